From an optimization exercise on the open Yosys and OpenROAD flow, aimed at small area; shortcuts taken in it are not production practice.
RTL that was checked went through simulation tests only; none was proved equivalent to the original.
Order is by start time. A run may have started before the one above it ended, and the first run may already hold edits.
The series may have gaps, and a smaller design here may also do less where the tests do not look.
For run 6, only the layout was checked, not whether the RTL still works.
Power is estimated from default activity; no workload was simulated.

File: flow/config.mk
export PLATFORM = sky130hd
export DESIGN_NAME = Scheduler
export DESIGN_NICKNAME = Scheduler
export VERILOG_FILES = /design/flow/design.v
export SDC_FILE = /design/flow/constraint.sdc
export NUM_CORES = 4
export LEC_CHECK = 0
export CAP_MARGIN = 20
export CORE_MARGIN = 2
export CORE_UTILIZATION = 40
export PLACE_DENSITY = 0.6
export SLEW_MARGIN = 20
File: flow/constraint.sdc
create_clock -name core_clock -period 12.0 [get_ports {clock}]
set_input_delay 2.4000 -clock core_clock [delete_from_list [all_inputs] [get_ports {clock}]]
set_output_delay 2.4000 -clock core_clock [all_outputs]
set_load 0.01 [all_outputs]
File: flow/design.v
module Compare #(parameter CW = 16) (Count1, Count2, Index1, Index2, Max);
input [CW-1:0]Count1, Count2;
input [2:0]Index1,Index2;
output logic [2:0] Max;
always_comb begin
	if(Count2>Count1)
		Max = Index2;
	else 
		Max = Index1;
end
endmodule
module CalcMax#(parameter BuffLength = 8, parameter CW = 16)(Counters, MaxValue);
input [BuffLength - 1:0][CW-1:0] Counters;
output logic [2:0]MaxValue;
wire [5:0][2:0]max;
Compare #(.CW(CW)) c0(Counters[0],Counters[1],3'd0,3'd1,max[0]);
Compare #(.CW(CW)) c1(Counters[2],Counters[3],3'd2,3'd3,max[1]);
Compare #(.CW(CW)) c2(Counters[4],Counters[5],3'd4,3'd5,max[2]);
Compare #(.CW(CW)) c3(Counters[6],Counters[7],3'd6,3'd7,max[3]);
Compare #(.CW(CW)) c4(Counters[max[0]],Counters[max[1]],max[0],max[1],max[4]);
Compare #(.CW(CW)) c5(Counters[max[2]],Counters[max[3]],max[2],max[3],max[5]);
Compare #(.CW(CW)) c6(Counters[max[4]],Counters[max[5]],max[4],max[5],MaxValue);
endmodule
module Scheduler
#(
	parameter TRP = 16,
	parameter TRCD = 16,
	parameter TCL = 16,
	parameter TCCD_L = 6,
	parameter TCCD_S = 4,
	parameter CWIDTH = 10,
	parameter RWIDTH = 15,
	parameter BWIDTH = 2,
	parameter BGWIDTH = 2,
	parameter TWIDTH = 3,
	parameter DATAWIDTH = 64,
	parameter ADDRESSWIDTH = 32,
	parameter AWIDTH = 18,
	parameter DWIDTH = 64,
	parameter BANKGROUP = 4,
	parameter BANKS = 4,
	parameter B_BITS = $clog2(BANKS),	
	parameter BG_BITS = $clog2(BANKGROUP),	
	parameter SHIFTBITS = $clog2(TCL),
	parameter BuffLength = 8,
	parameter BuffBits = $clog2(BuffLength),
	parameter Threshold = 16'h1000
)
(
	input logic [DATAWIDTH-1:0] DataIn,
	input logic [ADDRESSWIDTH-1:0] AddrIn,
	input logic rw_in,reset,clock,
	input logic done,valid,buff,
	input logic [BuffBits-1:0] tagfsm,
	output logic [DATAWIDTH-1:0] DataOut,
	output logic [ADDRESSWIDTH-1:0] AddrOut,
	output logic rw_out, full,refresh,ap,
	output logic start,
	output logic [BuffBits -1:0]tagread, tag,
	output logic PageMiss, PageEmpty,
	output logic [1:0] PageHit
);
logic [BuffLength-1:0]                 Queue_rw;
logic [BuffLength-1:0][DATAWIDTH-1:0]  Queue_data;
logic [BuffLength-1:0][RWIDTH-1:0]     Queue_row;
logic [BuffLength-1:0][CWIDTH-1:0]     Queue_column;
logic [BuffLength-1:0][BWIDTH-1:0]     Queue_bank;
logic [BuffLength-1:0][BGWIDTH-1:0]    Queue_bankgrp;
logic [BuffLength-1:0]                 Queue_rstcount;
logic [RWIDTH-1:0]  CurrentTx_row;
logic [BWIDTH-1:0]  CurrentTx_bank;
logic [BGWIDTH-1:0] CurrentTx_bankgrp;
assign refresh = 1'b0;
assign ap = 1'b0;
wire checkthresh;
wire empty;
wire issue;
logic NextPageHitL, NextPageHitS;
logic [BuffBits-1:0] PageHitIndL,PageHitIndS;
logic [BuffLength-1:0][15:0] Counters;
logic [BuffLength-1:0][16:0] EligibleCount;
logic [BuffBits-1:0] Readptr,Writeptr;
logic [BuffBits-1:0] NextTr;
logic [BuffLength-1:0] Freelist;
logic [BuffLength-1:0] ThresholdCrossed;
logic [BuffLength-1:0] ScheduledList;
logic [BuffLength-1:0] Eligible;
logic [BuffBits-1:0] MaxValue;
logic [1:0] PageHitT;
logic PageMissT;
logic PageEmptyT;
logic [BuffLength-1:0] OpenPageShort, OpenPageLong;
logic [BANKGROUP*BANKS-1:0]             OpenRowValid;
logic [BANKGROUP*BANKS-1:0][RWIDTH-1:0] OpenRowAddress;
assign full = &Freelist;  
assign empty = ~(|Eligible);
assign tag = valid ? Writeptr : '0;
always_comb begin
	Writeptr = '0;
	for (int i = BuffLength-1; i >= 0; i--)
		if (!Freelist[i])
			Writeptr = i[BuffBits-1:0];
end
always_ff@(posedge clock) begin
	if(valid) begin
		Queue_rw[Writeptr] <= rw_in;
		Queue_row[Writeptr] <= AddrIn[31:17];
		Queue_column[Writeptr] <= {AddrIn[14:8],AddrIn[5:3]};
		Queue_bank[Writeptr] <= AddrIn[16:15];
		Queue_bankgrp[Writeptr] <= AddrIn[7:6];
		Queue_data[Writeptr] <= DataIn;
		Queue_rstcount[Writeptr] <= 1'b1;
	end
	else begin
		Queue_rstcount <= '0;
	end
end
always_ff@(posedge clock) begin
	for (int i = 0; i < BuffLength; i++) begin
		if(Queue_rstcount[i] || ~Freelist[i] || ScheduledList[i])
			Counters[i] <= '0;
		else	 
			Counters[i] <= Counters[i] + 1'b1;
	end
end
always_ff@(posedge clock) begin
	if(reset)
		Freelist <= '0;
	else begin
	if(valid)
		Freelist[Writeptr] <= 1'b1;
	if(start && !rw_out)
		Freelist[tagread] <= 1'b0;
	if(buff)
		Freelist[tagfsm] <= 1'b0;
	end
end
always_ff@(posedge clock) begin
	if(reset)
		ScheduledList <= '0;
	else begin
		if(start && rw_out)
			ScheduledList[tagread] <= 1'b1;
		if(buff)
			ScheduledList[tagfsm] <= 1'b0;
	end
end
assign Eligible = Freelist & ~ScheduledList;
always_comb begin
	for (int i = 0; i < BuffLength; i++)
		EligibleCount[i] = Eligible[i] ? {1'b1, Counters[i]} : 17'd0;
end
CalcMax #(.BuffLength(BuffLength), .CW(17)) CM (EligibleCount, MaxValue);
always_comb begin
	for (int i = 0; i<BuffLength; i++) begin
		if(Eligible[i] && Counters[i] > Threshold)
			ThresholdCrossed[i] = 1'b1;
		else
			ThresholdCrossed[i] = 1'b0;
	end
end
assign checkthresh = |ThresholdCrossed;
always_comb begin
	for (int i = 0; i < BuffLength; i++) begin
		OpenPageLong[i] = Queue_row[i] == OpenRowAddress[{Queue_bankgrp[i], Queue_bank[i]}]
				&& OpenRowValid[{Queue_bankgrp[i], Queue_bank[i]}] && Eligible[i];
		OpenPageShort[i] = OpenPageLong[i] && CurrentTx_bankgrp != Queue_bankgrp[i];
	end
end
always_comb begin
	NextPageHitS = 1'b0;
	PageHitIndS = '0;
	for (int i = BuffLength-1; i >= 0; i--)
		if (OpenPageShort[i]) begin
			NextPageHitS = 1'b1;
			PageHitIndS = i[BuffBits-1:0];
		end
end
always_comb begin
	NextPageHitL = 1'b0;
	PageHitIndL = '0;
	for (int i = BuffLength-1; i >= 0; i--)
		if (OpenPageLong[i]) begin
			NextPageHitL = 1'b1;
			PageHitIndL = i[BuffBits-1:0];
		end
end
always_comb begin
	if(checkthresh) begin
		NextTr = MaxValue;
		if(OpenPageShort[MaxValue])
			{PageHitT,PageMissT,PageEmptyT} = 4'b1000;
		else if(OpenPageLong[MaxValue])
			{PageHitT,PageMissT,PageEmptyT} = 4'b1100;
		else if(OpenRowValid[{Queue_bankgrp[MaxValue],Queue_bank[MaxValue]}])
			{PageHitT,PageMissT,PageEmptyT} = 4'b0010;
		else
			{PageHitT,PageMissT,PageEmptyT} = 4'b0001;
	end
	else if(NextPageHitS) begin
		NextTr = PageHitIndS;
		{PageHitT,PageMissT,PageEmptyT} = 4'b1000;
	end
	else if(NextPageHitL) begin
		NextTr = PageHitIndL;
		{PageHitT,PageMissT,PageEmptyT} = 4'b1100;
	end
	else begin
		NextTr = MaxValue;
		if(OpenRowValid[{Queue_bankgrp[MaxValue],Queue_bank[MaxValue]}])
			{PageHitT,PageMissT,PageEmptyT} = 4'b0010;
		else
			{PageHitT,PageMissT,PageEmptyT} = 4'b0001;
	end
end
assign issue = done && !start && !empty;
always_ff@(posedge clock) begin
	if(reset)
		start <= 1'b0;
	else
		start <= issue;
end
always_ff@(posedge clock) begin
	if(issue) begin
		CurrentTx_row <= Queue_row[NextTr];
		CurrentTx_bank <= Queue_bank[NextTr];
		CurrentTx_bankgrp <= Queue_bankgrp[NextTr];
		{PageHit,PageMiss,PageEmpty} <= {PageHitT,PageMissT,PageEmptyT};
		Readptr <= NextTr;
		tagread <= NextTr;
	end
end
always_ff@(posedge clock) begin
	if(issue) begin
		rw_out <= Queue_rw[NextTr];
	 	AddrOut[31:17] <= Queue_row[NextTr];
		AddrOut[14:8] <= Queue_column[NextTr][CWIDTH-1:3];
		AddrOut[16:15] <= Queue_bank[NextTr];
		AddrOut[7:6] <= Queue_bankgrp[NextTr];
		AddrOut[5:0] <= 6'b0;
		DataOut <= Queue_data[NextTr];
	end
end
always_ff@(posedge clock) begin
	if(reset)
		OpenRowValid <= '0;
	else if(start)
		OpenRowValid[{CurrentTx_bankgrp,CurrentTx_bank}] <= 1'b1;
end
always_ff@(posedge clock) begin
	OpenRowAddress[{CurrentTx_bankgrp,CurrentTx_bank}] <= CurrentTx_row;
end
endmodule
File: flow/run.sh
#!/bin/bash
# synth_recipe.tcl (not shown) runs the flow's synth.tcl, then flattens the netlist and writes it again
# the make line also repeats each setting of config.mk as NAME=value (left out here)
make -C /OpenROAD-flow-scripts/flow DESIGN_CONFIG=/design/flow/config.mk WORK_HOME=/design/flow/orfs CLKGATE_MAP_FILE= SYNTH_SCRIPT=/design/flow/synth_recipe.tcl finish
==> impl.org, run 1 <==
** Finish
- Number of nets at the end of the flow :: around 7,100
- Final design instance area without fill :: 0.0896 mm^2
- Once layout is complete, the cells apart from fillers number between 9,000 and 10,000.
- From synthesis to final layout, the design area changed by 12.0%.
- Ratio of cells with drive above 1 in the final layout :: 0.185

** Hold path
- Type of the worst min-delay path :: reg -> reg
- Start point of the worst hold path :: Queue_rstcount[2]

** Timing
- Clock skew :: 61.5 ps
- The hold violation total from the final report is 0.
- In this run the tightest slew margin relative to its limit is 0.136.
- Static timing analysis puts the maximum clock frequency at 91.0 MHz.
- Setup violations, final :: 0
- For the pin with the worst max-slew slack, the measured transition is 1280 ps.
- Summed over all failing endpoints, the final setup total negative slack is 0 ps.
- On the final layout, the worst hold slack is 455 ps.
- The number of slew-limit violations in the final report came to 0.
- The clock period could shrink to 10,990 ps.
- Setup repair after global routing missed its margin :: false
- Share of the cycle needed by the critical path after routing :: 0.916

** Synthesis
- Leading post-synthesis cells by cell area :: sky130_fd_sc_hd__edfxtp_1 31%, sky130_fd_sc_hd__mux4_2 13%, sky130_fd_sc_hd__dfxtp_1 10%
- Of the total synthesized cell area, the portion taken by AND, OR, NAND and NOR gates is 0.0881.
- Number of standard cells after synthesis :: 6,778
- Share of synthesized area occupied by flip-flops and latches :: 0.412
- Multiplexer share of the synthesized area :: 0.290
- Counting flops and latches in the post-synthesis netlist gives roughly 1,200.
- Most common cell in the netlist :: sky130_fd_sc_hd__edfxtp_1
- Top cells by instance count after synthesis :: 826 x sky130_fd_sc_hd__edfxtp_1, 791 x sky130_fd_sc_hd__mux2i_1, 682 x sky130_fd_sc_hd__nand2_1
- The biggest area contributor in the post-synthesis netlist is sky130_fd_sc_hd__edfxtp_1.
- Post-synth top area share :: 0.310
- Post-synthesis share of cell area spent on xor and xnor gates :: 0.0275
- Avg Inst Size Synth :: about 12 um^2
- Async set-or-reset flop fraction in the synthesized netlist :: 0
- Number of synthesized flops with an enable pin :: around 830
- Share of the synthesized area in compound gates (AO/OA/AOI/OAI) :: 0.120
- For this run, the leading register cell type out of synthesis is sky130_fd_sc_hd__edfxtp_1.
- Post-synthesis share of cell area spent on full adders, half adders and majority gates :: 0.0250
- YS warnings :: 2
- Combined area of all synthesized cells :: roughly 0.080 mm^2
- After synthesis, the largest family of logic cells by area is multiplexers.
- Number of distinct library cells after synthesis :: 96

** Route
- After detailed routing, the average wire length per cell comes to approximately 32 um.
- Summed over all layers, the routed wires come to around 300,000 um.
- The first detailed-routing pass ran for 7 iterations.
- Vias after detailed routing :: between 60,000 and 70,000
- DR vias/cell :: 6.55
- DRC marker count from the first detailed-route iteration :: 8,772
- Remaining number of nets flagged by the antenna check after routing :: 0
- DR DRC count :: 0

** Power and ir drop
- In this run the power density over the cells is about 220 mW/mm^2.
- Power share of the sequential group :: 0.345
- Of the total power, the share spent switching nets is 0.385.
- The share of total power dissipated in combinational logic is 0.423.
- The analysis attributes to net switching a power of ~7400 uW.
- Part of the total power dissipated in the clock network :: 0.232
- Cell internal power was estimated by the tool at between 10,000 and 15,000 uW.
- Largest vdd supply drop :: ~0.20 mV
- The analysis attributes to cell leakage a power of 0.0340 uW.

** Clocking
- Max clock buf depth :: 3
- H-tree depth :: 4
- TritonCTS clock tree :: yes
- # hold bufs at CTS :: 0
- Post-CTS setup repair buffer count :: 0
- After clock tree synthesis, the clock-pin slew on the worst setup and hold paths is ~60 ps.
- Clock Sinks :: around 1,200
- At the later pin of the worst-skew pair, clock insertion delay measures 850 ps.
- Clock root cell :: sky130_fd_sc_hd__clkbuf_16
- Post-cts sizing count :: 0
- The number of clock buffers added by TritonCTS is around 150.

** Die
- Std-Cell Rows :: approximately 160
- Width of the die :: 451 um
- 216 I/O pins were placed.
- DIE AREA :: around 0.20 mm^2
- Floorplan core area :: between 0.15 and 0.2 mm^2
- Effective utilization at floorplan :: 0.401
- The die is roughly 450 um tall.

** Placed design
- Once detailed placement completed, the half-perimeter wirelength came to between 150,000 and 200,000 um.
- IO Port Bufs :: 204
- At the end of routability-driven placement, the weighted congestion stood at between 1 and 1.5.
- Cell Area, Placed :: about 0.085 mm^2
- Once placement completed, the tool counted placed cells totaling a little over 9,000.

** Setup path
- In this design, the critical path's most frequently occurring cell is sky130_fd_sc_hd__buf_4.
- Required time at the endpoint of the critical path :: approximately 13,000 ps
- In this run the critical register-to-register path is launched from Freelist[0].
- Among all stages on the critical path, the largest delay is contributed by sky130_fd_sc_hd__a31oi_4.
- Critical Path Sink Type :: flip-flop
- Biggest cell delay along the critical path :: approximately 920 ps
- By startpoint and endpoint, the worst setup path is classified as reg -> reg.
- Critical path peak fanout :: 85
- Arrival time at the worst endpoint :: ~12,000 ps
- Crit path from :: Freelist[0]
- The worst setup path is launched from a flip-flop.

** Global route
- Entering global routing, the biggest net connects between 150 and 200 pins.
- Global-route usage over all layers :: 0.293
- The via count of the first global-routing pass was 59,700.
- First-pass GRT wire length :: 438,000 um
- The number of antenna violations at the first check in global routing came to a little over 40.
- Global routing finished with a remaining overflow of 0.

** Status
- Status :: finished clean

** Job
- The tool flagged a number of max-cap violations equal to 0.
-- sequential cells by signal, summed over array words and instances (netlist names), 2 cells and up --
register / flops
Queue_data: 512
CurrentTx_row: 15
Queue_bankgrp: 16
Queue_rstcount: 8
PageHit: 2
Freelist: 8
tagread: 3
OpenRowAddress: 240
AddrOut: 9
Queue_rw: 8
Queue_bank: 16
OpenRowValid: 16
Counters: 128
ScheduledList: 8
Queue_row: 120
Queue_column: 56
DataOut: 64
-- logic make-up (layout without fill, tap and decap cells) --
group	after synthesis	in the layout
AO/OA/AOI/OAI	1269	1269
XOR/XNOR	251	251
adder cells (fa/ha/maj)	160	160
buffers and inverters	651	783
flip-flops	1235	1235
multiplexers	1669	1669
other	1	19
AND/OR/NAND/NOR	1542	1542
-- layout by cell type (no fill, tap or decap), types with 41 or more instances in the layout --
cell / n
sky130_fd_sc_hd__ha_1: 160
sky130_fd_sc_hd__clkdlybuf4s50_1: 202
sky130_fd_sc_hd__and3_1: 41
sky130_fd_sc_hd__nor3_1: 57
sky130_fd_sc_hd__and2_1: 47
sky130_fd_sc_hd__clkbuf_16: 152
sky130_fd_sc_hd__a31oi_1: 43
sky130_fd_sc_hd__mux2_2: 328
sky130_fd_sc_hd__dfxtp_1: 409
sky130_fd_sc_hd__nand3_1: 123
sky130_fd_sc_hd__a21oi_1: 145
sky130_fd_sc_hd__mux2_1: 64
sky130_fd_sc_hd__nand4_1: 55
sky130_fd_sc_hd__xnor2_1: 121
sky130_fd_sc_hd__mux2i_1: 790
sky130_fd_sc_hd__nand2_1: 677
sky130_fd_sc_hd__a21o_1: 66
sky130_fd_sc_hd__or3_1: 44
sky130_fd_sc_hd__buf_4: 160
sky130_fd_sc_hd__o21ai_0: 164
sky130_fd_sc_hd__nor2b_1: 46
sky130_fd_sc_hd__xor2_1: 129
sky130_fd_sc_hd__nor2_1: 308
sky130_fd_sc_hd__clkbuf_1: 42
sky130_fd_sc_hd__edfxtp_1: 826
sky130_fd_sc_hd__a22o_1: 554
sky130_fd_sc_hd__inv_1: 123
sky130_fd_sc_hd__a22oi_1: 66
sky130_fd_sc_hd__mux4_2: 476
-- power by group through the flow --
| stage | Combinational, uW | Sequential (uW) | Clock [uW] |
|---|---|---|---|
| after global routing | 8460 | 6760 | 4690 |
| after detailed placement | 7930 | 6670 | 0 |
| after CTS | 7970 | 6590 | 4530 |
| final | 8160 | 6660 | 4470 |
| after global placement | 7870 | 6620 | 0 |
| after floorplan | 5700 | 6220 | 0 |
-- stage by stage --
stage / setup WS [ps] / total power (uW) / utilization
global placement: 1290 / 14500 / 0.425
detailed placement: 1300 / 14600 / 0.425
global route: 326 / 19900 / 0.449
floorplan: 2900 / 11900 / -
CTS: 1220 / 19100 / 0.449
finish: 1010 / 19300 / 0.449
-- critical path, delay by kind of cell, from the launching register on --
family | cells | cell delay (ps)
compound gates | 14 | 4730
simple gates | 9 | 2110
buf+inv | 5 | 1740
fa+ha+maj | 3 | 910
mux | 3 | 700
flops | 1 | 400
-- final cells by class --
cell class              instances  area [um^2]
multi-input cells            4899        44300
diodes                         11         27.5
clock buffers                 207         4130
clock inverters                65          672
inverters                     127          477
flip-flops and latches       1235        33000
fillers                     18100       110000
repair buffers                384         3640
well taps                    2656         3320
-- routing by layer --
layer,share of wire,track usage,vias up
li1,-,-,26400
met1,0.39,0.389,31600
met2,0.43,0.432,3883
met3,0.12,0.0881,849
met4,0.061,0.148,28
met5,0.00086,0.00284,-
-- path summary, 6_finish.rpt --
check | endpoint | slack, ps | cells past startpoint
max reg2reg | DataOut[57] | 1010 | 34
min | Queue_rstcount[2] | 450 | 1
min reg2reg | Queue_rstcount[2] | 450 | 1
max | DataOut[57] | 1010 | 34
==> run 2: changes to the inputs <==
==> flow/design.v (replaced) <==
module CalcMax #(parameter BuffLength = 8, parameter CW = 17) (Counters, MaxValue, MaxCount);
input  [BuffLength-1:0][CW-1:0] Counters;
output logic [2:0]    MaxValue;
output logic [CW-1:0] MaxCount;
logic [3:0][CW-1:0] v1;
logic [3:0]         i1;
logic [1:0][CW-1:0] v2;
logic [1:0][1:0]    i2;
logic               g3;
assign i1[0] = Counters[1] > Counters[0];
assign i1[1] = Counters[3] > Counters[2];
assign i1[2] = Counters[5] > Counters[4];
assign i1[3] = Counters[7] > Counters[6];
assign v1[0] = i1[0] ? Counters[1] : Counters[0];
assign v1[1] = i1[1] ? Counters[3] : Counters[2];
assign v1[2] = i1[2] ? Counters[5] : Counters[4];
assign v1[3] = i1[3] ? Counters[7] : Counters[6];
assign i2[0][1] = v1[1] > v1[0];
assign i2[1][1] = v1[3] > v1[2];
assign i2[0][0] = i2[0][1] ? i1[1] : i1[0];
assign i2[1][0] = i2[1][1] ? i1[3] : i1[2];
assign v2[0] = i2[0][1] ? v1[1] : v1[0];
assign v2[1] = i2[1][1] ? v1[3] : v1[2];
assign g3 = v2[1] > v2[0];
assign MaxCount = g3 ? v2[1] : v2[0];
assign MaxValue = g3 ? {1'b1, i2[1]} : {1'b0, i2[0]};
endmodule
module Scheduler
#(
	parameter RWIDTH = 15,
	parameter DATAWIDTH = 64,
	parameter ADDRESSWIDTH = 32,
	parameter BuffLength = 8,
	parameter BuffBits = $clog2(BuffLength),
	parameter Threshold = 16'h1000
)
(
	input logic [DATAWIDTH-1:0] DataIn,
	input logic [ADDRESSWIDTH-1:0] AddrIn,
	input logic rw_in,reset,clock,
	input logic done,valid,buff,
	input logic [BuffBits-1:0] tagfsm,
	output logic [DATAWIDTH-1:0] DataOut,
	output logic [ADDRESSWIDTH-1:0] AddrOut,
	output logic rw_out, full,refresh,ap,
	output logic start,
	output logic [BuffBits -1:0]tagread, tag,
	output logic PageMiss, PageEmpty,
	output logic [1:0] PageHit
);
localparam EW = 1 + RWIDTH + 2 + 7 + 2 + DATAWIDTH;
logic [BuffLength-1:0][EW-1:0]  Queue;
logic [BuffLength-1:0]          Queue_hit;       
logic [BuffLength-1:0]          Queue_rstcount;
logic [BuffLength-1:0][15:0]    Counters;
logic [BuffLength-1:0]          Freelist;        
logic [BuffLength-1:0]          ScheduledList;   
logic [15:0]             OpenRowValid;
logic [15:0][RWIDTH-1:0] OpenRowAddress;
assign refresh = 1'b0;
assign ap = 1'b0;
assign AddrOut[5:0] = 6'b0;
wire [RWIDTH-1:0] CurRow  = AddrOut[31:17];
wire [3:0]        CurBank = {AddrOut[7:6], AddrOut[16:15]};
function automatic [RWIDTH-1:0] e_row(input [EW-1:0] e);  e_row  = e[EW-2 -: RWIDTH]; endfunction
function automatic [3:0]        e_bank(input [EW-1:0] e); e_bank = {e[DATAWIDTH+1:DATAWIDTH], e[DATAWIDTH+10:DATAWIDTH+9]}; endfunction
function automatic [1:0]        e_bg(input [EW-1:0] e);   e_bg   = e[DATAWIDTH+1:DATAWIDTH]; endfunction
logic [BuffLength-1:0] WriteSel;
assign full = &Freelist;
logic [BuffBits-1:0]   Writeptr;
always_comb begin
	Writeptr = '0;
	for (int i = BuffLength-1; i >= 0; i--)
		if (!Freelist[i])
			Writeptr = i[BuffBits-1:0];
	WriteSel = '0;
	WriteSel[Writeptr] = !full;
end
assign tag = Writeptr;
wire [3:0] InBank = {AddrIn[7:6], AddrIn[16:15]};
wire InHit = OpenRowValid[InBank] && AddrIn[31:17] == OpenRowAddress[InBank];
always_ff @(posedge clock)
	for (int i = 0; i < BuffLength; i++)
		if (valid && WriteSel[i])
			Queue[i] <= {rw_in, AddrIn[31:17], AddrIn[16:15], AddrIn[14:8], AddrIn[7:6], DataIn};
always_ff @(posedge clock)
	for (int i = 0; i < BuffLength; i++)
		if (valid && WriteSel[i])
			Queue_hit[i] <= InHit;
		else if (start && e_bank(Queue[i]) == CurBank)
			Queue_hit[i] <= e_row(Queue[i]) == CurRow;
always_ff @(posedge clock)
	if (valid) begin
		for (int i = 0; i < BuffLength; i++)
			if (WriteSel[i])
				Queue_rstcount[i] <= 1'b1;
	end
	else
		Queue_rstcount <= '0;
always_ff @(posedge clock) begin
	if (reset)
		Freelist <= '0;
	else begin
		if (valid)
			Freelist[Writeptr] <= 1'b1;
		if (start && !rw_out)
			Freelist[tagread] <= 1'b0;
		if (buff)
			Freelist[tagfsm] <= 1'b0;
	end
end
always_ff @(posedge clock) begin
	if (reset)
		ScheduledList <= '0;
	else begin
		if (start && rw_out)
			ScheduledList[tagread] <= 1'b1;
		if (buff)
			ScheduledList[tagfsm] <= 1'b0;
	end
end
wire [BuffLength-1:0] Eligible = Freelist & ~ScheduledList;
always_ff @(posedge clock)
	for (int i = 0; i < BuffLength; i++)
		if (Queue_rstcount[i] || !Eligible[i])
			Counters[i] <= '0;
		else
			Counters[i] <= Counters[i] + 1'b1;
logic [BuffLength-1:0][16:0] EligibleCount;
always_comb
	for (int i = 0; i < BuffLength; i++)
		EligibleCount[i] = {Eligible[i], Eligible[i] ? Counters[i] : 16'd0};
logic [BuffBits-1:0] MaxValue;
logic [16:0] MaxCount;
CalcMax #(.BuffLength(BuffLength), .CW(17)) CM (EligibleCount, MaxValue, MaxCount);
wire checkthresh = MaxCount[16] && MaxCount[15:0] > Threshold;
logic [BuffLength-1:0] OpenPageLong, OpenPageShort;
always_comb
	for (int i = 0; i < BuffLength; i++) begin
		OpenPageLong[i]  = Queue_hit[i] && Eligible[i];
		OpenPageShort[i] = OpenPageLong[i] && e_bg(Queue[i]) != AddrOut[7:6];
	end
logic [BuffBits-1:0] PageHitIndS, PageHitIndL;
always_comb begin
	PageHitIndS = '0;
	PageHitIndL = '0;
	for (int i = BuffLength-1; i >= 0; i--) begin
		if (OpenPageShort[i]) PageHitIndS = i[BuffBits-1:0];
		if (OpenPageLong[i])  PageHitIndL = i[BuffBits-1:0];
	end
end
logic [BuffBits-1:0] NextTr;
always_comb
	if (checkthresh)            NextTr = MaxValue;
	else if (|OpenPageShort)    NextTr = PageHitIndS;
	else if (|OpenPageLong)     NextTr = PageHitIndL;
	else                        NextTr = MaxValue;
wire [EW-1:0] Next = Queue[NextTr];
wire NextHit = Queue_hit[NextTr];
wire NextOpen = OpenRowValid[e_bank(Next)];
wire issue = done && !start && |Eligible;
always_ff @(posedge clock)
	if (reset)
		start <= 1'b0;
	else
		start <= issue;
always_ff @(posedge clock)
	if (issue) begin
		tagread <= NextTr;
		{rw_out, AddrOut[31:17], AddrOut[16:15], AddrOut[14:8], AddrOut[7:6], DataOut} <= Next;
		PageHit <= {NextHit, NextHit && e_bg(Next) == AddrOut[7:6]};
		PageMiss <= !NextHit && NextOpen;
		PageEmpty <= !NextHit && !NextOpen;
	end
always_ff @(posedge clock)
	if (reset)
		OpenRowValid <= '0;
	else if (issue)
		OpenRowValid[e_bank(Next)] <= 1'b1;
always_ff @(posedge clock)
	if (issue)
		OpenRowAddress[e_bank(Next)] <= e_row(Next);
endmodule
==> impl.org, run 2 <==
** Status
- Status :: finished clean

** Finish
- The layout has 13,100 filler cells.
- Highest-count cells in the layout ignoring fill and taps :: 1,074 x sky130_fd_sc_hd__edfxtp_1, 960 x sky130_fd_sc_hd__nand2_1, 485 x sky130_fd_sc_hd__nand3_1
- In the final layout, the share of cells above drive strength 1 is 0.0950.
- Syn-to-layout area delta :: 14.7%
- The register with the most flip-flops in the layout has around 730 of them.
- The register with the most flip-flops in the final layout is Queue.
- Registers with the most flip-flops :: Queue (728), OpenRowAddress (240), Counters (128)
- Commonest non-fill, non-tap cell in the layout :: sky130_fd_sc_hd__edfxtp_1
- Number of nets at the end of the flow :: 5,339

** Synthesis
- Averaged over all synthesized cells, the footprint is 11.9 um^2.
- Post-synth top area share :: 0.550
- Number of synthesized register bits :: ~1,200
- The number of different library cells used by synthesis comes to 100.
- In the synthesized netlist the dominant register cell turns out to be sky130_fd_sc_hd__edfxtp_1.
- The synthesized design contains ~1,100 enable-type register cells.
- Async set-or-reset flop fraction in the synthesized netlist :: 0
- By area the synthesized netlist is led by sky130_fd_sc_hd__edfxtp_1 55%, sky130_fd_sc_hd__nand2_1 6.2%, sky130_fd_sc_hd__dfxtp_1 5.8%.
- Most common cell in the netlist :: sky130_fd_sc_hd__edfxtp_1
- The cell area that synthesis handed to floorplanning was 0.0586 mm^2.
- Number of standard cells after synthesis :: 4,926
- Share of synthesized area occupied by flip-flops and latches :: 0.608
- YS warnings :: 1
- Top cells by instance count after synthesis :: 1,074 x sky130_fd_sc_hd__edfxtp_1, 961 x sky130_fd_sc_hd__nand2_1, 485 x sky130_fd_sc_hd__nand3_1
- Biggest area consumer among synthesized cells :: sky130_fd_sc_hd__edfxtp_1

** Timing
- Total negative setup slack :: 0 ps
- Slew @ Worst Pin :: roughly 1200 ps
- The hold violation total from the final report was 0.
- Across the routed clock network, the largest skew measured is approximately 64 ps.
- Setup repair after global routing missed its margin :: false
- Achievable frequency :: ~90 MHz
- In the finished design, the share of the clock period the worst path needs comes to 0.946.
- Headroom to the max-slew limit came out at 0.209.
- The tightest hold path in the finished design has a slack of between 400 and 500 ps.
- Setup violations remaining at the end of the flow were counted as 0.
- Post-layout min period :: about 11,000 ps
- Final Slew Violations :: 0

** Hold path
- Type of the worst min-delay path :: reg -> reg
- In this run the most critical hold path is launched from Queue_rstcount[1].
- Destination of the worst hold path :: Queue_rstcount[1]
- The worst hold path was traced through 2 stages.

** Global route
- Number of global-route vias before repair :: slightly below 40,000
- Entering global routing, the biggest net connects a little over 200 pins.
- The first global-routing pass estimated between 200,000 and 250,000 um of wire.
- For this run, the total global-route usage over all layers was measured as 0.209.
- Global routing finished with a remaining overflow of 0.
- Antenna violations before repair :: 10

** Die
- Floorplan core area :: approximately 0.15 mm^2
- Row generation in the floorplan step produced 140 rows.
- Width of the die :: ~390 um
- For this configuration, the core starts out at a cell density of 0.403.
- Y dimension of the die :: 387 um
- between 200 and 250 I/O pins were placed.
- The floorplan step defined a die boundary enclosing approximately 0.15 mm^2.

** Setup path
- RR Startpoint :: Freelist[0]
- CP Launch Type :: flip-flop
- Reg-to-reg slack, setup :: 650 ps
- Slowest cell on crit path :: sky130_fd_sc_hd__dfxtp_1
- At the worst endpoint, the arrival time is around 12,000 ps.
- Critical path peak fanout :: 23
- Biggest cell delay along the critical path :: between 400 and 500 ps
- The critical path is of the reg -> reg type.
- In this run the critical register-to-register path is captured at OpenRowAddress[149].
- Required time at the endpoint of the critical path :: 12,520 ps
- Length in cells of the worst reg-to-reg path :: 43
- Critical Path Sink Type :: flip-flop
- The cell that appears most often on the critical path is sky130_fd_sc_hd__buf_4.

** Clocking
- Post-CTS setup repair buffer count :: 0
- Clock insertion delay at the later pin of the skew report :: 780 ps
- Max clock buf depth :: 3
- After clock tree synthesis, the clock-pin slew on the worst setup and hold paths is about 60 ps.
- Number of buffers inserted during clock tree synthesis :: about 140
- The clock net in this run drives a total of 1,243 sinks.
- The clock tree synthesis step divided the H-tree into 4 levels.
- TritonCTS clock tree :: yes
- # hold bufs at CTS :: 0
- The tree is rooted in a sky130_fd_sc_hd__clkbuf_16.

** Route
- For this block, the initial DRC count from the detailed router was 3,498.
- Total Wirelength :: 160,000 um
- The first detailed-routing pass took 5 iterations.
- After detailed routing, the average wire length per cell comes to 22.5 um.
- DR vias/cell :: roughly 5.6
- Once detail routing completed, the nets flagged for antenna violations numbered 0.
- Vias after detailed routing :: around 40,000
- DR DRC count :: 0

** Power and ir drop
- Largest vdd supply drop :: approximately 0.24 mV
- Total power divided by cell area :: just over 200 mW/mm^2
- In this run the static leakage power is between 0.02 and 0.025 uW.

** Placed design
- Final HPWL DP :: approximately 96,000 um
- Final weighted congestion of routability-driven global placement :: 0.868
- Buffers placed on the I/O ports in this run total around 200.

** Job
- Across the run, the number of max-cap violations was 0.
-- run 2: critical path, delay by kind of cell, from the launching register on --
| kind | cells | cell delay, ps |
|---|---|---|
| buf+inv | 9 | 1970 |
| fa+ha+maj | 4 | 1400 |
| compound gates | 15 | 4040 |
| simple gates | 12 | 2470 |
| flops | 1 | 480 |
| mux | 3 | 710 |
-- run 2: how the worst max path moves through the flow --
stage / startpoint / endpoint / slack (ps) / cells past startpoint
2_1_floorplan: valid / Queue_hit[6] / 1150 / 4
3_3_place_gp: Freelist[0] / OpenRowAddress[169] / 580 / 42
3_5_place_dp: Freelist[0] / OpenRowAddress[172] / 470 / 42
4_1_cts: Freelist[0] / OpenRowAddress[169] / 420 / 42
5_1_grt: Freelist[0] / OpenRowAddress[149] / 40 / 43
6_report: Freelist[0] / OpenRowAddress[149] / 650 / 43
-- run 2: routing by layer --
metal | vias up | routed length, um | GRT usage | share of wire
met2 | 1229 | 76600 | 0.344 | 0.48
met5 | - | 67 | 0 | 0.00042
met1 | 19600 | 70500 | 0.287 | 0.44
li1 | 18500 | - | - | -
met4 | 10 | 3750 | 0.0579 | 0.023
met3 | 241 | 9360 | 0.0341 | 0.058
-- run 2: repair_timing --
item | CTS | global route
endpoints found under the setup margin | 0 | 99
resized for setup | 0 | 4
endpoints found under the hold margin | 0 | 0
-- run 2: stage by stage --
| step | setup slack [ps] | area, um^2 | total power, uW | utilization | instances |
|---|---|---|---|---|---|
| floorplan | 1150 | 58600 | 8220 | - | 4933 |
| global placement | 584 | 62800 | 9810 | 0.431 | 6866 |
| detailed placement | 473 | 62800 | 9850 | 0.431 | 6866 |
| CTS | 421 | 67200 | 14000 | 0.462 | 7113 |
| global route | 35.1 | 67200 | 14500 | 0.462 | 7118 |
| finish | 646 | 67200 | 13900 | 0.462 | 7119 |
-- run 2: area by class of cell --
| class | instances | area (um^2) | area share |
|---|---|---|---|
| diodes | 4 | 10.0 | 0.000149 |
| flip-flops and latches | 1243 | 35600 | 0.530 |
| multi-input cells | 3332 | 21600 | 0.321 |
| well taps | 1917 | 2400 | 0.0357 |
| clock buffers | 176 | 3670 | 0.0547 |
| clock inverters | 71 | 719 | 0.0107 |
| inverters | 72 | 299 | 0.00445 |
| repair buffers | 304 | 2880 | 0.0428 |
-- run 2: kinds of logic after synthesis --
logic type | synth area share
compound gates | 0.0825
xor+xnor | 0.0420
fa+ha+maj | 0.0307
buf+inv | 0.0254
flops | 0.608
mux | 0.0578
other cells | 0.0000640
simple gates | 0.153
-- run 2: report_power, final --
group | internal, uW | switching, uW | leakage [uW]
clock network | 2340 | 1770 | 0.00212
registers | 5180 | 187 | 0.0112
logic | 1450 | 2970 | 0.0101
total | 8980 | 4930 | 0.0234
==> run 3: changes to the inputs <==
--- a/flow/design.v
+++ b/flow/design.v
@@ -1,30 +1,3 @@
-module CalcMax #(parameter BuffLength = 8, parameter CW = 17) (Counters, MaxValue, MaxCount);
-input  [BuffLength-1:0][CW-1:0] Counters;
-output logic [2:0]    MaxValue;
-output logic [CW-1:0] MaxCount;
-logic [3:0][CW-1:0] v1;
-logic [3:0]         i1;
-logic [1:0][CW-1:0] v2;
-logic [1:0][1:0]    i2;
-logic               g3;
-assign i1[0] = Counters[1] > Counters[0];
-assign i1[1] = Counters[3] > Counters[2];
-assign i1[2] = Counters[5] > Counters[4];
-assign i1[3] = Counters[7] > Counters[6];
-assign v1[0] = i1[0] ? Counters[1] : Counters[0];
-assign v1[1] = i1[1] ? Counters[3] : Counters[2];
-assign v1[2] = i1[2] ? Counters[5] : Counters[4];
-assign v1[3] = i1[3] ? Counters[7] : Counters[6];
-assign i2[0][1] = v1[1] > v1[0];
-assign i2[1][1] = v1[3] > v1[2];
-assign i2[0][0] = i2[0][1] ? i1[1] : i1[0];
-assign i2[1][0] = i2[1][1] ? i1[3] : i1[2];
-assign v2[0] = i2[0][1] ? v1[1] : v1[0];
-assign v2[1] = i2[1][1] ? v1[3] : v1[2];
-assign g3 = v2[1] > v2[0];
-assign MaxCount = g3 ? v2[1] : v2[0];
-assign MaxValue = g3 ? {1'b1, i2[1]} : {1'b0, i2[0]};
-endmodule
 module Scheduler
 #(
 	parameter RWIDTH = 15,
@@ -120,43 +93,88 @@
 	end
 end
 wire [BuffLength-1:0] Eligible = Freelist & ~ScheduledList;
-always_ff @(posedge clock)
-	for (int i = 0; i < BuffLength; i++)
-		if (Queue_rstcount[i] || !Eligible[i])
+localparam [15:0] AgeThresh = 16'h9ed6;
+localparam [15:0] AgeLast   = 16'h8000;
+function automatic [15:0] age_step(input [15:0] c);
+	age_step = {c[14:0], c[15] ^ c[13] ^ c[12] ^ c[10] ^ ~|c[14:0]};
+endfunction
+logic [BuffLength-1:0] Clear;    
+logic [BuffLength-1:0] Zero;     
+logic [BuffLength-1:0] Over;
+always_comb
+	for (int i = 0; i < BuffLength; i++) begin
+		Clear[i] = Queue_rstcount[i] || !Eligible[i];
+		Zero[i] = Clear[i] || Counters[i] == AgeLast;
+	end
+always_ff @(posedge clock)
+	for (int i = 0; i < BuffLength; i++) begin
+		if (Clear[i])
 			Counters[i] <= '0;
 		else
-			Counters[i] <= Counters[i] + 1'b1;
-logic [BuffLength-1:0][16:0] EligibleCount;
+			Counters[i] <= age_step(Counters[i]);
+		Over[i] <= !Zero[i] && (Over[i] || Counters[i] == AgeThresh);
+	end
+logic [BuffLength-1:0][BuffLength-1:0] Older, Beats;
+logic [BuffLength-1:0] MaxSel;       
+genvar gi, gj;
+generate
+	for (gi = 0; gi < BuffLength; gi++) begin : g_row
+		for (gj = 0; gj < BuffLength; gj++) begin : g_col
+			if (gj < gi) begin : g_lo
+				always_ff @(posedge clock)
+					Older[gi][gj] <= !Zero[gi] && (Zero[gj] || Older[gi][gj]);
+				assign Beats[gi][gj] = !Eligible[gj] || Older[gi][gj];
+			end
+			else if (gj > gi) begin : g_hi
+				assign Older[gi][gj] = 1'b0;
+				assign Beats[gi][gj] = !Eligible[gj] || !Older[gj][gi];
+			end
+			else begin : g_eq
+				assign Older[gi][gj] = 1'b0;
+				assign Beats[gi][gj] = Eligible[gi];
+			end
+		end
+		assign MaxSel[gi] = &Beats[gi];
+	end
+endgenerate
+logic [BuffLength-1:0] ThresholdCrossed;
 always_comb
 	for (int i = 0; i < BuffLength; i++)
-		EligibleCount[i] = {Eligible[i], Eligible[i] ? Counters[i] : 16'd0};
-logic [BuffBits-1:0] MaxValue;
-logic [16:0] MaxCount;
-CalcMax #(.BuffLength(BuffLength), .CW(17)) CM (EligibleCount, MaxValue, MaxCount);
-wire checkthresh = MaxCount[16] && MaxCount[15:0] > Threshold;
+		ThresholdCrossed[i] = Eligible[i] && Over[i];
+wire checkthresh = |ThresholdCrossed;
 logic [BuffLength-1:0] OpenPageLong, OpenPageShort;
 always_comb
 	for (int i = 0; i < BuffLength; i++) begin
 		OpenPageLong[i]  = Queue_hit[i] && Eligible[i];
 		OpenPageShort[i] = OpenPageLong[i] && e_bg(Queue[i]) != AddrOut[7:6];
 	end
-logic [BuffBits-1:0] PageHitIndS, PageHitIndL;
+logic [BuffLength-1:0] FirstS, FirstL, Sel;
 always_comb begin
-	PageHitIndS = '0;
-	PageHitIndL = '0;
+	FirstS = '0;
+	FirstL = '0;
 	for (int i = BuffLength-1; i >= 0; i--) begin
-		if (OpenPageShort[i]) PageHitIndS = i[BuffBits-1:0];
-		if (OpenPageLong[i])  PageHitIndL = i[BuffBits-1:0];
-	end
-end
+		if (OpenPageShort[i]) FirstS = 8'd1 << i;
+		if (OpenPageLong[i])  FirstL = 8'd1 << i;
+	end
+end
+always_comb
+	if (checkthresh)            Sel = MaxSel;
+	else if (|OpenPageShort)    Sel = FirstS;
+	else if (|OpenPageLong)     Sel = FirstL;
+	else                        Sel = MaxSel;
 logic [BuffBits-1:0] NextTr;
-always_comb
-	if (checkthresh)            NextTr = MaxValue;
-	else if (|OpenPageShort)    NextTr = PageHitIndS;
-	else if (|OpenPageLong)     NextTr = PageHitIndL;
-	else                        NextTr = MaxValue;
-wire [EW-1:0] Next = Queue[NextTr];
-wire NextHit = Queue_hit[NextTr];
+logic [EW-1:0] Next;
+logic NextHit;
+always_comb begin
+	NextTr = '0;
+	Next = '0;
+	NextHit = 1'b0;
+	for (int i = 0; i < BuffLength; i++) begin
+		NextTr = NextTr | ({BuffBits{Sel[i]}} & i[BuffBits-1:0]);
+		Next = Next | ({EW{Sel[i]}} & Queue[i]);
+		NextHit = NextHit | (Sel[i] & Queue_hit[i]);
+	end
+end
 wire NextOpen = OpenRowValid[e_bank(Next)];
 wire issue = done && !start && |Eligible;
 always_ff @(posedge clock)
--- a/flow/config.mk
+++ b/flow/config.mk
@@ -7,6 +7,6 @@
 export LEC_CHECK = 0
 export CAP_MARGIN = 20
 export CORE_MARGIN = 2
-export CORE_UTILIZATION = 40
-export PLACE_DENSITY = 0.6
+export CORE_UTILIZATION = 65
+export PLACE_DENSITY = 0.75
 export SLEW_MARGIN = 20
==> impl.org, run 3 <==
** Route
- Final routed wire length divided by cell count :: 29.6 um
- Dividing the detail-routed via count by the number of cells gives 6.96.
- Vias after detailed routing :: between 30,000 and 40,000
- Total Wirelength :: ~140,000 um
- Remaining number of nets flagged by the antenna check after routing :: 0
- Number of detailed-route iterations in the first pass :: 6
- After detailed routing, the number of remaining DRC violations is 0.
- For this block, the initial DRC count from the detailed router was between 4,000 and 5,000.

** Synthesis
- Avg Inst Size Synth :: between 15 and 20 um^2
- After synthesis the netlist holds a flip-flop and latch count of roughly 1,300.
- After synthesis, the most frequently instantiated cells are 1,074 x sky130_fd_sc_hd__edfxtp_1, 301 x sky130_fd_sc_hd__a22oi_1, 205 x sky130_fd_sc_hd__dfxtp_1.
- The largest total area in the synthesized netlist belongs to sky130_fd_sc_hd__edfxtp_1.
- In the post-synthesis netlist, the cell with the most instances is sky130_fd_sc_hd__edfxtp_1.
- YS warnings :: 29
- The netlist uses between 90 and 100 different library cells.
- Number of synthesized flops with an enable pin :: around 1,100
- The share of synthesized area in the top cell type comes to 0.619.
- Number of standard cells after synthesis :: 3,282
- Share of synthesized area occupied by flip-flops and latches :: 0.698
- Combined area of all synthesized cells :: about 0.052 mm^2
- Async set-or-reset flop fraction in the synthesized netlist :: 0
- Sorting the synthesized cells by area gives the leading types as sky130_fd_sc_hd__edfxtp_1 62%, sky130_fd_sc_hd__dfxtp_1 7.9%, sky130_fd_sc_hd__a22oi_1 4.3%.
- The most used flip-flop cell after synthesis is sky130_fd_sc_hd__edfxtp_1.

** Finish
- Sequential cell area in the final layout :: 0.0364 mm^2
- Final design instance area without fill :: just under 0.06 mm^2
- For this run, the share of the core covered by cells in the final layout is 0.747.
- The register with the most flip-flops in the layout has ~730 of them.
- The filler cells instantiated in the layout total approximately 4,700.
- Of the cells placed in the final design, the portion with a size suffix greater than 1 is 0.123.
- The library cell used most frequently in the layout, excluding fill and tap cells, is sky130_fd_sc_hd__edfxtp_1.
- Registers with the most flip-flops :: Queue (728), OpenRowAddress (240), Counters (128)
- Highest-count cells in the layout ignoring fill and taps :: 1,074 x sky130_fd_sc_hd__edfxtp_1, 301 x sky130_fd_sc_hd__a22oi_1, 205 x sky130_fd_sc_hd__dfxtp_1
- Number of nets at the end of the flow :: roughly 3,600
- Register bank with the most flops :: Queue
- Count of placed standard cells in the final layout, fillers left out :: between 4,000 and 5,000
- The multi-input combinational cells in the finished layout cover a total of around 0.015 mm^2.
- Syn-to-layout area delta :: 13.5%

** Global route
- Pin count of the biggest net entering global routing :: between 150 and 200
- The number of antenna violations at the first check in global routing is 3.
- The first global-routing pass estimated 203,000 um of wire.
- After global routing the overflow that remains totals 0.
- Global-route usage over all layers :: 0.332
- The via count of the first global-routing pass is about 32,000.

** Placed design
- Before CTS, the worst setup slack after placement is ~4500 ps.
- The congestion estimate from routability-driven global placement came to approximately 0.93.
- IO Port Bufs :: ~200
- After detailed placement, the design holds a cell count of roughly 4,400.
- Final HPWL DP :: ~79,000 um
- Once placement finished, the instance area stood at between 0.05 and 0.06 mm^2.

** Clocking
- CTS saw 1,279 sinks.
- Post-CTS repair changed the size of 0 cells.
- Buffers inserted to repair hold after CTS numbered 0.
- Max clock buf depth :: 3
- TritonCTS built the clock tree.
- CTS built an H-tree with a depth of 4.
- Counting the buffers created by CTS gives 130.
- In this run the clock root is driven by a sky130_fd_sc_hd__clkbuf_16.
- After clock tree synthesis, the clock-pin slew on the worst setup and hold paths is 60 ps.
- Post-CTS setup repair buffer count :: 0
- Clock insertion delay at the later pin of the skew report :: between 700 and 800 ps

** Timing
- Slew @ Worst Pin :: between 1000 and 1500 ps
- Share of the cycle needed by the critical path after routing :: 0.628
- Setup violations, final :: 0
- Final Slew Violations :: 0
- Once routing completed, OpenROAD measured the worst setup slack at 4470 ps.
- Total negative setup slack :: 0 ps
- Setup repair after global routing left no endpoint under its margin.
- Timing would allow up to between 100 and 150 MHz.
- Post-layout min period :: roughly 7500 ps
- Count of final hold-check violations :: 0
- Across the routed clock network, the largest skew measured is about 33 ps.
- Measured against its own limit, the worst slew margin works out to 0.167.

** Setup path
- For this run, the slowest stage of the critical path takes between 800 and 900 ps.
- Number of buffer and inverter instances along the worst setup path :: 3
- Data on the critical path is required at its endpoint by ~12,000 ps.
- Delay-heaviest family, CP :: simple AND/OR/NAND/NOR gates
- Critical path peak fanout :: 46
- Crit-path most repeated cell :: sky130_fd_sc_hd__or2_1
- The worst setup path is of the reg -> reg kind.
- Sequence of cells on the critical path :: nand2b_1, o2111ai_1, or2_1, o2111ai_2, nand3_4, buf_4, a22o_1, a221o_1, or2_1, inv_2, ha_1, inv_1, nor2_2, nand3_1, a32o_1
- STA classifies the critical path endpoint as a flip-flop.
- At the worst endpoint, the arrival time is approximately 8000 ps.
- CP Launch Type :: flip-flop
- Slowest cell on crit path :: sky130_fd_sc_hd__nand3_1

** Die
- DIE AREA :: just over 0.08 mm^2
- Floorplan core area :: 0.0791 mm^2
- Std-Cell Rows :: just over 100
- Effective utilization at floorplan :: 0.659
- The floorplan step set the die height to 287 um.
- During I/O placement, the number of pins put on the boundary was between 200 and 250.
- Width of the die :: 287 um

** Hold path
- In this run the worst hold path is classified as reg -> reg.

** Power and ir drop
- VDD sags by at most 0.141 mV.
- Total power divided by cell area :: between 150 and 200 mW/mm^2
- In this run the static leakage power is just under 0.02 uW.

** Job
- Across the run, the number of max-cap violations was 0.

** Status
- Status :: finished clean
==> run 3: metal layers <==
layer	vias up	routed length [um]	GRT usage
li1	13600	-	-
met1	16200	51100	0.449
met2	1959	66300	0.537
met3	292	13900	0.0629
met4	2	5120	0.138
met5	-	8	0
==> run 3: area by class of cell <==
class | instances | share of cell area
Sequential cell | 1279 | 0.615
Multi-Input combinational cell | 1752 | 0.248
Clock buffer | 157 | 0.0574
Timing Repair Buffer | 248 | 0.0406
Tap cell | 1050 | 0.0222
Clock inverter | 74 | 0.0140
Inverter | 42 | 0.00288
Antenna cell | 2 | 0.0000846
==> run 3: kinds of logic after synthesis <==
family          synth area share
compound gates             0.118
other cells            0.0000720
mux                       0.0503
flops                      0.698
xor+xnor                  0.0358
simple gates              0.0716
buf+inv                   0.0236
fa+ha+maj                0.00312
==> run 3: stage by stage <==
step,total power (uW),hold slack (ps)
3_5_place_dp,6510,435
6_report,10500,444
5_1_grt,10800,466
3_3_place_gp,6470,436
4_1_cts,10500,440
2_1_floorplan,6090,421
==> run 3: path summary, 6_finish.rpt <==
kind / start / depth (start not counted) / to / slack (ps)
min reg2reg: Queue_rstcount[5] / 1 / Counters[80] / 440
max reg2reg: ScheduledList[0] / 15 / OpenRowAddress[196] / 4470
min: Queue_rstcount[5] / 1 / Counters[80] / 440
max: ScheduledList[0] / 15 / OpenRowAddress[196] / 4470
==> run 3: power by group <==
group / total (uW) / internal, uW / switching (uW)
sequential: 5160 / 5060 / 102
combinational: 1290 / 480 / 813
clock: 4020 / 2310 / 1710
total: 10500 / 7850 / 2630
==> run 4: changes to the inputs <==
--- a/flow/config.mk
+++ b/flow/config.mk
@@ -8,5 +8,6 @@
 export CAP_MARGIN = 20
 export CORE_MARGIN = 2
 export CORE_UTILIZATION = 65
+export CTS_BUF_LIST = sky130_fd_sc_hd__clkbuf_4 sky130_fd_sc_hd__clkbuf_8
 export PLACE_DENSITY = 0.75
 export SLEW_MARGIN = 20
==> impl.org, run 4 <==
** Synthesis
- Number of synthesized register bits :: ~1,300
- Of the synthesized area, sequential elements account for 0.698.
- Number of standard cells after synthesis :: around 3,300
- Ranked by total cell area, the synthesized netlist is headed by sky130_fd_sc_hd__edfxtp_1 62%, sky130_fd_sc_hd__dfxtp_1 7.9%, sky130_fd_sc_hd__a22oi_1 4.3%.
- Number of synthesized flops with an enable pin :: about 1,100
- Yosys printed 29 warnings.
- Top cells by instance count after synthesis :: 1,074 x sky130_fd_sc_hd__edfxtp_1, 301 x sky130_fd_sc_hd__a22oi_1, 205 x sky130_fd_sc_hd__dfxtp_1
- Combined area of all synthesized cells :: ~0.052 mm^2
- Avg Inst Size Synth :: 15.9 um^2
- The most common cell in the synthesized netlist is sky130_fd_sc_hd__edfxtp_1.
- After synthesis, the share of flip-flops with an asynchronous set or reset is 0.
- Of all cell types, the one taking the most synthesized area is sky130_fd_sc_hd__edfxtp_1.
- Counting distinct cell types in the post-synthesis netlist gives 96.
- The most used flip-flop cell after synthesis is sky130_fd_sc_hd__edfxtp_1.
- Post-synth top area share :: 0.619

** Finish
- The count of cells in the finished layout, fillers not included, comes to between 4,000 and 5,000.
- Register bank with the most flops :: Queue
- The library cells used most frequently in the layout, excluding fill and tap cells, are 1,074 x sky130_fd_sc_hd__edfxtp_1, 301 x sky130_fd_sc_hd__a22oi_1, 208 x sky130_fd_sc_hd__clkbuf_8.
- Filler Cells Inserted :: ~4,800
- The final layout contains approximately 3,600 nets.
- Registers with the most flip-flops :: Queue (728), OpenRowAddress (240), Counters (128)
- The register with the most flip-flops in the layout has roughly 730 of them.
- Layout Utilization :: 0.743
- Leaving out fill and tap cells, the most frequent cell in the layout is sky130_fd_sc_hd__edfxtp_1.
- Syn-to-layout area delta :: 12.9%
- Of the cells placed in the final design, the portion with a size suffix greater than 1 is 0.149.

** Clocking
- Clock transition at path regs :: 60 ps
- TritonCTS clock tree :: yes
- H-tree depth :: 4
- Post-cts sizing count :: 0
- The longest clock path from root to sink contains 3 buffers.
- Clock root cell :: sky130_fd_sc_hd__clkbuf_8
- Once the clock tree was built, the setup fixing pass inserted 0 buffers.
- Number of buffers inserted during clock tree synthesis :: roughly 200
- Clock insertion delay at the later pin of the skew report :: just under 900 ps
- Clock Sinks :: between 1,000 and 1,500
- # hold bufs at CTS :: 0

** Timing
- The number of slew-limit violations in the final report was 0.
- Total negative setup slack :: 0 ps
- For the pin with the worst max-slew slack, the measured transition is approximately 1200 ps.
- Of the available clock period, the critical path in the final layout requires 0.634.
- Worst-case headroom to the max-slew limit :: 0.167
- Count of final hold-check violations :: 0
- Across the routed clock network, the largest skew measured is 43.7 ps.
- Achievable frequency :: between 100 and 150 MHz
- Setup repair after global routing missed its margin :: false
- Post-layout min period :: around 7600 ps
- Setup violations remaining at the end of the flow were counted as 0.

** Setup path
- The worst setup path is launched from a flip-flop.
- In this run the register-to-register setup slack is roughly 4400 ps.
- Slowest cell on crit path :: sky130_fd_sc_hd__nand3_1
- Crit-path most repeated cell :: sky130_fd_sc_hd__or2_1
- Length in cells of the worst reg-to-reg path :: 15
- For this run, the slowest stage of the critical path takes roughly 870 ps.
- Sequence of cells on the critical path :: nand2b_1, o2111ai_1, or2_1, o2111ai_2, nand3_4, buf_4, a22o_1, a221o_1, or2_1, inv_2, ha_1, inv_1, nor2_2, nand3_1, a32o_1
- Terminus of the critical flop-to-flop path :: OpenRowAddress[199]
- Data on the critical path is required at its endpoint by roughly 13,000 ps.
- Arrival time at the worst endpoint :: approximately 8200 ps
- The setup path with the least slack is of type reg -> reg.
- STA classifies the critical path endpoint as a flip-flop.
- The worst register-to-register path begins at Freelist[0].
- Critical path peak fanout :: between 40 and 50

** Global route
- Number of global-route vias before repair :: roughly 33,000
- Entering global routing, the biggest net connects between 150 and 200 pins.
- Total overflow reported by the global router :: 0
- For this run, the total global-route usage over all layers was measured as 0.331.
- The number of antenna violations at the first check in global routing was 10.
- The first global-routing pass estimated 202,000 um of wire.

** Placed design
- Final HPWL DP :: between 70,000 and 80,000 um
- Port buffering added between 200 and 250 buffers.
- Final weighted congestion of routability-driven global placement :: roughly 0.93
- Placed Instances :: roughly 4,400

** Die
- For this design the top-level I/O count stands at approximately 220.
- Effective utilization at floorplan :: 0.659
- Floorplan core area :: about 0.079 mm^2
- Y dimension of the die :: between 200 and 300 um
- The die covers 0.0825 mm^2.
- Width of the die :: approximately 290 um
- In this run the core area contains approximately 100 standard-cell rows.

** Power and ir drop
- Dividing total power by cell area gives a power density of roughly 170 mW/mm^2.
- Largest vdd supply drop :: between 0.1 and 0.15 mV
- Summed over all cells, the static leakage comes to ~0.019 uW.
- Total Power Consumption :: 10,000 uW

** Hold path
- The worst hold path terminates at Counters[80].
- Type of the worst min-delay path :: reg -> reg
- The startpoint identified for the worst hold timing path is Queue_rstcount[5].
- Counting instances, the worst hold path has a depth of 1.

** Route
- Vias after detailed routing :: approximately 32,000
- After the first detailed-routing iteration, the DRC count stood at 4,371.
- Before antenna repair, the detailed router went through 6 iterations.
- After detailed routing, the total wire length is 136,000 um.
- DR vias/cell :: approximately 6.8
- In this run the remaining antenna-violating nets after routing total 0.
- DR DRC count :: 0
- In the final routed layout, each cell accounts on average for ~29 um.

** Status
- The flow ran to the end and the layout has no timing, DRC or antenna violations.

** Job
- Max-cap viol count :: 0
run 4: cell counts after synthesis:
No cell type changed its count.
run 4: worst max-delay path by stage:
stage,startpoint,end,slack [ps]
6_report,Freelist[0],OpenRowAddress[199],4390
5_1_grt,Freelist[0],OpenRowAddress[224],4150
4_1_cts,ScheduledList[0],OpenRowAddress[5],4460
3_5_place_dp,ScheduledList[0],OpenRowAddress[1],4460
3_3_place_gp,ScheduledList[0],OpenRowAddress[120],4490
2_1_floorplan,done,OpenRowValid[11],170
run 4: area by class of cell:
class,count,area [um^2],area share
antenna,10,25.0,0.000425
clock buffer,270,3330,0.0566
clock inverter,85,584,0.00993
inverter,42,170,0.00289
multi-input combinational,1752,14700,0.249
sequential,1279,36400,0.618
tap,1050,1310,0.0223
timing repair buffer,247,2380,0.0404
run 4: cells by family after synthesis:
kind of cell,count (synthesis),synth area share
other cells,1,0.0000720
compound gates,731,0.118
fa+ha+maj,13,0.00312
buf+inv,258,0.0236
mux,147,0.0503
xor+xnor,209,0.0358
flops,1279,0.698
simple gates,644,0.0716
run 4: where the power goes:
part / internal (uW) / switching (uW) / total (uW)
logic: 478 / 811 / 1290
clock network: 1930 / 1660 / 3590
registers: 5060 / 101 / 5160
total: 7470 / 2570 / 10000
run 4: stage by stage:
step           worst slack, ps  hold WS, ps  instance area, um^2
3_3_place_gp              4490          436                54800
6_report                  4390          447                58800
2_1_floorplan              173          421                52200
3_5_place_dp              4460          435                54900
4_1_cts                   4460          446                58800
5_1_grt                   4150          469                58800
run 4: critical path, delay by kind of cell, from the launching register on:
kind / cells / cell delay, ps
AO/OA/AOI/OAI: 5 / 1880
buffers and inverters: 3 / 1200
adder cells (fa/ha/maj): 1 / 320
AND/OR/NAND/NOR: 6 / 3440
flip-flops: 1 / 430
run 4: layer usage:
layer,GRT usage,up-vias,wire length [um]
met3,0.0773,306,15100
met2,0.527,2000,65300
li1,-,13800,-
met4,0.148,6,5060
met1,0.441,16100,50300
met5,0,-,33
==> run 5: changes to the inputs <==
--- a/flow/design.v
+++ b/flow/design.v
@@ -51,7 +51,17 @@
 end
 assign tag = Writeptr;
 wire [3:0] InBank = {AddrIn[7:6], AddrIn[16:15]};
-wire InHit = OpenRowValid[InBank] && AddrIn[31:17] == OpenRowAddress[InBank];
+logic [RWIDTH-1:0] InOpenRow;
+logic InOpen;
+always_comb begin
+	InOpenRow = '0;
+	InOpen = 1'b0;
+	for (int b = 0; b < 16; b++) begin
+		InOpenRow = InOpenRow | ({RWIDTH{InBank == b}} & OpenRowAddress[b]);
+		InOpen = InOpen | (InBank == b && OpenRowValid[b]);
+	end
+end
+wire InHit = InOpen && AddrIn[31:17] == InOpenRow;
 always_ff @(posedge clock)
 	for (int i = 0; i < BuffLength; i++)
 		if (valid && WriteSel[i])
@@ -182,10 +192,18 @@
 		start <= 1'b0;
 	else
 		start <= issue;
+wire [EW-1:0] OutReg = {rw_out, AddrOut[31:17], AddrOut[16:15], AddrOut[14:8], AddrOut[7:6], DataOut};
+logic [EW-1:0] OutNext;
+always_comb begin
+	OutNext = {EW{!issue}} & OutReg;
+	for (int i = 0; i < BuffLength; i++)
+		OutNext = OutNext | ({EW{issue && Sel[i]}} & Queue[i]);
+end
+always_ff @(posedge clock)
+	{rw_out, AddrOut[31:17], AddrOut[16:15], AddrOut[14:8], AddrOut[7:6], DataOut} <= OutNext;
 always_ff @(posedge clock)
 	if (issue) begin
 		tagread <= NextTr;
-		{rw_out, AddrOut[31:17], AddrOut[16:15], AddrOut[14:8], AddrOut[7:6], DataOut} <= Next;
 		PageHit <= {NextHit, NextHit && e_bg(Next) == AddrOut[7:6]};
 		PageMiss <= !NextHit && NextOpen;
 		PageEmpty <= !NextHit && !NextOpen;
@@ -196,6 +214,7 @@
 	else if (issue)
 		OpenRowValid[e_bank(Next)] <= 1'b1;
 always_ff @(posedge clock)
-	if (issue)
-		OpenRowAddress[e_bank(Next)] <= e_row(Next);
+	for (int b = 0; b < 16; b++)
+		if (issue && e_bank(Next) == b)
+			OpenRowAddress[b] <= e_row(Next);
 endmodule
--- a/flow/config.mk
+++ b/flow/config.mk
@@ -7,7 +7,6 @@
 export LEC_CHECK = 0
 export CAP_MARGIN = 20
 export CORE_MARGIN = 2
-export CORE_UTILIZATION = 65
-export CTS_BUF_LIST = sky130_fd_sc_hd__clkbuf_4 sky130_fd_sc_hd__clkbuf_8
-export PLACE_DENSITY = 0.75
+export CORE_UTILIZATION = 70
+export PLACE_DENSITY = 0.8
 export SLEW_MARGIN = 20
==> impl.org, run 5 <==
** Synthesis
- Synthesis instantiated 74 different standard cells from the library.
- Of all flip-flops after synthesis, the portion carrying an async set or reset was 0.
- The biggest area contributor in the post-synthesis netlist is sky130_fd_sc_hd__edfxtp_1.
- sky130_fd_sc_hd__edfxtp_1 is the most common cell in the netlist.
- After synthesis the netlist holds a flip-flop and latch count of between 1,000 and 1,500.
- Ranked by total cell area, the synthesized netlist is headed by sky130_fd_sc_hd__edfxtp_1 62%, sky130_fd_sc_hd__dfxtp_1 12%, sky130_fd_sc_hd__a222oi_1 2.9%.
- Number of standard cells after synthesis :: around 3,200
- Counting flops with a built-in enable in the synthesized netlist gives 983.
- Combined area of all synthesized cells :: 0.0479 mm^2
- Top cells by instance count after synthesis :: 983 x sky130_fd_sc_hd__edfxtp_1, 296 x sky130_fd_sc_hd__dfxtp_1, 257 x sky130_fd_sc_hd__nand2_1
- The share of synthesized area in the top cell type comes to 0.616.
- YS warnings :: 29
- Avg Inst Size Synth :: roughly 15 um^2
- Share of synthesized area occupied by flip-flops and latches :: 0.740
- Among all flip-flop cells after synthesis, the most frequent one is sky130_fd_sc_hd__edfxtp_1.

** Clocking
- For the worst-skew pair, the clock arrives at the later sink with an insertion delay of around 700 ps.
- Clock root cell :: sky130_fd_sc_hd__clkbuf_16
- Clock tree synthesis found a total of between 1,000 and 1,500 sinks.
- TritonCTS built the clock tree.
- Clock-pin slew was measured on the worst setup and hold paths at 70 ps.
- The longest clock path from root to sink contains 3 buffers.
- CTS built an H-tree with a depth of 3.
- Number of buffers inserted during clock tree synthesis :: about 120
- The number of setup buffers added after CTS is 0.
- For this design, the CTS-stage hold fixing added 0 buffers.
- Post-CTS repair changed the size of 0 cells.

** Setup path
- For flop-to-flop paths, the worst setup slack is roughly 6400 ps.
- The most critical setup path has its startpoint at AddrIn[6].
- The worst setup path is launched from a primary input.
- Terminus of the critical flop-to-flop path :: OpenRowAddress[192]
- For the worst flop-to-flop path, the logic depth is 11.
- The worst setup path is of the in -> reg kind.
- For the worst setup path, the data arrival time is between 7000 and 8000 ps.
- In this run the worst setup path terminates at Queue_hit[7].
- Required time at the endpoint of the critical path :: approximately 12,000 ps
- The startpoint identified for the worst register-to-register timing path is AddrOut[7].
- STA classifies the critical path endpoint as a flip-flop.
- In this run the worst path has a maximum fanout of 16.

** Route
- Vias after detailed routing :: 30,300
- After the first detailed-routing iteration, the DRC count stood at ~4,700.
- DR DRC count :: 0
- Final routed wire length divided by cell count :: approximately 28 um
- The first detailed-routing pass ran for 8 iterations.
- Remaining number of nets flagged by the antenna check after routing :: 0
- The routed design has ~120,000 um of wire.
- Using the TritonRoute via totals, the vias-per-cell ratio works out to a little under 7.

** Global route
- Antenna violations before repair :: 12
- Pin count of the biggest net entering global routing :: 83
- The via count of the first global-routing pass was ~31,000.
- First-pass GRT wire length :: ~180,000 um
- Summed over all layers, the global routing overflow is 0.
- For this run, the total global-route usage over all layers was measured as 0.349.

** Power and ir drop
- The share of total power dissipated in sequential elements is 0.497.
- Largest vdd supply drop :: 0.154 mV
- Internal power summed over all cells :: approximately 7900 uW
- Part of the total power dissipated in the clock network :: 0.367
- Pleak :: roughly 0.019 uW
- Net switching power :: around 2800 uW
- Dividing total power by cell area gives a power density of roughly 190 mW/mm^2.
- Sw frac :: 0.258
- Share of total power in combinational logic :: 0.136

** Timing
- Of the available clock period, the critical path in the final layout requires 0.547.
- Worst-case setup margin in the final layout :: 5440 ps
- Setup repair after global routing missed its margin :: false
- Clock skew :: 44.5 ps
- Setup violations, final :: 0
- Worst-case headroom to the max-slew limit :: 0.175
- Post-layout min period :: around 6600 ps
- The number of slew-limit violations in the final report was 0.
- Slew @ Worst Pin :: 1240 ps
- For the final routed database, the setup TNS stands at 0 ps.
- Achievable frequency :: around 150 MHz
- Count of final hold-check violations :: 0

** Finish
- More flip-flops sit in one register than any other, and that register is Queue.
- Number of flip-flops under the largest register name :: between 700 and 800
- Highest-count cells in the layout ignoring fill and taps :: 983 x sky130_fd_sc_hd__edfxtp_1, 296 x sky130_fd_sc_hd__dfxtp_1, 257 x sky130_fd_sc_hd__nand2_1
- Number of nets at the end of the flow :: around 3,500
- The largest registers in the layout are Queue (728), OpenRowAddress (240), Counters (128).
- Area of the multi-input gates :: 0.0119 mm^2
- Sequential cell area in the final layout :: about 0.035 mm^2
- Ratio of cells with drive above 1 in the final layout :: 0.0913
- The library cell used most frequently in the layout, excluding fill and tap cells, is sky130_fd_sc_hd__edfxtp_1.
- Counting the fill cells in the layout gives between 3,000 and 4,000.
- After routing the design area is roughly 0.055 mm^2.
- Compared with the post-synthesis result, the final layout area differs by 15.0%.

** Placed design
- Routability-driven placement finished with a final weighted congestion of between 0.9 and 1.
- Once placement finished, the instance area stood at around 0.051 mm^2.
- Detailed placement ended at an HPWL of roughly 70,000 um.
- At the placement stage, the worst setup path has a slack of between 5000 and 6000 ps.
- Input and output buffers added on the ports amount to 201.

** Die
- In this run the vertical extent of the chip is approximately 270 um.
- The die is ~270 um wide.
- The die covers around 0.071 mm^2.
- 216 I/O pins were placed.
- Std-Cell Rows :: 95
- The initial utilization of the core area, before any placement, comes to 0.710.
- The core region is 0.0675 mm^2.

** Hold path
- Cell depth of the worst hold path :: 1
- Type of the worst min-delay path :: reg -> reg

** Job
- Max-cap violations in this run came to 0.

** Status
- The flow ran to the end and the layout has no timing, DRC or antenna violations.
==> run 5: cell count changes in the layout (fill, tap and decap cells not counted), sizes merged, moves of 91 or more <==
cell | previous run | this run
a32o | 180 | 0
nand2 | 87 | 257
edfxtp | 1074 | 983
a21oi | 35 | 161
clkbuf | 270 | 157
a222oi | 2 | 138
dfxtp | 205 | 296
a22oi | 301 | 78
==> run 5: worst max-delay path: stages <==
cell and delay [ps]:
sky130_fd_sc_hd__clkdlybuf4s50_1 1160, sky130_fd_sc_hd__nand2_1 380, sky130_fd_sc_hd__nor2_2 980, sky130_fd_sc_hd__a22o_1 260, sky130_fd_sc_hd__a221oi_1 70, sky130_fd_sc_hd__nand4_1 140, sky130_fd_sc_hd__xnor2_1 120, sky130_fd_sc_hd__o21ai_0 170
sky130_fd_sc_hd__nor3_1 330, sky130_fd_sc_hd__nand4_1 590, sky130_fd_sc_hd__o21ai_0 410
==> run 5: how the worst min path moves through the flow <==
| stage | start | to | slack [ps] |
|---|---|---|---|
| 3_3_place_gp | Queue[405] | DataOut[41] | 430 |
| 3_5_place_dp | Queue_rstcount[0] | Counters[0] | 430 |
| 5_1_grt | Queue_rstcount[0] | Counters[0] | 450 |
| 6_report | Queue_rstcount[3] | Counters[48] | 430 |
| 4_1_cts | Queue_rstcount[0] | Counters[0] | 440 |
| 2_1_floorplan | Queue_rstcount[3] | Counters[48] | 420 |
==> run 5: logic make-up (layout without fill, tap and decap cells) <==
group	after synthesis	in the layout	share of synthesized area
DFF	1279	1279	0.740
and+or+nand+nor	833	833	0.0885
AOI/OAI and AO/OA	665	665	0.108
xor gates and xnor gates	210	210	0.0384
buffers and inverters	202	498	0.0172
muxes	20	20	0.00444
adders and majority gates	13	13	0.00339
other	1	12	0.0000783
==> run 5: cell type report <==
class                           count  area share
Antenna cell                        4    0.000182
Clock buffer                      157      0.0605
Clock inverter                     66      0.0148
Inverter                           29     0.00211
Multi-Input combinational cell   1749       0.216
Sequential cell                  1279       0.643
Tap cell                          873      0.0198
Timing Repair Buffer              246      0.0431
==> run 5: power groups by stage <==
stage	clock network [uW]	registers (uW)	logic [uW]
floorplan	0	5320	756
global placement	0	5380	1350
detailed placement	0	5400	1400
CTS	3930	5310	1420
global route	4090	5330	1540
finish	3930	5310	1450
==> run 5: through the flow <==
stage	util	hold slack, ps	power [uW]	std cells
final	0.816	434	10700	4403
after global routing	0.816	451	11000	4403
after CTS	0.815	436	10700	4396
after detailed placement	0.754	435	6790	4173
after global placement	0.753	433	6730	4171
after floorplan	-	421	6080	3230
==> run 5: per-layer routing <==
layer,part of all wire,track usage,vias to the layer above,wire (um)
met1,0.35,0.445,14900,43800
met3,0.11,0.0765,343,13800
met5,0.00077,0,-,95
met4,0.039,0.161,14,4840
li1,-,-,13000,-
met2,0.50,0.579,2027,61400
==> run 6: changes to the inputs <==
--- a/flow/design.v
+++ b/flow/design.v
@@ -80,28 +80,24 @@
 	end
 	else
 		Queue_rstcount <= '0;
-always_ff @(posedge clock) begin
-	if (reset)
-		Freelist <= '0;
-	else begin
-		if (valid)
-			Freelist[Writeptr] <= 1'b1;
-		if (start && !rw_out)
-			Freelist[tagread] <= 1'b0;
-		if (buff)
-			Freelist[tagfsm] <= 1'b0;
-	end
-end
-always_ff @(posedge clock) begin
-	if (reset)
-		ScheduledList <= '0;
-	else begin
-		if (start && rw_out)
-			ScheduledList[tagread] <= 1'b1;
-		if (buff)
-			ScheduledList[tagfsm] <= 1'b0;
-	end
-end
+always_ff @(posedge clock)
+	for (int i = 0; i < BuffLength; i++)
+		if (reset)
+			Freelist[i] <= 1'b0;
+		else if (buff && tagfsm == i)
+			Freelist[i] <= 1'b0;
+		else if (start && !rw_out && tagread == i)
+			Freelist[i] <= 1'b0;
+		else if (valid && WriteSel[i])
+			Freelist[i] <= 1'b1;
+always_ff @(posedge clock)
+	for (int i = 0; i < BuffLength; i++)
+		if (reset)
+			ScheduledList[i] <= 1'b0;
+		else if (buff && tagfsm == i)
+			ScheduledList[i] <= 1'b0;
+		else if (start && rw_out && tagread == i)
+			ScheduledList[i] <= 1'b1;
 wire [BuffLength-1:0] Eligible = Freelist & ~ScheduledList;
 localparam [15:0] AgeThresh = 16'h9ed6;
 localparam [15:0] AgeLast   = 16'h8000;
@@ -185,7 +181,12 @@
 		NextHit = NextHit | (Sel[i] & Queue_hit[i]);
 	end
 end
-wire NextOpen = OpenRowValid[e_bank(Next)];
+logic NextOpen;
+always_comb begin
+	NextOpen = 1'b0;
+	for (int b = 0; b < 16; b++)
+		NextOpen = NextOpen | (e_bank(Next) == b && OpenRowValid[b]);
+end
 wire issue = done && !start && |Eligible;
 always_ff @(posedge clock)
 	if (reset)
@@ -211,8 +212,10 @@
 always_ff @(posedge clock)
 	if (reset)
 		OpenRowValid <= '0;
-	else if (issue)
-		OpenRowValid[e_bank(Next)] <= 1'b1;
+	else
+		for (int b = 0; b < 16; b++)
+			if (issue && e_bank(Next) == b)
+				OpenRowValid[b] <= 1'b1;
 always_ff @(posedge clock)
 	for (int b = 0; b < 16; b++)
 		if (issue && e_bank(Next) == b)
--- a/flow/config.mk
+++ b/flow/config.mk
@@ -8,5 +8,7 @@
 export CAP_MARGIN = 20
 export CORE_MARGIN = 2
 export CORE_UTILIZATION = 70
+export CTS_CLUSTER_DIAMETER = 100
+export CTS_CLUSTER_SIZE = 30
 export PLACE_DENSITY = 0.8
 export SLEW_MARGIN = 20
==> impl.org, run 6 <==
** Timing
- Total negative setup slack :: 0 ps
- Clock skew :: between 30 and 40 ps
- For this run, the top clock speed supported by timing is approximately 160 MHz.
- Worst-case headroom to the max-slew limit :: 0.220
- At the pin with the least slew margin, the transition time is 1170 ps.
- Setup violations, final :: 0
- The hold violation total from the final report was 0.
- Worst slack on hold paths :: 455 ps
- Final Slew Violations :: 0
- Setup repair after global routing missed its margin :: false
- Post-layout min period :: around 6300 ps
- Worst-case setup margin in the final layout :: ~5700 ps
- Share of the cycle needed by the critical path after routing :: 0.524

** Die
- After floorplanning, the core was sized to cover ~0.067 mm^2.
- Y dimension of the die :: around 260 um
- In this run the core area contains 95 standard-cell rows.
- Width of the die :: about 260 um
- The initial utilization of the core area, before any placement, comes to 0.707.
- In this run the count of I/O pins placed on the die edge is around 220.
- DIE AREA :: 0.0701 mm^2

** Setup path
- The worst setup path is captured at a flip-flop.
- Delay-heaviest family, CP :: simple AND/OR/NAND/NOR gates
- Among the stages of the critical path, the cell type that occurs most often is sky130_fd_sc_hd__nand4_1.
- By startpoint and endpoint, the worst setup path is classified as in -> reg.
- The largest individual stage delay along the critical path comes from the cell sky130_fd_sc_hd__clkdlybuf4s50_1.
- STA puts the critical path data arrival time at 6760 ps.
- Traced cell by cell, the critical path runs through clkdlybuf4s50_1, nand2b_1, nor2_2, a22o_1, a221oi_1, nand4_1, xnor2_1, nand4_1, or4_1, o21ai_0.
- Biggest cell delay along the critical path :: slightly above 1000 ps
- Required time at the endpoint of the critical path :: approximately 12,000 ps
- Critical path peak fanout :: 16
- Counting both buffers and inverters, the worst setup path holds a total of 1.
- CP Launch Type :: primary input

** Synthesis
- sky130_fd_sc_hd__edfxtp_1 is the most common cell in the netlist.
- Share of synthesized area occupied by flip-flops and latches :: 0.745
- YS warnings :: 29
- Combined area of all synthesized cells :: between 0.04 and 0.05 mm^2
- In this run, synthesis produced a sequential element count of between 1,000 and 1,500.
- Number of distinct library cells after synthesis :: 80
- After synthesis, the most frequently instantiated cells are 983 x sky130_fd_sc_hd__edfxtp_1, 296 x sky130_fd_sc_hd__dfxtp_1, 199 x sky130_fd_sc_hd__nand2_1.
- Post-synth top area share :: 0.620
- By area the synthesized netlist is led by sky130_fd_sc_hd__edfxtp_1 62%, sky130_fd_sc_hd__dfxtp_1 12%, sky130_fd_sc_hd__a222oi_1 2.4%.
- Avg Inst Size Synth :: around 15 um^2
- Number of standard cells after synthesis :: 3,163
- Number of synthesized flops with an enable pin :: between 900 and 1,000
- Biggest area consumer among synthesized cells :: sky130_fd_sc_hd__edfxtp_1
- For this run, the leading register cell type out of synthesis is sky130_fd_sc_hd__edfxtp_1.
- Async set-or-reset flop fraction in the synthesized netlist :: 0

** Clocking
- After clock tree synthesis, the clock-pin slew on the worst setup and hold paths is 110 ps.
- Max clock buf depth :: 3
- TritonCTS clock tree :: yes
- CTS placed an instance of sky130_fd_sc_hd__clkbuf_16 at the clock tree root.
- Number of buffers inserted during clock tree synthesis :: between 40 and 50
- Clock tree synthesis found a total of between 1,000 and 1,500 sinks.
- Buffers added to address setup during post-CTS repair amount to 0.
- The H-tree was split into 2 levels.
- # hold bufs at CTS :: 0
- Clock insertion delay at the later pin of the skew report :: 660 ps
- Post-cts sizing count :: 0

** Status
- Status :: finished clean

** Route
- In this run, the number of DRC markers left after iteration 0 of detailed routing was 4,301.
- Top routing layer in use :: met5
- The final route contains between 20,000 and 30,000 vias.
- For this block, the routed nets add up to ~120,000 um of wire.
- After detailed routing, the number of remaining DRC violations is 0.
- Number of detailed-route iterations in the first pass :: 9
- The detailed router put a total of between 40,000 and 50,000 um of wire on met1.
- Dividing the detail-routed wire length by the instance count gives roughly 28 um.
- The count of nets left with antenna violations once routing finished came out at 0.
- The routed design uses roughly 57,000 um of met2 wire.
- Routed length on met3 :: 13,100 um
- Using the TritonRoute via totals, the vias-per-cell ratio works out to roughly 6.9.

** Finish
- Count of placed standard cells in the final layout, fillers left out :: around 4,200
- Syn-to-layout area delta :: 9.32%
- Leaving out fill and tap cells, the most frequent cell in the layout is sky130_fd_sc_hd__edfxtp_1.
- Highest-count cells in the layout ignoring fill and taps :: 983 x sky130_fd_sc_hd__edfxtp_1, 296 x sky130_fd_sc_hd__dfxtp_1, 201 x sky130_fd_sc_hd__clkdlybuf4s50_1
- Number of flip-flops under the largest register name :: about 730
- Number of nets at the end of the flow :: ~3,400
- Registers with the most flip-flops :: Queue (728), OpenRowAddress (240), Counters (128)
- Register bank with the most flops :: Queue
- Ratio of cells with drive above 1 in the final layout :: 0.0507

** Placed design
- Placed Instances :: roughly 4,100
- Port buffering added 201 buffers.
- Final HPWL DP :: around 70,000 um
- Placement Setup Slack :: roughly 5200 ps
- Routability-driven placement finished with a final weighted congestion of around 0.95.

** Job
- Across the run, the number of max-cap violations was 0.

** Power and ir drop
- Pleak :: roughly 0.017 uW
- In this run the power density over the cells is 171 mW/mm^2.
- Largest vdd supply drop :: 0.186 mV

** Hold path
- The tightest min-delay check is of the reg -> reg type.

** Global route
- The number of antenna violations at the first check in global routing came to 9.
- For this run the aggregate overflow at the end of global routing stands at 0.
- Entering global routing, the biggest net connects just over 80 pins.
- The first global-routing pass estimated 177,000 um of wire.
- Number of global-route vias before repair :: between 20,000 and 30,000
- Across every metal layer, demand over resource in global routing totals 0.339.
[run 6: final cells by class]
class / count / area [um^2]
Sequential cell: 1279 / 35400
Antenna cell: 5 / 12.5
Fill cell: 3889 / 15300
Clock buffer: 84 / 1380
Timing Repair Buffer: 248 / 2370
Tap cell: 873 / 1090
Multi-Input combinational cell: 1688 / 11500
Inverter: 31 / 134
Clock inverter: 4 / 56.3
[run 6: where the power goes]
part           internal, uW  switching, uW
sequential             5110            245
combinational           600            859
clock                   820           1250
total                  6530           2350
[run 6: cell families after synthesis]
kind of cell,count (synthesis),share of synthesized area
and+or+nand+nor,814,0.0887
buffers and inverters,203,0.0177
adders and majority gates,1,0.000263
AOI/OAI and AO/OA,659,0.110
other,1,0.0000788
DFF,1279,0.745
muxes,4,0.000841
xor gates and xnor gates,202,0.0372
[run 6: per-layer routing]
layer	global-route usage	vias up
li1	-	12700
met1	0.472	14400
met2	0.554	1851
met3	0.0550	288
met4	0.115	8
met5	0	-
[run 6: worst reg2reg max path, cell delays in order (launching register included)]
cell                        delay, ps
sky130_fd_sc_hd__dfxtp_1          420
sky130_fd_sc_hd__nand2b_1         530
sky130_fd_sc_hd__o2111ai_2        290
sky130_fd_sc_hd__or2_1            490
sky130_fd_sc_hd__o2111ai_2        330
sky130_fd_sc_hd__o221ai_4         470
sky130_fd_sc_hd__a2111oi_0        720
sky130_fd_sc_hd__and3_1           510
sky130_fd_sc_hd__nand3_1          250
sky130_fd_sc_hd__nor2_1           880
sky130_fd_sc_hd__buf_4            380
[run 6: worst paths after layout]
kind                startpoint            endpoint  slack, ps  depth (start not counted)
min reg2reg  Queue_rstcount[0]         Counters[0]        460                          1
max reg2reg   ScheduledList[0]  OpenRowAddress[63]       6440                         10
max                  AddrIn[7]        Queue_hit[4]       5710                         10
min          Queue_rstcount[0]         Counters[0]        460                          1
[run 6: stage by stage]
| step | utilization | cell area (um^2) | total power, uW |
|---|---|---|---|
| finish | 0.773 | 52000 | 8880 |
| global route | 0.773 | 52000 | 9140 |
| CTS | 0.773 | 52000 | 8860 |
| detailed placement | 0.751 | 50600 | 6870 |
| global placement | 0.751 | 50600 | 6820 |
| floorplan | - | 47600 | 6130 |
==> run 7: changes to the inputs <==
--- a/flow/design.v
+++ b/flow/design.v
@@ -99,10 +99,13 @@
 		else if (start && rw_out && tagread == i)
 			ScheduledList[i] <= 1'b1;
 wire [BuffLength-1:0] Eligible = Freelist & ~ScheduledList;
-localparam [15:0] AgeThresh = 16'h9ed6;
-localparam [15:0] AgeLast   = 16'h8000;
+localparam [15:0] AgePol    = 16'haaaa;
+localparam [15:0] AgeThresh = 16'h9ed6 ^ AgePol;
+localparam [15:0] AgeLast   = 16'h8000 ^ AgePol;
 function automatic [15:0] age_step(input [15:0] c);
-	age_step = {c[14:0], c[15] ^ c[13] ^ c[12] ^ c[10] ^ ~|c[14:0]};
+	logic [15:0] t;
+	t = c ^ AgePol;
+	age_step = {t[14:0], t[15] ^ t[13] ^ t[12] ^ t[10] ^ ~|t[14:0]} ^ AgePol;
 endfunction
 logic [BuffLength-1:0] Clear;    
 logic [BuffLength-1:0] Zero;     
@@ -115,7 +118,7 @@
 always_ff @(posedge clock)
 	for (int i = 0; i < BuffLength; i++) begin
 		if (Clear[i])
-			Counters[i] <= '0;
+			Counters[i] <= AgePol;
 		else
 			Counters[i] <= age_step(Counters[i]);
 		Over[i] <= !Zero[i] && (Over[i] || Counters[i] == AgeThresh);
==> flow/flow/run.sh (new file) <==
#!/bin/bash
# Standard ORFS layout, with two changes: port buffers use the smallest
# buffer cell, and clock tree synthesis inserts no dummy loads.
set -euo pipefail
bash standard.sh \
  "BUFFER_PORTS_ARGS=-buffer_cell sky130_fd_sc_hd__buf_1" \
  "CTS_ARGS=-sink_clustering_enable -repair_clock_nets -dont_use_dummy_load" \
  finish > flow_make.log 2>&1
==> flow/standard.sh (new file) <==
#!/bin/bash
# synth_recipe.tcl (not shown) runs the flow's synth.tcl, then flattens the netlist and writes it again
# the make line also repeats each setting of config.mk as NAME=value (left out here)
make -C /OpenROAD-flow-scripts/flow DESIGN_CONFIG=/design/flow/config.mk WORK_HOME=/design/flow/orfs CLKGATE_MAP_FILE= SYNTH_SCRIPT=/design/flow/synth_recipe.tcl "${@:-finish}"
--- a/flow/config.mk
+++ b/flow/config.mk
@@ -8,7 +8,5 @@
 export CAP_MARGIN = 20
 export CORE_MARGIN = 2
 export CORE_UTILIZATION = 70
-export CTS_CLUSTER_DIAMETER = 100
-export CTS_CLUSTER_SIZE = 30
 export PLACE_DENSITY = 0.8
 export SLEW_MARGIN = 20
removed: flow/run.sh
==> impl.org, run 7 <==
** Finish
- Highest-count cells in the layout ignoring fill and taps :: 983 x sky130_fd_sc_hd__edfxtp_1, 296 x sky130_fd_sc_hd__dfxtp_1, 215 x sky130_fd_sc_hd__nand2_1
- The sequential cells in the finished layout cover a total of between 0.03 and 0.04 mm^2.
- Register bank with the most flops :: Queue
- The net count of the finished layout is approximately 3,500.
- Registers with the most flip-flops :: Queue (728), OpenRowAddress (240), Counters (128)
- The layout has between 3,000 and 4,000 filler cells.
- Final design instance area without fill :: approximately 0.052 mm^2
- Summing all multi-input logic gate instances after layout gives around 0.011 mm^2.
- The register with the most flip-flops in the layout has approximately 730 of them.
- The library cell used most frequently in the layout, excluding fill and tap cells, is sky130_fd_sc_hd__edfxtp_1.
- Syn-to-layout area delta :: 10.1%
- In the final layout, the share of cells above drive strength 1 is 0.0717.

** Route
- For this block, the initial DRC count from the detailed router was approximately 4,000.
- Using the TritonRoute via totals, the vias-per-cell ratio works out to around 7.1.
- The count of nets left with antenna violations once routing finished came out at 0.
- Summed over all layers, the routed wires come to 124,000 um.
- Final routed wire length divided by cell count :: roughly 30 um
- The first detailed-routing pass ran for 8 iterations.
- Vias after detailed routing :: between 30,000 and 40,000
- DR DRC count :: 0

** Timing
- Post-layout min period :: about 6000 ps
- Final Slew Violations :: 0
- Slew @ Worst Pin :: 1240 ps
- The hold violation total from the final report was 0.
- Setup repair after global routing left no endpoint under its margin.
- The tightest hold path in the finished design has a slack of around 330 ps.
- Clock skew :: approximately 110 ps
- Dividing the final minimum period by the clock period gives 0.511.
- Setup violations, final :: 0
- Worst-case headroom to the max-slew limit :: 0.174
- Total negative setup slack :: 0 ps
- Achievable frequency :: between 150 and 200 MHz

** Hold path
- The path class of the tightest hold or removal check is reg -> reg.
- For hold timing, the worst endpoint is Counters[65].
- Start point of the worst hold path :: Counters[64]
- Cell depth of the worst hold path :: 1

** Clocking
- Clock insertion delay at the later pin of the skew report :: about 700 ps
- TritonCTS clock tree :: yes
- Clock root cell :: sky130_fd_sc_hd__clkbuf_16
- Clock Sinks :: ~1,300
- Clock tree synthesis inserted a total of approximately 120 buffers.
- After clock tree synthesis, the clock-pin slew on the worst setup and hold paths is 60 ps.
- Max clock buf depth :: 3
- Post-cts sizing count :: 0
- Post-CTS setup repair buffer count :: 0
- H-tree depth :: 3
- The number of hold buffers added after CTS was 0.

** Global route
- The via count of the first global-routing pass came to about 31,000.
- Global-route usage over all layers :: 0.353
- Pin count of the biggest net entering global routing :: 73
- First-pass GRT wire length :: roughly 180,000 um
- The number of antenna violations at the first check in global routing came to 9.
- After global routing the overflow that remains totals 0.

** Synthesis
- In this run, distinct cell masters in the synthesized netlist total 70.
- Yosys printed 29 warnings.
- Biggest area consumer among synthesized cells :: sky130_fd_sc_hd__edfxtp_1
- After synthesis, the cell types taking the most area are sky130_fd_sc_hd__edfxtp_1 62%, sky130_fd_sc_hd__dfxtp_1 13%, sky130_fd_sc_hd__xnor2_1 2.5%.
- Combined area of all synthesized cells :: approximately 0.047 mm^2
- Async set-or-reset flop fraction in the synthesized netlist :: 0
- In the synthesized netlist the dominant register cell turns out to be sky130_fd_sc_hd__edfxtp_1.
- Yosys mapped a number of flops with a built-in enable equal to 983.
- Number of synthesized register bits :: 1,279
- The commonest cells after synthesis are 983 x sky130_fd_sc_hd__edfxtp_1, 296 x sky130_fd_sc_hd__dfxtp_1, 217 x sky130_fd_sc_hd__nand2_1.
- A synthesized cell averages around 15 um^2.
- Number of standard cells after synthesis :: 3,158
- Share of synthesized area occupied by flip-flops and latches :: 0.749
- Post-synth top area share :: 0.624
- Most common cell in the netlist :: sky130_fd_sc_hd__edfxtp_1

** Setup path
- Critical path peak fanout :: 16
- CP Launch Type :: primary input
- Length in cells of the worst reg-to-reg path :: 10
- For the worst setup path, the data arrival time is roughly 6600 ps.
- STA classifies the critical path endpoint as a flip-flop.
- Reg-to-reg slack, setup :: slightly above 6000 ps
- Terminus of the critical flop-to-flop path :: AddrOut[27]
- The worst register-to-register path begins at AddrOut[6].
- Classification of the worst setup path :: in -> reg
- Required time at the endpoint of the critical path :: 12,430 ps

** Power and ir drop
- For this design the ratio of total power to cell area is about 190 mW/mm^2.
- IR analysis of the VDD net gives a maximum drop of between 0.15 and 0.2 mV.
- Pleak :: around 0.017 uW

** Placed design
- Detailed placement finished with a half-perimeter wire length of approximately 70,000 um.
- Input and output buffers added on the ports amount to 201.
- Cell Area, Placed :: 0.0491 mm^2
- Final weighted congestion of routability-driven global placement :: around 0.92

** Die
- Floorplan core area :: about 0.067 mm^2
- The die covers approximately 0.070 mm^2.
- roughly 220 I/O pins were placed.
- Effective utilization at floorplan :: 0.706
- The floorplan step set the die height to 264 um.
- Width of the die :: roughly 260 um
- Std-Cell Rows :: between 90 and 100

** Job
- Max-cap viol count :: 0

** Status
- The flow ran to the end and the layout has no timing, DRC or antenna violations.
-- run 7: critical path, stage by stage --
cell and delay (ps):
sky130_fd_sc_hd__buf_1 790, sky130_fd_sc_hd__nand2_1 420, sky130_fd_sc_hd__nor2_2 1050, sky130_fd_sc_hd__a22o_1 250, sky130_fd_sc_hd__a221oi_1 70, sky130_fd_sc_hd__nand4_1 210, sky130_fd_sc_hd__xnor2_1 150, sky130_fd_sc_hd__nand4_1 200
sky130_fd_sc_hd__or4_1 730, sky130_fd_sc_hd__o21ai_0 260
-- run 7: through the flow --
stage / total power [uW] / setup slack (ps) / util / instances
after floorplan: 6120 / 1680 / - / 3165
after global placement: 6600 / 5530 / 0.732 / 4114
after detailed placement: 6650 / 5360 / 0.732 / 4114
after CTS: 9730 / 5940 / 0.776 / 4232
after global routing: 10000 / 5730 / 0.777 / 4238
final: 9770 / 5870 / 0.777 / 4241
-- run 7: where the power goes --
part	switching [uW]	leakage (uW)	internal, uW
Clock	1440	0.00145	1710
Sequential	268	0.0113	5090
Combinational	835	0.00402	424
Total	2540	0.0168	7230
-- run 7: worst max-delay path by stage --
stage / startpoint / end / slack (ps) / cells past startpoint
2_1_floorplan: valid / Freelist[0] / 1680 / 4
3_3_place_gp: AddrIn[15] / Queue_hit[4] / 5530 / 10
3_5_place_dp: AddrIn[15] / Queue_hit[6] / 5360 / 10
4_1_cts: AddrIn[15] / Queue_hit[4] / 5940 / 10
5_1_grt: AddrIn[16] / Queue_hit[4] / 5730 / 10
6_report: AddrIn[16] / Queue_hit[4] / 5870 / 10
-- run 7: cell type report --
class	count	area share
flip-flops and latches	1279	0.680
multi-input cells	1689	0.217
clock buffers	118	0.0567
repair buffers	253	0.0223
well taps	873	0.0210
inverters	23	0.00199
diodes	6	0.000288
-- run 7: layer usage --
layer	up-vias	GRT usage	share of wire
li1	12800	-	-
met4	8	0.156	0.038
met1	14800	0.468	0.37
met5	-	0	0.00047
met2	2027	0.575	0.48
met3	356	0.0702	0.11
-- run 7: logic make-up after synthesis --
group           after synthesis  synth area share
buf+inv                     197            0.0169
other cells                   1         0.0000793
fa+ha+maj                     1          0.000264
compound gates              654             0.110
xor+xnor                    195            0.0361
mux                          11           0.00249
simple gates                820            0.0846
flops                      1279             0.749
==> run 8: changes to the inputs <==
==> flow/run.sh (new file) <==
#!/bin/bash
# synth_recipe.tcl (not shown) runs the flow's synth.tcl, then flattens the netlist and writes it again
# the make line also repeats each setting of config.mk as NAME=value (left out here)
make -C /OpenROAD-flow-scripts/flow DESIGN_CONFIG=/design/flow/config.mk WORK_HOME=/design/flow/orfs CLKGATE_MAP_FILE= SYNTH_SCRIPT=/design/flow/synth_recipe.tcl finish
--- a/flow/config.mk
+++ b/flow/config.mk
@@ -8,5 +8,7 @@
 export CAP_MARGIN = 20
 export CORE_MARGIN = 2
 export CORE_UTILIZATION = 70
+export CTS_CLUSTER_DIAMETER = 100
+export CTS_CLUSTER_SIZE = 25
 export PLACE_DENSITY = 0.8
 export SLEW_MARGIN = 20
removed: flow/flow/run.sh
removed: flow/standard.sh
==> impl.org, run 8 <==
** Global route
- M1 GR Usage :: 0.459
- After global routing the overflow that remains totals 0.
- For this run, global-route usage on met3 was measured as 0.0653.
- Entering global routing, the biggest net connects 73 pins.
- Global-route usage over all layers :: 0.341
- The number of antenna violations at the first check in global routing came to 13.
- First-pass GRT wire length :: about 180,000 um
- In this run the most used layer during global routing was met2.
- Number of global-route vias before repair :: just under 30,000
- In the global route stage, met2 resource usage came out at 0.555.

** Finish
- Register bank with the most flops :: Queue
- For this run, the number of standard cells in the final layout without fillers is 4,229.
- Highest-count cells in the layout ignoring fill and taps :: 983 x sky130_fd_sc_hd__edfxtp_1, 296 x sky130_fd_sc_hd__dfxtp_1, 215 x sky130_fd_sc_hd__nand2_1
- Ratio of cells with drive above 1 in the final layout :: 0.0558
- Number of flip-flops under the largest register name :: about 730
- From synthesis to final layout, the design area changed by 10.2%.
- Filler Cells Inserted :: roughly 3,800
- Number of nets at the end of the flow :: 3,412
- The library cell used most frequently in the layout, excluding fill and tap cells, is sky130_fd_sc_hd__edfxtp_1.
- The largest registers in the layout are Queue (728), OpenRowAddress (240), Counters (128).
- Once layout is complete, the utilization of the core stands at 0.777.
- Sequential cell area in the final layout :: 0.0354 mm^2
- Area of the multi-input gates :: 0.0113 mm^2

** Hold path
- The worst hold path begins at Counters[40].
- For hold timing, the worst endpoint is Counters[41].
- Along the worst hold path, the cell count comes to 1.
- Type of the worst min-delay path :: reg -> reg

** Timing
- Setup violations, final :: 0
- On the final layout, the worst clock skew is approximately 22 ps.
- The smallest clock period supported by the final layout is computed as just over 6000 ps.
- Slew @ Worst Pin :: roughly 1200 ps
- Count of final hold-check violations :: 0
- Dividing the final minimum period by the clock period gives 0.518.
- Final Slew Violations :: 0
- Based on the critical path, the design can be clocked at up to between 150 and 200 MHz.
- Setup repair after global routing left no endpoint under its margin.
- Total negative setup slack :: 0 ps
- Headroom to the max-slew limit came out at 0.203.

** Clocking
- Clock transition at path regs :: between 100 and 150 ps
- H-tree depth :: 2
- Max clock buf depth :: 3
- # hold bufs at CTS :: 0
- The tree built by TritonCTS fans out to 1,279 sinks.
- TritonCTS built the clock tree.
- Post-cts sizing count :: 0
- CTS placed an instance of sky130_fd_sc_hd__clkbuf_16 at the clock tree root.
- Clock insertion delay at the later pin of the skew report :: around 680 ps
- Number of buffers inserted during clock tree synthesis :: 57
- Post-CTS setup repair buffer count :: 0

** Placed design
- Final weighted congestion of routability-driven global placement :: ~0.93
- During placement, the flow inserted port buffers numbering roughly 200.
- Placed Instances :: between 4,000 and 5,000
- Final HPWL DP :: about 70,000 um

** Route
- The detail route stage leaves a number of antenna-violating nets equal to 0.
- Total Wirelength :: 120,000 um
- DR DRC count :: 0
- The pre-antenna-repair detailed-routing pass consisted of 8 iterations.
- Across all layers, the routed design uses roughly 30,000 vias.
- Dividing the detail-routed wire length by the instance count gives approximately 28 um.
- After the first detailed-routing iteration, the DRC count stood at a little over 4,000.
- Dividing the detail-routed via count by the number of cells gives ~7.

** Synthesis
- Counting flops with a built-in enable in the synthesized netlist gives just under 1,000.
- The cell area that synthesis handed to floorplanning was between 0.04 and 0.05 mm^2.
- YS warnings :: 29
- The average instance in the mapped netlist occupies approximately 15 um^2.
- Leading post-synthesis cells by cell area :: sky130_fd_sc_hd__edfxtp_1 62%, sky130_fd_sc_hd__dfxtp_1 13%, sky130_fd_sc_hd__xnor2_1 2.5%
- Share of synthesized area occupied by flip-flops and latches :: 0.749
- After technology mapping, the gate count stands at around 3,200.
- Most common cell in the netlist :: sky130_fd_sc_hd__edfxtp_1
- Post-synth top area share :: 0.624
- Async set-or-reset flop fraction in the synthesized netlist :: 0
- The number of different library cells used by synthesis comes to 70.
- Number of synthesized register bits :: 1,279
- Ys flop type :: sky130_fd_sc_hd__edfxtp_1
- Biggest area consumer among synthesized cells :: sky130_fd_sc_hd__edfxtp_1
- Top cells by instance count after synthesis :: 983 x sky130_fd_sc_hd__edfxtp_1, 296 x sky130_fd_sc_hd__dfxtp_1, 217 x sky130_fd_sc_hd__nand2_1

** Setup path
- The worst register-to-register path begins at Freelist[0].
- Crit-path most repeated cell :: sky130_fd_sc_hd__nand4_1
- The largest single stage delay on the critical path is between 1000 and 1500 ps.
- Critical path peak fanout :: 16
- Delay-heaviest family, CP :: simple AND/OR/NAND/NOR gates
- Counting both buffers and inverters, the worst setup path holds a total of 1.
- The critical path crosses 10 cells after its start point.
- The worst register-to-register path has a depth of 10.
- Arrival time at the worst endpoint :: 6720 ps
- Critical Path Sink Type :: flip-flop
- Reg-to-reg slack, setup :: between 6000 and 7000 ps
- Sequence of cells on the critical path :: clkdlybuf4s50_1, nand2_1, nor2_2, a22o_1, a221oi_1, nand4_1, xnor2_1, nand4_1, or4_1, o21ai_0
- The worst setup path is of the in -> reg kind.
- At the worst endpoint, the required time is between 10,000 and 15,000 ps.
- STA classifies the critical path startpoint as a primary input.
- Slowest cell on crit path :: sky130_fd_sc_hd__clkdlybuf4s50_1
- The endpoint identified for the worst register-to-register timing path is OpenRowAddress[15].

** Die
- For this configuration, the core starts out at a cell density of 0.706.
- The die covers approximately 0.070 mm^2.
- The floorplan step defined a core boundary enclosing roughly 0.067 mm^2.
- The floorplan has 95 rows.
- Y dimension of the die :: about 260 um
- between 200 and 250 I/O pins were placed.
- From left edge to right edge, the die measures between 200 and 300 um.

** Power and ir drop
- Net switching power :: about 2400 uW
- For this design the static power due to leakage is between 0.015 and 0.02 uW.
- Cell internal power was estimated by the tool at ~6600 uW.
- The share of total power dissipated in sequential elements is 0.591.
- Part of the total power dissipated in the clock network :: 0.247
- Sw frac :: 0.266
- Share of total power in combinational logic :: 0.162
- Largest vdd supply drop :: around 0.16 mV
- For this design the ratio of total power to cell area is between 150 and 200 mW/mm^2.

** Status
- Status :: finished clean

** Job
- The tool flagged a number of max-cap violations equal to 0.
[run 8: area by class of cell]
| type | count | area share |
|---|---|---|
| Multi-Input combinational cell | 1689 | 0.218 |
| Antenna cell | 7 | 0.000336 |
| Clock inverter | 3 | 0.00132 |
| Clock buffer | 99 | 0.0308 |
| Sequential cell | 1279 | 0.680 |
| Inverter | 23 | 0.00197 |
| Tap cell | 873 | 0.0210 |
| Timing Repair Buffer | 256 | 0.0470 |
[run 8: logic make-up (layout without fill, tap and decap cells)]
family          Yosys count  after routing  synth area share
xor+xnor                195            195            0.0361
flops                  1279           1279             0.749
simple gates            820            820            0.0846
buf+inv                 197            381            0.0169
mux                      11             11           0.00249
fa+ha+maj                 1              1          0.000264
other cells               1             15         0.0000793
compound gates          654            654             0.110
[run 8: per-layer routing]
| metal | vias to the layer above | part of all wire |
|---|---|---|
| li1 | 12700 | - |
| met1 | 14700 | 0.37 |
| met2 | 1888 | 0.48 |
| met3 | 324 | 0.11 |
| met4 | 14 | 0.039 |
| met5 | - | 0.00080 |
[run 8: through the flow]
stage	worst slack, ps	total power, uW	cell area [um^2]	hold WS [ps]
floorplan	1680	6120	47300	353
global placement	5300	6820	50400	355
detailed placement	5200	6870	50400	362
CTS	5890	9020	52100	387
global route	5660	9300	52100	394
finish	5780	9050	52100	388
[run 8: worst max path at each step]
stage | start | endpoint | slack, ps
after floorplan | valid | Freelist[0] | 1680
after global routing | AddrIn[15] | Queue_hit[3] | 5660
final | AddrIn[15] | Queue_hit[3] | 5780
after CTS | AddrIn[15] | Queue_hit[3] | 5890
after global placement | AddrIn[16] | Queue_hit[4] | 5300
after detailed placement | AddrIn[15] | Queue_hit[3] | 5200
[run 8: power by group through the flow]
stage	clock network [uW]	logic (uW)	registers [uW]
floorplan	0	754	5360
global placement	0	1400	5430
detailed placement	0	1430	5440
CTS	2230	1440	5350
global route	2370	1550	5380
finish	2230	1460	5350
==> run 9: changes to the inputs <==
--- a/flow/design.v
+++ b/flow/design.v
@@ -4,8 +4,7 @@
 	parameter DATAWIDTH = 64,
 	parameter ADDRESSWIDTH = 32,
 	parameter BuffLength = 8,
-	parameter BuffBits = $clog2(BuffLength),
-	parameter Threshold = 16'h1000
+	parameter BuffBits = $clog2(BuffLength)
 )
 (
 	input logic [DATAWIDTH-1:0] DataIn,
==> flow/flow/run.sh (new file) <==
#!/bin/bash
# The standard ORFS layout (standard synthesis unchanged), with two
# changes that only cut buffer area:
#  - each port gets its buffer from the smallest buffer cell (buf_1);
#  - clock tree synthesis uses larger sink clusters and no dummy loads.
# make's full output goes to flow_make.log; ORFS keeps each step's log
# under orfs/logs/.
set -euo pipefail
bash standard.sh \
  "BUFFER_PORTS_ARGS=-buffer_cell sky130_fd_sc_hd__buf_1" \
  "CTS_ARGS=-sink_clustering_enable -repair_clock_nets -dont_use_dummy_load -sink_clustering_size 25 -sink_clustering_max_diameter 60" \
  finish > flow_make.log 2>&1
==> flow/standard.sh (new file) <==
#!/bin/bash
# synth_recipe.tcl (not shown) runs the flow's synth.tcl, then flattens the netlist and writes it again
# the make line also repeats each setting of config.mk as NAME=value (left out here)
make -C /OpenROAD-flow-scripts/flow DESIGN_CONFIG=/design/flow/config.mk WORK_HOME=/design/flow/orfs CLKGATE_MAP_FILE= SYNTH_SCRIPT=/design/flow/synth_recipe.tcl "${@:-finish}"
--- a/flow/config.mk
+++ b/flow/config.mk
@@ -8,7 +8,5 @@
 export CAP_MARGIN = 20
 export CORE_MARGIN = 2
 export CORE_UTILIZATION = 70
-export CTS_CLUSTER_DIAMETER = 100
-export CTS_CLUSTER_SIZE = 25
 export PLACE_DENSITY = 0.8
 export SLEW_MARGIN = 20
removed: flow/run.sh
==> impl.org, run 9 <==
** Route
- After detailed routing, the total wire length is between 100,000 and 150,000 um.
- For this run, design rule violations remaining after detail routing come to 0.
- DRC marker count from the first detailed-route iteration :: between 4,000 and 5,000
- In the routed layout, each cell is associated on average with a via count of ~7.
- The final route contains 29,500 vias.
- Final routed wire length divided by cell count :: 28.5 um
- For this run, the detailed router's first-pass iteration total came to 8.
- The detail route stage leaves a number of antenna-violating nets equal to 0.

** Global route
- Across every metal layer, demand over resource in global routing totals 0.341.
- In the global route stage, met1 resource usage came out at 0.459.
- Antenna violations before repair :: 10
- Pin count of the biggest net entering global routing :: between 70 and 80
- In the global route stage, met2 resource usage came out at 0.560.
- Total overflow reported by the global router :: 0
- Met3 Usage GRT :: 0.0617
- The layer flagged by global routing as most heavily used is met2.
- The via count of the first global-routing pass is just under 30,000.
- First-pass GRT wire length :: 178,000 um

** Status
- Status :: finished clean

** Hold path
- Cell depth of the worst hold path :: 1
- Start point of the worst hold path :: Counters[64]
- Type of the worst min-delay path :: reg -> reg
- Destination of the worst hold path :: Counters[65]

** Setup path
- Length in cells of the worst reg-to-reg path :: 10
- Data arrives at the worst endpoint at between 6000 and 7000 ps.
- Sequence of cells on the critical path :: buf_1, nand2_1, nor2_2, a22o_1, a221oi_1, nand4_1, xnor2_1, nand4_1, or4_1, o21ai_0
- The endpoint identified for the worst register-to-register timing path is AddrOut[27].
- Among all stages on the critical path, the largest delay is contributed by sky130_fd_sc_hd__nor2_2.
- In this run the register-to-register setup slack is 6090 ps.
- STA classifies the critical path endpoint as a flip-flop.
- The worst setup path is of the in -> reg kind.
- The most numerous cell type found on the critical path is sky130_fd_sc_hd__nand4_1.
- The worst setup path is launched from a primary input.
- The kind of cell with the highest combined delay along the critical path is simple AND/OR/NAND/NOR gates.
- The startpoint identified for the worst register-to-register timing path is AddrOut[6].
- The largest single stage delay on the critical path is about 1000 ps.
- Required time at the endpoint of the critical path :: around 12,000 ps
- Number of buffer and inverter instances along the worst setup path :: 1
- Critical path peak fanout :: 16

** Synthesis
- The number of different library cells used by synthesis comes to 70.
- Summed over all instances, the cell type with the most area after synthesis is sky130_fd_sc_hd__edfxtp_1.
- Ys flop type :: sky130_fd_sc_hd__edfxtp_1
- By area the synthesized netlist is led by sky130_fd_sc_hd__edfxtp_1 62%, sky130_fd_sc_hd__dfxtp_1 13%, sky130_fd_sc_hd__xnor2_1 2.5%.
- During synthesis, Yosys emitted a total of 29 warnings.
- The commonest cells after synthesis are 983 x sky130_fd_sc_hd__edfxtp_1, 296 x sky130_fd_sc_hd__dfxtp_1, 217 x sky130_fd_sc_hd__nand2_1.
- After synthesis, the mean cell area works out to about 15 um^2.
- Number of synthesized flops with an enable pin :: between 900 and 1,000
- For this run, the register share of the synthesized area comes to 0.749.
- Most common cell in the netlist :: sky130_fd_sc_hd__edfxtp_1
- In the synthesized netlist, the number of instances is around 3,200.
- Async set-or-reset flop fraction in the synthesized netlist :: 0
- Number of synthesized register bits :: 1,279
- Post-synth top area share :: 0.624
- The cell area that synthesis handed to floorplanning was approximately 0.047 mm^2.

** Timing
- Dividing the final minimum period by the clock period gives 0.516.
- Count of final hold-check violations :: 0
- The smallest clock period supported by the final layout is computed as roughly 6200 ps.
- The number of slew-limit violations in the final report was 0.
- In the final timing run, aggregate negative setup slack is 0 ps.
- At the pin with the least slew margin, the transition time is 1190 ps.
- On the final layout, the worst clock skew is about 67 ps.
- Setup repair after global routing missed its margin :: false
- Derived from the worst setup path, the maximum achievable clock frequency is about 160 MHz.
- Setup violations, final :: 0
- Worst-case headroom to the max-slew limit :: 0.209
- Final hold analysis gives a worst-case slack of around 350 ps.

** Placed design
- Summing all placed instances gives a cell area of roughly 0.049 mm^2.
- Final weighted congestion of routability-driven global placement :: around 0.92
- Summed over all nets, the half-perimeter wirelength after detailed placement is ~70,000 um.
- IO Port Bufs :: about 200

** Clocking
- Post-cts sizing count :: 0
- For the worst-skew pair, the clock arrives at the later sink with an insertion delay of ~640 ps.
- Clock-pin slew was measured on the worst setup and hold paths at approximately 90 ps.
- Counting along the longest clock path gives a buffer depth of 3.
- Number of buffers inserted during clock tree synthesis :: just under 70
- TritonCTS built the clock tree.
- # hold bufs at CTS :: 0
- Once the clock tree was built, the setup fixing pass inserted 0 buffers.
- The H-tree was split into 3 levels.
- Clock root cell :: sky130_fd_sc_hd__clkbuf_16
- The tree built by TritonCTS fans out to approximately 1,300 sinks.

** Finish
- Filler Cells Inserted :: 3,957
- Registers with the most flip-flops :: Queue (728), OpenRowAddress (240), Counters (128)
- Commonest non-fill, non-tap cell in the layout :: sky130_fd_sc_hd__edfxtp_1
- After the last flow step, the layout net total stands at ~3,400.
- In the layout the commonest cells are 983 x sky130_fd_sc_hd__edfxtp_1, 296 x sky130_fd_sc_hd__dfxtp_1, 215 x sky130_fd_sc_hd__nand2_1.
- Ratio of cells with drive above 1 in the final layout :: 0.0574
- The register with the most flip-flops in the layout has approximately 730 of them.
- Final design instance area without fill :: just over 0.05 mm^2
- The area growth from synthesis to layout is 7.46%.
- Register bank with the most flops :: Queue

** Die
- Boundary pin count :: about 220
- The core region is around 0.067 mm^2.
- For this configuration, the core starts out at a cell density of 0.706.
- The floorplan has 95 rows.
- From bottom edge to top edge, the die measures 264 um.
- DIE AREA :: between 0.06 and 0.07 mm^2
- The die is about 260 um wide.

** Job
- The tool flagged a number of max-cap violations equal to 0.

** Power and ir drop
- Power spread over the standard cell area amounts to 175 mW/mm^2.
- Pleak :: around 0.016 uW
- The worst-case IR drop observed on VDD is about 0.16 mV.
## run 9: cell counts after synthesis
Identical to the previous run, type by type.
## run 9: metrics by stage
step                      instances  power [uW]  worst slack [ps]   util
after detailed placement       4114        6650              5360  0.732
after global placement         4114        6600              5530  0.732
after global routing           4186        9130              5770  0.758
after floorplan                3165        6120              1680      -
after CTS                      4182        8850              5930  0.757
final                          4189        8880              5810  0.758
## run 9: where the power goes
group	switching (uW)	internal (uW)	leakage, uW
registers	264	5080	0.0113
clock network	1270	1010	0.000838
logic	822	423	0.00401
total	2360	6520	0.0162
## run 9: layout make-up
cell class	instances	area [um^2]	area share
sequential	1279	35400	0.697
multi-input combinational	1689	11300	0.223
clock buffer	68	1700	0.0335
timing repair buffer	252	1150	0.0227
tap	873	1090	0.0215
inverter	23	104	0.00204
antenna	5	12.5	0.000246
## run 9: worst reg2reg max path: stages, from the launching register on
cell and delay [ps]:
sky130_fd_sc_hd__dfxtp_1 810, sky130_fd_sc_hd__xnor2_1 220, sky130_fd_sc_hd__a21oi_1 170, sky130_fd_sc_hd__nor4_1 900
sky130_fd_sc_hd__a21oi_1 140, sky130_fd_sc_hd__o221ai_1 710, sky130_fd_sc_hd__nand2_4 620, sky130_fd_sc_hd__buf_4 600
sky130_fd_sc_hd__a222oi_1 480, sky130_fd_sc_hd__nand4_1 630, sky130_fd_sc_hd__mux2_2 530
## run 9: metal layers
layer | vias up | wire [um]
li1 | 12700 | -
met2 | 1916 | 58000
met1 | 14600 | 44000
met3 | 319 | 12900
met4 | 12 | 4490
met5 | - | 90
## run 9: worst max path at each step
stage	start	to	slack, ps	depth (start not counted)
6_report	AddrIn[15]	Queue_hit[6]	5810	10
5_1_grt	AddrIn[6]	Queue_hit[4]	5770	10
3_5_place_dp	AddrIn[15]	Queue_hit[6]	5360	10
2_1_floorplan	valid	Freelist[0]	1680	4
4_1_cts	AddrIn[15]	Queue_hit[6]	5930	10
3_3_place_gp	AddrIn[15]	Queue_hit[4]	5530	10
## run 9: cells by family after synthesis
logic type / count (synthesis) / synth area share
DFF: 1279 / 0.749
and+or+nand+nor: 820 / 0.0846
AOI/OAI and AO/OA: 654 / 0.110
buffers and inverters: 197 / 0.0169
xor gates and xnor gates: 195 / 0.0361
muxes: 11 / 0.00249
adders and majority gates: 1 / 0.000264
other: 1 / 0.0000793
==> run 10: changes to the inputs <==
--- a/flow/design.v
+++ b/flow/design.v
@@ -26,7 +26,7 @@
 logic [BuffLength-1:0]          Queue_rstcount;
 logic [BuffLength-1:0][15:0]    Counters;
 logic [BuffLength-1:0]          Freelist;        
-logic [BuffLength-1:0]          ScheduledList;   
+logic [BuffLength-1:0]          Eligible;        
 logic [15:0]             OpenRowValid;
 logic [15:0][RWIDTH-1:0] OpenRowAddress;
 assign refresh = 1'b0;
@@ -92,12 +92,13 @@
 always_ff @(posedge clock)
 	for (int i = 0; i < BuffLength; i++)
 		if (reset)
-			ScheduledList[i] <= 1'b0;
+			Eligible[i] <= 1'b0;
 		else if (buff && tagfsm == i)
-			ScheduledList[i] <= 1'b0;
-		else if (start && rw_out && tagread == i)
-			ScheduledList[i] <= 1'b1;
-wire [BuffLength-1:0] Eligible = Freelist & ~ScheduledList;
+			Eligible[i] <= 1'b0;
+		else if (start && tagread == i)
+			Eligible[i] <= 1'b0;
+		else if (valid && WriteSel[i])
+			Eligible[i] <= 1'b1;
 localparam [15:0] AgePol    = 16'haaaa;
 localparam [15:0] AgeThresh = 16'h9ed6 ^ AgePol;
 localparam [15:0] AgeLast   = 16'h8000 ^ AgePol;
==> impl.org, run 10 <==
** Status
- The flow ran to the end and the layout has no timing, DRC or antenna violations.

** Timing
- After routing, the total negative slack on setup checks comes to 0 ps.
- Clock skew :: 71.3 ps
- Setup repair after global routing missed its margin :: false
- Setup violations remaining at the end of the flow were counted as 0.
- The smallest clock period supported by the final layout is computed as ~6100 ps.
- Slew @ Worst Pin :: ~1200 ps
- Headroom to the max-slew limit came out at 0.222.
- Count of final hold-check violations :: 0
- The number of slew-limit violations in the final report was 0.
- Static timing analysis puts the maximum clock frequency at between 150 and 200 MHz.
- In the finished design, the share of the clock period the worst path needs comes to 0.506.

** Setup path
- STA classifies the critical path endpoint as a flip-flop.
- STA puts the critical path data arrival time at 6510 ps.
- The worst setup path is of the in -> reg kind.
- Terminus of the critical flop-to-flop path :: OpenRowAddress[125]
- Biggest cell delay along the critical path :: between 900 and 1000 ps
- Slowest cell on crit path :: sky130_fd_sc_hd__nor2_2
- Crit path from :: AddrIn[15]
- STA classifies the critical path startpoint as a primary input.
- Count of cell instances traversed by the critical path :: 10
- The cell family contributing the most delay on the critical path is simple AND/OR/NAND/NOR gates.
- Crit-path most repeated cell :: sky130_fd_sc_hd__nand4_1
- Length in cells of the worst reg-to-reg path :: 10
- RR Startpoint :: Eligible[4]
- Critical path peak fanout :: 16
- Together, buffers and inverters on the worst path number 1.
- End point of the critical path :: Queue_hit[5]
- Setup slack on the worst reg-to-reg path comes out at 6290 ps.
- The signal on the critical path passes through buf_1, nand2_1, nor2_2, a22o_1, a221oi_1, nand4_1, xnor2_1, nand4_1, or4_1, o21ai_0.
- Required time at the endpoint of the critical path :: 12,440 ps

** Job
- The tool flagged a number of max-cap violations equal to 0.

** Clocking
- Clock tree synthesis inserted a total of between 60 and 70 buffers.
- Post-CTS setup repair buffer count :: 0
- The H-tree generated during clock tree synthesis spans 3 levels.
- TritonCTS built the clock tree.
- The clock passes through at most 3 buffers.
- After clock tree synthesis, the flow added hold-fix buffers numbering 0.
- Counting every sink on the clock net gives ~1,300.
- Clock transition at path regs :: around 90 ps
- CTS placed an instance of sky130_fd_sc_hd__clkbuf_16 at the clock tree root.
- Post-cts sizing count :: 0
- The clock reaches the later pin of the worst-skew pair after around 640 ps.

** Power and ir drop
- Summed over all cells, the static leakage comes to about 0.016 uW.
- Largest vdd supply drop :: around 0.14 mV
- Power spread over the standard cell area amounts to approximately 180 mW/mm^2.

** Global route
- The number of antenna violations at the first check in global routing is 11.
- Pin count of the biggest net entering global routing :: between 90 and 100
- For this run, the total global-route usage over all layers was measured as 0.336.
- Total overflow reported by the global router :: 0
- Number of global-route vias before repair :: approximately 29,000
- First-pass GRT wire length :: roughly 180,000 um

** Finish
- Number of flip-flops under the largest register name :: between 700 and 800
- Syn-to-layout area delta :: 7.36%
- Leaving out filler cells and counting taps, the final layout contains roughly 4,100.
- In the final layout, the share of cells above drive strength 1 is 0.0669.
- Commonest non-fill, non-tap cell in the layout :: sky130_fd_sc_hd__edfxtp_1
- The largest registers in the layout are Queue (728), OpenRowAddress (240), Counters (128).
- Register bank with the most flops :: Queue
- Leaving out fill and tap cells, the most frequent cells in the layout are 983 x sky130_fd_sc_hd__edfxtp_1, 296 x sky130_fd_sc_hd__dfxtp_1, 229 x sky130_fd_sc_hd__nor2_1.
- Number of nets at the end of the flow :: 3,278

** Synthesis
- sky130_fd_sc_hd__edfxtp_1 is the most common cell in the netlist.
- The share of synthesized area in the top cell type comes to 0.627.
- YS warnings :: 29
- In the post-synthesis netlist, the biggest area contributors are sky130_fd_sc_hd__edfxtp_1 63%, sky130_fd_sc_hd__dfxtp_1 13%, sky130_fd_sc_hd__a222oi_1 3.8%.
- Number of synthesized flops with an enable pin :: just under 1,000
- Ys flop type :: sky130_fd_sc_hd__edfxtp_1
- Share of synthesized area occupied by flip-flops and latches :: 0.753
- Async set-or-reset flop fraction in the synthesized netlist :: 0
- Synthesis inferred 1,279 register bits.
- Biggest area consumer among synthesized cells :: sky130_fd_sc_hd__edfxtp_1
- After synthesis, the netlist uses 76 different library cells.
- Combined area of all synthesized cells :: approximately 0.047 mm^2
- Counting instances in the post-synthesis netlist gives the leading cell types as 983 x sky130_fd_sc_hd__edfxtp_1, 296 x sky130_fd_sc_hd__dfxtp_1, 243 x sky130_fd_sc_hd__nor2_1.
- Number of standard cells after synthesis :: between 3,000 and 4,000
- Avg Inst Size Synth :: 15.6 um^2

** Route
- Vias after detailed routing :: a little under 30,000
- Number of detailed-route iterations in the first pass :: 11
- DRC marker count from the first detailed-route iteration :: 4,916
- Remaining number of nets flagged by the antenna check after routing :: 0
- Routed metal-1 wirelength :: 43,000 um
- Total Wirelength :: 118,000 um
- In the routed design, unresolved DRC markers number 0.
- Routed wl met2 :: 55,500 um
- Final routed wire length divided by cell count :: just under 30 um
- Routed length on met3 :: 14,400 um
- Top routing layer in use :: met5
- Dividing the detail-routed via count by the number of cells gives between 7 and 8.

** Placed design
- Final weighted congestion of routability-driven global placement :: ~0.92
- IO Port Bufs :: roughly 200
- Final HPWL DP :: 68,300 um
- Placed Instances :: slightly below 4,000

** Die
- Width of the die :: roughly 260 um
- Std-Cell Rows :: 95
- Measured along the y axis, the die boundary spans ~260 um.
- DIE AREA :: just under 0.07 mm^2
- The core region is around 0.067 mm^2.
- Boundary pin count :: between 200 and 250
- For this configuration, the core starts out at a cell density of 0.703.

** Hold path
- Cell depth of the worst hold path :: 1
- Type of the worst min-delay path :: reg -> reg
[run 10: cell types whose count changed in the layout (fill, tap and decap cells not counted), sizes merged, moves of 47 or more]
cell / change
a22oi: -115
a222oi: +100
nand3: -92
a31oi: +80
nand2: -73
a221o: +53
o21ai: -51
a221oi: -47
[run 10: logic make-up after synthesis]
family / synth area share
AO/OA/AOI/OAI: 0.119
XOR/XNOR: 0.0370
adder cells (fa/ha/maj): 0.000266
buffers and inverters: 0.0178
flip-flops: 0.753
multiplexers: 0.00574
other: 0.0000797
AND/OR/NAND/NOR: 0.0669
[run 10: cell type report]
type | instances | area [um^2]
flip-flops and latches | 1279 | 35400
inverters | 23 | 96.3
multi-input cells | 1545 | 11000
diodes | 10 | 25.0
well taps | 873 | 1090
fillers | 3928 | 16400
clock buffers | 67 | 1680
repair buffers | 256 | 1170
[run 10: per-layer routing]
| layer | vias to the layer above | global-route usage |
|---|---|---|
| met4 | 4 | 0.149 |
| met2 | 2089 | 0.534 |
| li1 | 12400 | - |
| met1 | 14400 | 0.460 |
| met5 | - | 0 |
| met3 | 319 | 0.0658 |
[run 10: stage by stage]
stage	power (uW)	hold WS (ps)	cell area [um^2]	setup slack [ps]	util
CTS	8850	364	50500	6030	0.754
global route	9120	367	50500	5800	0.755
global placement	6600	359	48800	5560	0.729
detailed placement	6660	364	48800	5430	0.729
finish	8870	365	50500	5930	0.755
floorplan	6150	353	47100	1600	-
[run 10: how the worst min path moves through the flow]
stage,from,to,slack [ps]
finish,Counters[24],Counters[25],360
global route,Counters[24],Counters[25],370
CTS,Counters[24],Counters[25],360
global placement,Counters[40],Counters[41],360
detailed placement,Counters[120],Counters[121],360
floorplan,Counters[104],Counters[105],350
[run 10: power breakdown]
group | internal [uW] | total [uW] | switching (uW) | leakage (uW)
clock network | 1000 | 2270 | 1270 | 0.000826
logic | 477 | 1290 | 817 | 0.00393
registers | 5060 | 5310 | 249 | 0.0114
total | 6530 | 8870 | 2340 | 0.0161
==> run 11: changes to the inputs <==
--- a/flow/config.mk
+++ b/flow/config.mk
@@ -7,6 +7,6 @@
 export LEC_CHECK = 0
 export CAP_MARGIN = 20
 export CORE_MARGIN = 2
-export CORE_UTILIZATION = 70
-export PLACE_DENSITY = 0.8
+export CORE_UTILIZATION = 80
+export PLACE_DENSITY = 0.88
 export SLEW_MARGIN = 20
==> impl.org, run 11 <==
** Synthesis
- Combined area of all synthesized cells :: around 0.047 mm^2
- Top cells by instance count after synthesis :: 983 x sky130_fd_sc_hd__edfxtp_1, 296 x sky130_fd_sc_hd__dfxtp_1, 243 x sky130_fd_sc_hd__nor2_1
- Among all flip-flop cells after synthesis, the most frequent one is sky130_fd_sc_hd__edfxtp_1.
- Most common cell in the netlist :: sky130_fd_sc_hd__edfxtp_1
- The synthesized design contains ~1,300 register bits.
- Number of standard cells after synthesis :: 3,018
- A synthesized cell averages around 16 um^2.
- Summed over all instances, the cell type with the most area after synthesis is sky130_fd_sc_hd__edfxtp_1.
- Counting flops with an async set or reset pin after synthesis yields a share of 0.
- Number of distinct library cells after synthesis :: 76
- The share of synthesized area in the top cell type comes to 0.627.
- Sorting the synthesized cells by area gives the leading types as sky130_fd_sc_hd__edfxtp_1 63%, sky130_fd_sc_hd__dfxtp_1 13%, sky130_fd_sc_hd__a222oi_1 3.8%.
- Yosys printed 29 warnings.
- Of the synthesized area, sequential elements account for 0.753.
- In this run, synthesis inferred 983 flip-flops with an integrated enable.

** Clocking
- Buffers inserted to repair hold after CTS numbered 0.
- H-tree depth :: 2
- Clock-pin slew was measured on the worst setup and hold paths at approximately 80 ps.
- Clock Sinks :: ~1,300
- TritonCTS built the clock tree.
- Clock insertion delay at the later pin of the skew report :: 660 ps
- In this run the post-CTS setup repair buffer count came out at 0.
- Max clock buf depth :: 3
- Clock root cell :: sky130_fd_sc_hd__clkbuf_16
- Once the clock tree was built, the resizer swapped 0 gates to a different size.
- In this run, CTS created clock tree buffers numbering 60.

** Setup path
- Of all nets on the critical path, the largest fanout is 69.
- The worst setup path is of the reg -> reg kind.
- Required time at the endpoint of the critical path :: between 10,000 and 15,000 ps
- Critical Path Sink Type :: flip-flop
- Arrival time at the worst endpoint :: between 6000 and 7000 ps
- CP Launch Type :: flip-flop

** Finish
- In the final layout, the share of cells above drive strength 1 is 0.0651.
- Register bank with the most flops :: Queue
- At the end of the flow, the number of nets in the layout was between 3,000 and 4,000.
- Compared with the post-synthesis result, the final layout area differs by 6.62%.
- The library cell used most frequently in the layout, excluding fill and tap cells, is sky130_fd_sc_hd__edfxtp_1.
- The top cell types in the final layout, fill and taps aside, are 983 x sky130_fd_sc_hd__edfxtp_1, 296 x sky130_fd_sc_hd__dfxtp_1, 230 x sky130_fd_sc_hd__nor2_1.
- Number of flip-flops under the largest register name :: about 730
- The filler cells instantiated in the layout total 2,453.
- Registers with the most flip-flops :: Queue (728), OpenRowAddress (240), Counters (128)

** Status
- The run finished with no timing, DRC or antenna violations.

** Timing
- Count of final hold-check violations :: 0
- For the pin with the worst max-slew slack, the measured transition is 1180 ps.
- Static timing analysis puts the maximum clock frequency at ~160 MHz.
- Final Slew Violations :: 0
- Post-layout min period :: 6320 ps
- Adding up every negative setup slack in the final design gives 0 ps.
- Share of the cycle needed by the critical path after routing :: 0.527
- Worst-case setup margin in the final layout :: between 5000 and 6000 ps
- Between clock sinks in the finished design, the worst skew comes to 52.7 ps.
- In this run the tightest slew margin relative to its limit is 0.211.
- Setup violations, final :: 0
- Setup repair after global routing missed its margin :: false

** Global route
- In the global route stage, overall resource usage came out at 0.429.
- Entering global routing, the biggest net connects 180 pins.
- For met2 alone, demand over resource in global routing was 0.686.
- Antenna violations before repair :: 5
- M1 GR Usage :: 0.561
- Met3 Usage GRT :: 0.0999
- For this run the aggregate overflow at the end of global routing stands at 0.
- Number of global-route vias before repair :: between 30,000 and 40,000
- met2 is the most crowded layer.
- First-pass GRT wire length :: between 150,000 and 200,000 um

** Power and ir drop
- Pleak :: roughly 0.016 uW
- Total power divided by cell area :: approximately 180 mW/mm^2
- IR analysis of the VDD net gives a maximum drop of roughly 0.18 mV.

** Die
- Effective utilization at floorplan :: 0.813
- Boundary pin count :: roughly 220
- DIE AREA :: 0.0608 mm^2
- The initialized floorplan defines 88 standard-cell rows.
- Floorplan core area :: approximately 0.058 mm^2
- Y dimension of the die :: ~250 um
- Measured along the x axis, the die boundary spans around 250 um.

** Route
- Vias after detailed routing :: slightly above 30,000
- DR DRC count :: 0
- DR vias/cell :: roughly 8
- The pre-antenna-repair detailed-routing pass consisted of 12 iterations.
- Final routed wire length divided by cell count :: approximately 33 um
- DRC marker count from the first detailed-route iteration :: about 6,000
- Once detail routing completed, the nets flagged for antenna violations numbered 0.
- Wires add up to between 100,000 and 150,000 um.

** Placed design
- Final HPWL DP :: 73,100 um
- IO Port Bufs :: ~200
- Prior to clock tree synthesis, the placed netlist has a worst setup slack of about 5700 ps.
- Routability-driven placement finished with a final weighted congestion of between 0.9 and 1.

** Job
- The tool flagged a number of max-cap violations equal to 0.

** Hold path
- Type of the worst min-delay path :: reg -> reg
run 11: cell counts after synthesis:
Identical to the previous run, type by type.
run 11: final cells by class:
class	instances	area (um^2)	area share
repair buffers	258	1190	0.0238
flip-flops and latches	1279	35400	0.706
clock buffers	60	1500	0.0299
diodes	7	17.5	0.000349
well taps	765	957	0.0191
inverters	23	96.3	0.00192
multi-input cells	1545	11000	0.219
run 11: stage by stage:
step	utilization	power [uW]	hold slack, ps	cells	cell area, um^2
2_1_floorplan	-	6150	353	3025	47100
3_3_place_gp	0.840	6580	359	3870	48700
3_5_place_dp	0.840	6670	365	3870	48700
4_1_cts	0.866	8780	386	3930	50200
5_1_grt	0.866	9030	397	3934	50200
6_report	0.866	8860	383	3937	50200
run 11: metal layers:
metal | routed length (um) | vias up
li1 | - | 12400
met1 | 41600 | 14800
met2 | 62200 | 3144
met3 | 19000 | 608
met4 | 7500 | 2
met5 | 11 | -
run 11: worst paths after layout:
| path | start | to | slack, ps | cells after the start |
|---|---|---|---|---|
| worst min-delay path | Counters[40] | Counters[41] | 380 | 1 |
| worst max-delay path | AddrOut[7] | OpenRowAddress[16] | 5680 | 11 |
| worst min register to register | Counters[40] | Counters[41] | 380 | 1 |
| worst max register to register | AddrOut[7] | OpenRowAddress[16] | 5680 | 11 |
run 11: where the power goes:
| part | switching [uW] | total [uW] | internal [uW] |
|---|---|---|---|
| Combinational | 873 | 1350 | 478 |
| Sequential | 285 | 5340 | 5060 |
| Clock | 1280 | 2170 | 890 |
| Total | 2440 | 8860 | 6430 |
run 11: kinds of logic after synthesis:
logic type	after synthesis	share of synthesized area
other	1	0.0000797
adder cells (fa/ha/maj)	1	0.000266
flip-flops	1279	0.753
AND/OR/NAND/NOR	658	0.0669
XOR/XNOR	197	0.0370
buffers and inverters	201	0.0178
multiplexers	25	0.00574
AO/OA/AOI/OAI	656	0.119
run 11: critical path, cell delays in order, from the launching register on:
cell and delay, ps:
sky130_fd_sc_hd__dfxtp_1 810, sky130_fd_sc_hd__xor2_1 280, sky130_fd_sc_hd__o21ba_1 280, sky130_fd_sc_hd__nor4_2 540, sky130_fd_sc_hd__a21oi_1 190, sky130_fd_sc_hd__nor2_4 690
sky130_fd_sc_hd__buf_4 910, sky130_fd_sc_hd__a222oi_1 280, sky130_fd_sc_hd__nand4_1 480, sky130_fd_sc_hd__nand3_1 310, sky130_fd_sc_hd__nor2_1 820, sky130_fd_sc_hd__buf_4 380
==> run 12: changes to the inputs <==
==> flow/flow/run.sh (replaced) <==
#!/bin/bash
# The standard ORFS layout (standard synthesis unchanged), with two
# changes that only cut buffer area:
#  - each port gets its buffer from the smallest buffer cell (buf_1);
#  - clock tree synthesis uses larger sink clusters and no dummy loads;
#  - after global routing, gates off the critical paths are downsized
#    (ORFS's own power-recovery step, RECOVER_POWER).
# make's full output goes to flow_make.log; ORFS keeps each step's log
# under orfs/logs/.
set -euo pipefail
bash standard.sh \
  "BUFFER_PORTS_ARGS=-buffer_cell sky130_fd_sc_hd__buf_1" \
  "CTS_ARGS=-sink_clustering_enable -repair_clock_nets -dont_use_dummy_load -sink_clustering_size 25 -sink_clustering_max_diameter 60" \
  RECOVER_POWER=100 \
  finish > flow_make.log 2>&1
==> impl.org, run 12 <==
** Setup path
- The kind of cell with the highest combined delay along the critical path is simple AND/OR/NAND/NOR gates.
- Length in cells of the worst reg-to-reg path :: 12
- Biggest cell delay along the critical path :: 2550 ps
- Critical path peak fanout :: 56
- Counting both buffers and inverters, the worst setup path holds a total of 3.
- Among all stages on the critical path, the largest delay is contributed by sky130_fd_sc_hd__clkbuf_1.
- The worst setup path is launched from a flip-flop.
- The worst register-to-register path begins at AddrOut[7].
- Setup slack on the worst reg-to-reg path comes out at around 3000 ps.
- In this run the critical register-to-register path is captured at OpenRowAddress[16].
- Traced cell by cell, the critical path runs through xnor2_1, a21oi_1, nor4_1, nand2_2, o31ai_1, buf_4, clkbuf_1, nand2_1, nand4_1, nand3_1, nor2_1, buf_4.
- Classification of the worst setup path :: reg -> reg
- Data on the critical path arrives at its endpoint at 9320 ps.
- STA classifies the critical path endpoint as a flip-flop.
- Required time at the endpoint of the critical path :: between 10,000 and 15,000 ps
- The cell that appears most often on the critical path is sky130_fd_sc_hd__buf_4.

** Placed design
- After detailed placement, the total cell area comes to ~0.049 mm^2.
- Port buffering added approximately 200 buffers.
- Detailed placement finished with a half-perimeter wire length of about 73,000 um.
- At the end of routability-driven placement, the weighted congestion stood at approximately 0.94.
- The number of placed instances, taps included, is 3,870.

** Finish
- Final design instance area without fill :: about 0.05 mm^2
- In the final layout, the share of cells above drive strength 1 is 0.0556.
- Counting flops per register, the top entry is Queue.
- The area growth from synthesis to layout is 6.26%.
- Layout Utilization :: 0.863
- Highest-count cells in the layout ignoring fill and taps :: 983 x sky130_fd_sc_hd__edfxtp_1, 296 x sky130_fd_sc_hd__dfxtp_1, 233 x sky130_fd_sc_hd__nor2_1
- Registers with the most flip-flops :: Queue (728), OpenRowAddress (240), Counters (128)
- Number of nets at the end of the flow :: approximately 3,300
- Leaving out filler cells and counting taps, the final layout contains ~3,900.
- Commonest non-fill, non-tap cell in the layout :: sky130_fd_sc_hd__edfxtp_1
- The register with the most flip-flops in the layout has about 730 of them.

** Timing
- The worst path needs between 8000 and 9000 ps of the cycle, external delays included.
- Setup violations remaining at the end of the flow were counted as 0.
- Headroom to the max-slew limit came out at -2.21.
- Setup repair after global routing left no endpoint under its margin.
- The number of slew-limit violations in the final report was between 800 and 900.
- The clock arrives with between 50 and 60 ps of skew.
- The hold violation total from the final report is 0.
- Total negative setup slack :: 0 ps
- Timing would allow up to between 100 and 150 MHz.
- Slew @ Worst Pin :: approximately 4800 ps
- In the finished design, the share of the clock period the worst path needs comes to 0.748.

** Hold path
- Counting instances, the worst hold path has a depth of 1.
- The worst hold path terminates at Counters[41].
- In this run the worst hold path is classified as reg -> reg.
- Start point of the worst hold path :: Counters[40]

** Global route
- Total overflow reported by the global router :: 0
- Global-route usage over all layers :: 0.429
- Entering global routing, the biggest net connects 180 pins.
- Antenna violations before repair :: 5
- The via count of the first global-routing pass came to 30,700.
- First-pass GRT wire length :: between 150,000 and 200,000 um

** Power and ir drop
- Overall power consumption after layout is estimated at about 8900 uW.
- Internal power summed over all cells :: 6430 uW
- Net switching power :: between 2000 and 2500 uW
- Power share of the sequential group :: 0.604
- Total power divided by cell area :: about 180 mW/mm^2
- Largest vdd supply drop :: approximately 0.18 mV
- Pleak :: about 0.016 uW
- Share of total power in combinational logic :: 0.151
- Part of the total power dissipated in the clock network :: 0.245
- Sw frac :: 0.274

** Synthesis
- The synthesized design contains 983 enable-type register cells.
- Combined area of all synthesized cells :: between 0.04 and 0.05 mm^2
- Post-synth top area share :: 0.627
- Avg Inst Size Synth :: roughly 16 um^2
- Most common cell in the netlist :: sky130_fd_sc_hd__edfxtp_1
- Top cells by instance count after synthesis :: 983 x sky130_fd_sc_hd__edfxtp_1, 296 x sky130_fd_sc_hd__dfxtp_1, 243 x sky130_fd_sc_hd__nor2_1
- Share of synthesized area occupied by flip-flops and latches :: 0.753
- Ys flop type :: sky130_fd_sc_hd__edfxtp_1
- Async set-or-reset flop fraction in the synthesized netlist :: 0
- Yosys printed 29 warnings.
- Biggest area consumer among synthesized cells :: sky130_fd_sc_hd__edfxtp_1
- In the post-synthesis netlist, the biggest area contributors are sky130_fd_sc_hd__edfxtp_1 63%, sky130_fd_sc_hd__dfxtp_1 13%, sky130_fd_sc_hd__a222oi_1 3.8%.
- In the synthesized netlist, the number of instances is roughly 3,000.
- Number of synthesized register bits :: between 1,000 and 1,500
- The number of different library cells used by synthesis comes to 76.

** Clocking
- The tree built by TritonCTS fans out to 1,279 sinks.
- For this design, the CTS-stage hold fixing added 0 buffers.
- In this run the post-CTS setup repair buffer count came out at 0.
- Clock insertion delay at the later pin of the skew report :: 660 ps
- The H-tree was split into 2 levels.
- TritonCTS built the clock tree.
- Post-CTS repair changed the size of 0 cells.
- The clock passes through at most 3 buffers.
- Clock root cell :: sky130_fd_sc_hd__clkbuf_16
- Clock transition at path regs :: 80 ps
- Buffers inserted during clock tree synthesis total 60.

** Status
- Set of violated layout checks :: max-capacitance violations, max-slew violations
- The run finished, with violations left.

** Die
- DIE AREA :: 0.0608 mm^2
- around 220 I/O pins were placed.
- The die is between 200 and 250 um tall.
- Std-Cell Rows :: 88
- Floorplan core area :: between 0.05 and 0.06 mm^2
- The die is ~250 um wide.
- Effective utilization at floorplan :: 0.813

** Job
- The tool flagged a number of max-cap violations equal to 21.

** Route
- Final routed wire length divided by cell count :: 33.1 um
- DR vias/cell :: around 7.8
- DRC marker count from the first detailed-route iteration :: ~6,200
- Remaining number of nets flagged by the antenna check after routing :: 0
- After detailed routing, the number of remaining DRC violations is 0.
- Vias after detailed routing :: roughly 30,000
- Summed over all layers, the routed wires come to about 130,000 um.
- Number of detailed-route iterations in the first pass :: 11
==> run 12: cell counts after synthesis <==
Identical to the previous run, type by type.
==> run 12: through the flow <==
step	setup slack, ps	hold slack [ps]
floorplan	1600	353
global placement	5920	359
detailed placement	5650	365
CTS	5910	386
global route	2750	397
finish	3020	383
==> run 12: final cells by class <==
class	instances	area, um^2
repair buffers	258	1130
multi-input cells	1545	10900
diodes	9	22.5
clock buffers	60	1500
inverters	23	91.3
fillers	2499	7910
well taps	765	957
flip-flops and latches	1279	35400
==> run 12: logic make-up after synthesis <==
| logic type | after synthesis | synth area share |
|---|---|---|
| flops | 1279 | 0.753 |
| simple gates | 658 | 0.0669 |
| compound gates | 656 | 0.119 |
| buf+inv | 201 | 0.0178 |
| xor+xnor | 197 | 0.0370 |
| mux | 25 | 0.00574 |
| fa+ha+maj | 1 | 0.000266 |
| other cells | 1 | 0.0000797 |
==> run 12: per-layer routing <==
metal,global-route usage,wire length (um)
met5,0,11
met4,0.218,7260
met3,0.0999,19300
met2,0.686,62500
met1,0.561,41200
==> run 12: how the worst max path moves through the flow <==
stage | start | endpoint | cells after the start
2_1_floorplan | valid | Queue_hit[0] | 3
3_5_place_dp | AddrIn[16] | Queue_hit[3] | 9
6_report | AddrOut[7] | OpenRowAddress[16] | 12
4_1_cts | AddrOut[7] | OpenRowAddress[16] | 11
3_3_place_gp | AddrIn[16] | Queue_hit[7] | 11
5_1_grt | AddrOut[7] | OpenRowAddress[16] | 12
==> run 12: power groups by stage <==
| stage | logic, uW | clock network [uW] | registers (uW) |
|---|---|---|---|
| 2_1_floorplan | 808 | 0 | 5340 |
| 3_3_place_gp | 1200 | 0 | 5380 |
| 3_5_place_dp | 1260 | 0 | 5410 |
| 4_1_cts | 1310 | 2140 | 5330 |
| 5_1_grt | 1400 | 2260 | 5370 |
| 6_report | 1340 | 2170 | 5350 |

## what the ideal ports hide
No port has a modelled driver above. Below, the same layouts with a new extraction and two added sets of constraints. Step 1: set_driving_cell puts a clkbuf_16 on clock and a buf_2 on each other input, an assumption about the parent block. Step 2 moves the port delays by t, midway between the first and last clock arrival at a register: inputs arrive t later, outputs are due t later. That takes back most of the time a late clock gives input paths. a / b / c = no drivers / after step 1 / after step 2; a / b = the first two.
run | t, ns | slack for setup (ns) | slew at the worst register clock pin (ns)
run 1 | 0.905 | 1.011 / 1.011 / 1.011 | 0.07 / 0.07
run 2 | 0.821 | 0.646 / 0.646 / 0.646 | 0.07 / 0.07
run 3 | 0.776 | 4.468 / 4.468 / 4.468 | 0.07 / 0.07
run 4 | 0.911 | 4.393 / 4.393 / 4.393 | 0.07 / 0.07
run 5 | 0.750 | 5.437 / 5.474 / 4.724 | 0.07 / 0.07
run 6 | 0.710 | 5.710 / 5.670 / 4.960 | 0.12 / 0.12
run 7 | 0.717 | 5.872 / 5.908 / 5.191 | 0.07 / 0.07
run 8 | 0.736 | 5.778 / 5.821 / 5.085 | 0.11 / 0.11
run 9 | 0.673 | 5.808 / 5.840 / 5.167 | 0.09 / 0.09
run 10 | 0.667 | 5.933 / 5.957 / 5.290 | 0.10 / 0.10
run 11 | 0.710 | 5.679 / 5.679 / 5.418 | 0.10 / 0.10
run 12 | 0.708 | 3.022 / 3.022 / 2.446 | 0.10 / 0.10
For run 6, which loses most, drivers alone change the setup slack by -0.040 ns; drivers and shift together by -0.750 ns.
